What follows belongs to an exercise in optimizing a design on an open flow for small area; a production flow would make more cautious choices. At most, simulation tests tie the RTL to the original design; equivalence was not proved. Runs are listed by start time; runs that overlapped did not see each other's results, and the first one shown may already differ from the original design. Not every run is shown, and edits may drop behaviour that the tests do not exercise. For runs 3 and 4, only the layout was checked, not whether the RTL still works. No activity file was given, so power comes from the tool's default toggle rates.

File: flow/run.sh
#!/bin/bash
# synth_recipe.tcl (not shown) runs the flow's synth.tcl, then flattens the netlist and writes it again
# the make line also repeats each setting of config.mk as NAME=value (left out here)
make -C /OpenROAD-flow-scripts/flow DESIGN_CONFIG=/design/flow/config.mk WORK_HOME=/design/flow/orfs CLKGATE_MAP_FILE= SYNTH_SCRIPT=/design/flow/synth_recipe.tcl finish
File: flow/config.mk
export PLATFORM = sky130hd
export DESIGN_NAME = mscc_top
export DESIGN_NICKNAME = mscc_top
export VERILOG_FILES = /design/flow/design.v
export SDC_FILE = /design/flow/constraint.sdc
export NUM_CORES = 4
export LEC_CHECK = 0
export CAP_MARGIN = 20
export CELL_PAD_IN_SITES_DETAIL_PLACEMENT = 2
export CELL_PAD_IN_SITES_GLOBAL_PLACEMENT = 3
export CORE_MARGIN = 2
export CORE_UTILIZATION = 30
export SETUP_SLACK_MARGIN = 0.5
export SLEW_MARGIN = 20
File: flow/constraint.sdc
create_clock -name core_clock -period 15.0 [get_ports {clk}]
set_input_delay 3.0000 -clock core_clock [delete_from_list [all_inputs] [get_ports {clk}]]
set_output_delay 3.0000 -clock core_clock [all_outputs]
set_load 0.01 [all_outputs]
File: flow/design.v
module instruction_decoder
  (
   FD_reset, inst, aluout_1_0,
   immediate,
   alu_is_signed, aluop1_sel, aluop2_sel, alu_op,
   pc_update, pc_mepc,
   regwrite, jump, link, jr, br,
   dm_be, dm_we, mem_is_signed,
   csr_read, csr_write, csr_set, csr_clear, csr_imm,
   a_rs1, a_rs2, a_rd, funct3, funct7,
   exception_illegal_instruction,
   exception_load_misaligned,
   exception_store_misaligned,
   exception_ecall,
   exception_ebreak
   );
   input wire FD_reset;
   input wire [31:0] inst;
   input wire [1:0] aluout_1_0;
   output [31:0]     immediate;
   output 	     alu_is_signed;
   output [31:0]     aluop1_sel, aluop2_sel, alu_op;
   output 	     pc_update, pc_mepc;
   output 	     regwrite;
   output 	     jump, link, jr;
   output 	     br;
   output [3:0]      dm_be;
   output 	     dm_we;
   output 	     mem_is_signed;
   output 	     csr_read, csr_write, csr_set, csr_clear, csr_imm;
   output [4:0]      a_rs1, a_rs2, a_rd;
   output [2:0]      funct3;
   output [6:0]      funct7;
   output 	     exception_illegal_instruction;
   output 	     exception_load_misaligned;
   output 	     exception_store_misaligned;
   /*verilator lint_off UNUSED*/
   wire [6:0] 	     opcode;
   /*verilator lint_on UNUSED*/
   assign opcode = inst[6:0];
   reg [5:0] 	     instr_IURJBS;
   always @ (*) begin : INSTRUCTION_FORMAT
      /*verilator lint_off CASEOVERLAP*/
      case (opcode[6:2])
	5'b00100: instr_IURJBS = 6'b100000;
	5'b11001: instr_IURJBS = 6'b100000;
	5'b00000: instr_IURJBS = 6'b100000;
	5'b00011: instr_IURJBS = 6'b100000;
	5'b00100: instr_IURJBS = 6'b100000;
	5'b11100: instr_IURJBS = 6'b100000;
	5'b01101: instr_IURJBS = 6'b010000;
	5'b00101: instr_IURJBS = 6'b010000;
	5'b01100: instr_IURJBS = 6'b001000;
	5'b11011: instr_IURJBS = 6'b000100;
	5'b11000: instr_IURJBS = 6'b000010;
	5'b01000: instr_IURJBS = 6'b000001;
	default: instr_IURJBS = 6'b000000;
      endcase  
      /*verilator lint_on CASEOVERLAP*/
   end  
   reg [31:0] immediate;
   always @ (*) begin : IMMEDIATE_DECODE
      case (instr_IURJBS)
	6'b100000: begin : I_TYPE
	   immediate
	     = (opcode[6:2] == 5'b00100
		&& 
		(funct3 == 3'b101 || funct3 == 3'b001))
	       ? {27'b0, inst[24:20]}
	       : {{21{inst[31]}}, inst[30:20]};
	end
	6'b010000: immediate = {inst[31:12], 12'b0};
	6'b001000: immediate = 32'b0;
	6'b000100: immediate = {{12{inst[31]}}, inst[19:12], inst[20], inst[30:21], 1'b0};
	6'b000010: immediate = {{20{inst[31]}}, inst[7], inst[30:25], inst[11:8], 1'b0};
	6'b000001: immediate = {{21{inst[31]}}, inst[30:25], inst[11:8], inst[7]};
	default: begin
	   immediate = 32'b0;
	end
      endcase  
   end  
   wire [2:0] funct3;
   wire [6:0] funct7;
   assign funct3 = inst[14:12];
   assign funct7 = inst[31:25];
   reg 	      alu_is_signed, pc_update, pc_mepc, regwrite, jump, link, jr;
   reg 	      br;
   reg [3:0]  dm_be;
   reg 	      dm_we;
   reg 	      mem_is_signed;
   reg 	      csr_read, csr_write, csr_set, csr_clear, csr_imm;
   wire [4:0]  a_rs1, a_rs2, a_rd;
   reg 	      exception_illegal_instruction;
   reg 	      exception_load_misaligned;
   reg 	      exception_store_misaligned;
   output reg        exception_ecall, exception_ebreak;
   reg [31:0] aluop1_sel, aluop2_sel, alu_op;
   assign a_rs1 = (opcode[6:2] == 5'b01101) ? 5'd0 : inst[19:15];
   assign a_rs2 = inst[24:20];
   assign a_rd  = inst[11:7];
   always @ (*) begin : CONTROL_SIG_GENERATOR
      alu_is_signed = 1'b1;
      aluop1_sel = 0;
      aluop2_sel = 32'bX;
      alu_op = 32'bX;
      regwrite = 1'b0;
      pc_update = 1'b0;
      pc_mepc = 1'b0;
      dm_be = 4'b0;
      dm_we = 1'b0;
      mem_is_signed = 1'b0;
      jump = 1'b0;
      jr = 1'b0;
      link = 1'b0;
      br = 1'b0;
      csr_read = 1'b0;
      csr_write = 1'b0;
      csr_set = 1'b0;
      csr_clear = 1'b0;
      csr_imm = 1'b0;
      exception_illegal_instruction = 1'b0;
      exception_load_misaligned = 1'b0;
      exception_store_misaligned = 1'b0;
      exception_ecall = 1'b0;
      exception_ebreak = 1'b0;
      if (!FD_reset) begin
        case (opcode[6:2])
          5'b00100: begin
            regwrite = 1'b1;
            aluop2_sel = 1;
            case (funct3)
              3'b000: begin : ADDI
                alu_op = 0;
              end
              3'b001: begin : SLLI
                alu_op = 5;
              end
              3'b010: begin : SLTI
                alu_op = 1;
              end
              3'b011: begin : SLTIU
                alu_op = 1;
                alu_is_signed = 1'b0;
              end
              3'b100: begin : XORI
                alu_op = 4;
              end
              3'b101: begin : SRLI_SRAI
                alu_op = inst[30] ? 7 : 6;
              end
              3'b110: begin : ORI
                alu_op = 3;
              end
              3'b111: begin : ANDI
                alu_op = 2;
              end
            endcase  
          end  
          5'b01101: begin
            aluop2_sel = 1;
            alu_op = 0;
            regwrite = 1'b1;
          end
          5'b00101: begin
            regwrite = 1'b1;
            aluop1_sel = 1;
            aluop2_sel = 1;
            alu_op = 0;
          end
          5'b01100: begin
            regwrite = 1'b1;
            aluop2_sel = 0;
            case (funct3)
              3'b000: begin : ADD_SUB
                if (funct7[5]) begin : SUB
                  alu_op = 8; 
                end
                else begin : ADD
                  alu_op = 0;
                end
              end
              3'b001: begin : SLL
                alu_op = 5;
              end
              3'b010: begin : SLT
                alu_op = 1;
              end
              3'b011: begin : SLTU
                alu_op = 1;
                alu_is_signed = 1'b0;
              end
              3'b100: begin : XOR
                alu_op = 4;
              end
              3'b101: begin : SRL_SRA
                alu_op = funct7[5] ? 7 : 6;
              end
              3'b110: begin : OR
                alu_op = 3;
              end
              3'b111: begin : AND
                alu_op = 2;
              end
            endcase  
          end
          5'b11011: begin
            jump = 1'b1;
            link = 1'b1;
            regwrite = 1'b1;
            alu_op = 0;
            aluop2_sel = 0;
          end
          5'b11001: begin
            jr = 1'b1;
            link = 1'b1;
            regwrite = 1'b1;
            alu_op = 0;
            aluop2_sel = 0;
          end
          5'b11000: begin
            br = 1'b1;
            case (funct3)
              3'b000,3'b001,3'b100,3'b101,3'b110,3'b111: begin
              end
              default: begin
                exception_illegal_instruction = 1'b1;
              end
            endcase  
          end
          5'b00000: begin
            regwrite = 1'b1;
            case (funct3)
              3'b000, 3'b100: begin : LB
                mem_is_signed = (funct3 == 3'b000) ? 1'b1 : 1'b0;
                case (aluout_1_0[1:0])
                  2'b00: begin
                    dm_be = 4'b0001;
                  end
                  2'b01: begin
                    dm_be = 4'b0010;
                  end
                  2'b10: begin
                    dm_be = 4'b0100;
                  end
                  2'b11: begin
                    dm_be = 4'b1000;
                  end
                  default:
                    dm_be = 4'bX;
                endcase  
              end
              3'b001, 3'b101: begin : LH
                mem_is_signed = (funct3 == 3'b001) ? 1'b1 : 1'b0;
                exception_load_misaligned = aluout_1_0[0] ? 1'b1 : 1'b0;
                dm_be = aluout_1_0[0] ? 4'b0000
                : aluout_1_0[1] ? 4'b1100 : 4'b0011;
              end
              3'b010: begin : LW
                dm_be = 4'b1111;
                exception_load_misaligned 
                = (aluout_1_0[0] | aluout_1_0[1]) ? 1'b1 : 1'b0;
              end
              default: begin 
              exception_illegal_instruction = 1'b1;
            end
          endcase  
        end
        5'b01000: begin
          dm_we = 1'b1;
          case (funct3)
            3'b000: begin : SB
              case (aluout_1_0[1:0])
                2'b00: begin
                  dm_be = 4'b0001;
                end
                2'b01: begin
                  dm_be = 4'b0010;
                end
                2'b10: begin
                  dm_be = 4'b0100;
                end
                2'b11: begin
                  dm_be = 4'b1000;
                end
              endcase  
            end
            3'b001: begin : SH
              exception_store_misaligned = aluout_1_0[0] ? 1'b1 : 1'b0;
              dm_be = aluout_1_0[0] ? 4'b0
              : aluout_1_0[1] ? 4'b1100 : 4'b0011;
            end
            3'b010: begin : SW
              dm_be = 4'b1111;
              exception_store_misaligned
              = (aluout_1_0[0] | aluout_1_0[1]) ? 1'b1 : 1'b0;
            end
            default: begin 
            exception_illegal_instruction = 1'b1;
          end
        endcase  
      end
      5'b00011: begin
      end
      5'b11100: begin
        case (funct3)
          3'b000: begin : ECALL_EBREAK_RET
            case (funct7)
              7'b0: begin : ECALL_EBREAK_URET
                exception_ecall = ~immediate[0];
                exception_ebreak = immediate[0];
              end
              7'b0001000: begin : SRET_WFI
                exception_illegal_instruction = 1'b1;
              end
              7'b0011000: begin : MRET
                pc_update = 1'b1;
                pc_mepc = 1'b1;
              end
              default: begin 
              exception_illegal_instruction = 1'b1;
            end
          endcase  
        end
        3'b001: begin : CSRRW
          regwrite = 1'b1;
          csr_read = 1'b1;
          csr_write = 1'b1;
        end
        3'b010: begin : CSRRS
          regwrite = 1'b1;
          csr_read = 1'b1;
          csr_set = 1'b1;
        end
        3'b011: begin : CSRRC
          regwrite = 1'b1;
          csr_read = 1'b1;
          csr_clear = 1'b1;
        end
        3'b101: begin : CSRRWI
          regwrite = 1'b1;
          csr_read = 1'b1;
          csr_write = 1'b1;
          csr_imm = 1'b1;
        end
        3'b110: begin : CSRRSI
          regwrite = 1'b1;
          csr_read = 1'b1;
          csr_set = 1'b1;
          csr_imm = 1'b1;
        end
        3'b111: begin : CSRRCI
          regwrite = 1'b1;
          csr_read = 1'b1;
          csr_clear = 1'b1;
          csr_imm = 1'b1;
        end
        default: begin
          exception_illegal_instruction = 1'b1;
        end
      endcase  
    end
    default: begin
      exception_illegal_instruction = 1'b1;
    end
  endcase  
end 
      /*verilator lint_on CASEOVERLAP*/
      if (  exception_illegal_instruction
	  | exception_load_misaligned
	  | exception_store_misaligned) begin
	 regwrite = 1'b0;
      end
   end
endmodule  
module csr_ehu
  (
   clk, resetb, XB_bubble,
   read, write, set, clear, imm, a_rd,
   initiate_exception,
   XB_FD_exception_illegal_instruction,
   XB_FD_exception_ecall,
   XB_FD_exception_ebreak,
   XB_FD_exception_instruction_misaligned,
   XB_FD_exception_load_misaligned,
   XB_FD_exception_store_misaligned,
   irq_mtimecmp,
   src_dst, d_rs1, uimm, FD_aluout, 
   nextPC, XB_pc, 
   data_out, csr_mepc, csr_mtvec
   );
   input wire clk, resetb, XB_bubble;
   input wire read, write, set, clear, imm;
   input wire [4:0] a_rd;
   input wire [11:0] src_dst;
   input wire [31:2] XB_pc;
   input wire [31:0] d_rs1, FD_aluout, nextPC;
   input wire [4:0]  uimm;
   input wire	     XB_FD_exception_illegal_instruction;
   input wire	     XB_FD_exception_ecall;
   input wire	     XB_FD_exception_ebreak;
   input wire	     XB_FD_exception_instruction_misaligned;
   input wire	     XB_FD_exception_load_misaligned;
   input wire	     XB_FD_exception_store_misaligned;
   input wire        irq_mtimecmp;
   output reg [31:0] data_out;
   output reg 	     initiate_exception;
   output wire [31:0] csr_mepc;
   output wire [31:0] csr_mtvec;
   reg 		      XB_exception_illegal_instruction;
   reg [31:2] 	      mepc;
   reg [31:0] 	      mscratch, mcause, mtval;
   reg [31:2] 	      mtvec;
   reg 		      mpie, mie;
   reg 		      mtie;
   reg [63:0] 	      mcycle, minstret;
   reg 		     irq_mtimecmp_p;
   wire 	      FD_exception, XB_exception;
   assign csr_mepc = {mepc[31:2], 2'b0};
   assign csr_mtvec = {mtvec[31:2], 2'b0};
   reg 		      initiate_irq_mtimecmp,
		      initiate_illinst, initiate_misaligned, 
		      initiate_ecall, initiate_ebreak;
   always @ (*) begin : EXCEPTION_HANDLING_UNIT
      initiate_irq_mtimecmp
	= mtie & irq_mtimecmp & ~irq_mtimecmp_p;
      initiate_ecall
        = ~XB_bubble & XB_FD_exception_ecall;
      initiate_ebreak
        = ~XB_bubble & XB_FD_exception_ebreak;
      initiate_illinst
        = ~XB_bubble & (XB_exception_illegal_instruction |
			XB_FD_exception_illegal_instruction);
      initiate_misaligned
        = ~XB_bubble & (XB_FD_exception_instruction_misaligned |
			XB_FD_exception_load_misaligned |
			XB_FD_exception_store_misaligned);
      initiate_exception = initiate_irq_mtimecmp 
			   | initiate_ecall | initiate_ebreak
			   | initiate_illinst | initiate_misaligned;
   end
   assign FD_exception = XB_FD_exception_illegal_instruction |
			 XB_FD_exception_ecall |
			 XB_FD_exception_ebreak |
			 XB_FD_exception_instruction_misaligned |
			 XB_FD_exception_load_misaligned |
			 XB_FD_exception_store_misaligned;
   assign XB_exception = XB_exception_illegal_instruction | initiate_irq_mtimecmp;
   wire [31:0] 	     operand;
   assign operand = imm ? {27'b0, uimm} : d_rs1;
   wire 	     really_read, really_write, really_set, really_clear;
   assign really_read = read && (a_rd != 5'b0);
   assign really_write = write;
   assign really_set = set && (uimm != 5'b0);
   assign really_clear = clear && (uimm != 5'b0);
   reg [31:0] 	     badaddr_p, nextPC_p;
   /*verilator lint_off BLKSEQ*/
   always @ (posedge clk) begin : CSR_PIPELINE
      if (!resetb) begin
         mcycle <= 64'b0;
         minstret <= 64'b0;
         mepc <= 30'bX;
         data_out <= 32'bX;
         mtvec[31:2] <= 30'h1;  
         mpie <= 1'b0;
         mie <= 1'b0;
	 mtie <= 1'b0;
         badaddr_p <= 32'bX;
         nextPC_p <= 32'bX;
	 irq_mtimecmp_p <= 1'b0;
      end
      else begin
         XB_exception_illegal_instruction <= 1'b0;
         mcycle <= mcycle + 64'b1;
         if (initiate_exception) mpie <= mie;
	 irq_mtimecmp_p <= irq_mtimecmp;
         if (!XB_bubble) begin
            minstret <= minstret + 64'b1;
         end
         badaddr_p <= FD_aluout;
         nextPC_p <= nextPC;
         case (src_dst)
           12'hF11: begin
              if (really_read) data_out <= 32'b0;
           end
           12'hF12: begin
              if (really_read) data_out <= 32'b0;
           end
           12'hF13: begin
              if (really_read) data_out <= 32'b0;
           end
           12'hF14: begin
              if (really_read) data_out <= 32'b0;
           end
	   12'h300: begin
              if (really_read) 
		data_out <= {19'b0,2'b11,3'b0,mpie,3'b0,mie,3'b0};
              if (really_write) begin
		 mpie <= operand[7];
		 mie <= operand[3];
              end
              if (really_set) begin
		 mpie <= operand[7] ? 1 : mpie;
		 mie <= operand[3] ? 1 : mie;
              end
              if (really_clear) begin
		 mpie <= operand[7] ? 0 : mpie;
		 mie <= operand[3] ? 0 : mie;
              end
	   end
	   12'h301: begin
              if (really_read) data_out <= 32'b0100_0000_0000_0000_0000_0001_0000_0000;
	   end
	   12'h304: begin
	      if (really_read) data_out <= {24'b0, mtie, 7'b0};
	      if (really_write) mtie <= operand[7];
	      if (really_set) mtie <= mtie | operand[7];
	      if (really_clear) mtie <= mtie & ~operand[7];
	   end
	   12'h305: begin
	      if (really_read) data_out <= {mtvec[31:2], 2'b0};
	      if (really_write) mtvec[31:2] <= operand[31:2];
	      if (really_set) mtvec[31:2] <= mtvec[31:2] | operand[31:2];
	      if (really_clear) mtvec[31:2] <= mtvec[31:2] & ~operand[31:2];
	   end
	   12'h340: begin
	      if (really_read) data_out <= mscratch;
	      if (really_write) mscratch <= operand;
	      if (really_set) mscratch <= mscratch | operand;
	      if (really_clear) mscratch <= mscratch & ~operand;
	   end
	   12'h341: begin
	      if (really_read) data_out <= {mepc, 2'b0};
	      if (really_write) mepc[31:2] <= operand[31:2];
	      if (really_set) mepc[31:2] <= mepc[31:2] | operand[31:2];
	      if (really_clear) mepc[31:2] <= mepc & ~operand[31:2];
	   end
           12'h342: begin
              if (really_read) data_out <= mcause;
              if (really_write) mcause <= operand;
              if (really_set) mcause <= mcause | operand;
              if (really_clear) mcause <= mcause & ~operand;
           end
           12'h343: begin
              if (really_read) data_out <= mtval;
              if (really_write) mtval <= operand;
              if (really_set) mtval <= mtval | operand;
              if (really_clear) mtval <= mtval & ~operand;
           end
	   12'h344: begin
	      if (really_read) data_out <= {24'b0, irq_mtimecmp, 7'b0};
	   end
	   12'hB00: begin
              if (really_read) data_out <= mcycle[0+:32];
              if (really_write) mcycle[0+:32] <= operand;
              if (really_set) mcycle[0+:32] <= mcycle[0+:32] | operand;
              if (really_clear) mcycle[0+:32] <= mcycle[0+:32] & ~operand;
	   end
	   12'hB02: begin
	      if (really_read) data_out <= minstret[0+:32];
	      if (really_write) minstret[0+:32] <= operand;
	      if (really_set) minstret[0+:32] <= minstret[0+:32] | operand;
	      if (really_clear) minstret[0+:32] <= minstret[0+:32] & ~operand;
	   end
	   12'hB80: begin
	      if (really_read) data_out <= mcycle[32+:32];
	      if (really_write) mcycle[32+:32] <= operand;
	      if (really_set) mcycle[32+:32] <= mcycle[32+:32] | operand;
	      if (really_clear) mcycle[32+:32] <= mcycle[32+:32] & ~operand;
	   end
	   12'hB82: begin
	      if (really_read) data_out <= minstret[32+:32];
	      if (really_write) minstret[32+:32] <= operand;
	      if (really_set) minstret[32+:32] <= minstret[32+:32] | operand;
	      if (really_clear) minstret[32+:32] <= minstret[32+:32] & ~operand;
	   end
           default: begin
              if (src_dst[11:4] == 8'hB0 || 
		  src_dst[11:4] == 8'hB1 ||
		  src_dst[11:4] == 8'hB8 ||
		  src_dst[11:4] == 8'hB9 ||
		  src_dst[11:4] == 8'h32 ||
		  src_dst[11:4] == 8'h33
		  ) begin : PERFORMANCE_MONITORS
		 data_out <= 32'b0;
              end
              else begin
		 if (~XB_bubble & (read|write|set|clear))
                   XB_exception_illegal_instruction <= 1'b1;
              end  
           end  
         endcase  
         if (~XB_bubble & XB_exception) begin
	    mepc <= XB_pc[31:2];
            if (initiate_irq_mtimecmp) begin
	       mcause <= {1'b1, 31'd7};
	       mtval <= 32'b0;
            end
            else if (XB_exception_illegal_instruction) begin
               mcause <= 32'd2;  
               mtval <= 32'b0;
            end
         end
         else if (~XB_bubble & FD_exception) begin
            mepc <= XB_pc[31:2];
            if (XB_FD_exception_instruction_misaligned) begin
               mcause <= 32'd0;
               mtval <= nextPC_p;
            end
            else if (XB_FD_exception_illegal_instruction) begin
               mcause <= 32'd2;
               mtval <= 32'b0;
            end
            else if (XB_FD_exception_ebreak) begin
               mcause <= 32'd3;
            end
            else if (XB_FD_exception_load_misaligned) begin
               mcause <= 32'd4;
               mtval <= badaddr_p;
            end
            else if (XB_FD_exception_store_misaligned) begin
               mcause <= 32'd6;
               mtval <= badaddr_p;
            end
            else if (XB_FD_exception_ecall) begin
               mcause <= 32'd11;
            end
         end  
      end  
   end  
   /*verilator lint_on BLKSEQ*/
endmodule  
module regfile(
	       input wire 	  clk, input wire resetb,
	       input wire [4:0]   a_rs1,
	       output reg [31:0] d_rs1,
	       input wire [4:0]   a_rs2,
	       output reg [31:0] d_rs2,
	       input wire [4:0]   a_rd,
	       input wire [31:0] d_rd,
	       input wire we_rd
	       );
   reg [31:0] 		  data [0:31] ;
   integer 		  i;
   always @ (posedge clk) begin : MAIN_CLK_PROCESS
      if (!resetb) begin
      end
      else begin
	 if (we_rd) begin
	    data[a_rd] <= d_rd;
	 end
      end
   end  
   always @ (*) begin : COMBINATIONAL_PROCESS
      if (a_rs1 == 5'b0)
	d_rs1 = 32'b0;
      else if (we_rd && a_rd != 5'b0 && a_rs1 == a_rd)
	d_rs1 = d_rd;
      else
	d_rs1 = data[a_rs1];
      if (a_rs2 == 5'b0)
	d_rs2 = 32'b0;
      else if (we_rd && a_rd != 5'b0 && a_rs2 == a_rd)
	d_rs2 = d_rd;
      else
	d_rs2 = data[a_rs2];
   end
endmodule  
module mmu(
           clk, resetb, dm_we,
           im_addr, im_do, dm_addr, dm_di, dm_do,
           dm_be, is_signed,
	   ram_iaddr, ram_irdata, 
	   ram_addr, ram_wstrb, ram_rdata, ram_wdata,
           io_addr, io_en, io_we, io_data_read, io_data_write
           );
   parameter 
     WORD_DEPTH = 65536,
     WORD_DEPTH_LOG = 16;
   localparam
     DEV_RAM = 1,
     DEV_IO = 2,
     DEV_UNKN = 3;
   input wire clk, resetb, dm_we;
   /*verilator lint_off UNUSED*/
   input wire [31:0] im_addr, dm_addr, dm_di;
   /*verilator lint_on UNUSED*/
   input wire [3:0]  dm_be;
   input wire 	     is_signed;
   input wire [31:0] io_data_read;
   output reg [31:0]  io_data_write, dm_do;
   reg [31:0] 	      dm_do_tmp;
   output wire [31:0]  im_do;
   output reg [7:0]   io_addr;
   output reg 	      io_en, io_we;
   reg [31:0] 	      dm_di_shift;
   output reg [WORD_DEPTH_LOG-1:2] ram_addr;
   output wire [WORD_DEPTH_LOG-1:2] ram_iaddr;
   output reg [3:0]		    ram_wstrb;
   input wire [31:0] 		    ram_irdata, ram_rdata;
   output reg [31:0] 		    ram_wdata;
   /*verilator lint_off UNUSED*/
   integer 		    chosen_device_tmp;
   /*verilator lint_on UNUSED*/
   reg [2:0] 		    chosen_device_p;
   reg [3:0] 		    dm_be_p;
   reg 			    is_signed_p;
   reg [31:0] 		    io_data_write_tmp;
   reg [7:0] 		    io_addr_tmp;
   reg 			    io_en_tmp, io_we_tmp;
   assign ram_iaddr = im_addr[2+:WORD_DEPTH_LOG-2];
   assign im_do = ram_irdata;
   always @ (posedge clk) begin : MMU_PIPELINE
      if (!resetb) begin
	 chosen_device_p <= 3'bX;
	 is_signed_p <= 1'bX;
	 dm_be_p <= 4'b0;
	 io_data_write <= 32'bX;
	 io_en <= 1'b0;
	 io_we <= 1'b0;
	 io_addr <= 8'bX;
      end
      else begin
	 dm_be_p <= dm_be;
	 chosen_device_p <= chosen_device_tmp[2:0];
	 is_signed_p <= is_signed;
	 io_data_write <= io_data_write_tmp;
	 io_en <= io_en_tmp;
	 io_we <= io_we_tmp;
	 io_addr <= io_addr_tmp;
      end
   end
   /*verilator lint_off UNUSED*/
   reg [31:0] 		    ram_addr_temp, io_addr_temp;
   /*verilator lint_on UNUSED*/
   always @ (*) begin : DM_ADDR_MAP
      ram_addr_temp = dm_addr;
      io_addr_temp = dm_addr - 32'h80000000;
      io_addr_tmp = io_addr_temp[7:0];
      io_en_tmp = 1'b0;
      io_we_tmp = 1'b0;
      io_data_write_tmp = 32'bX;
      ram_wstrb = 4'b0;
      ram_addr = ram_addr_temp[2+:WORD_DEPTH_LOG-2];
      ram_wdata = 32'bX;
      chosen_device_tmp = DEV_UNKN;
      if (dm_addr[31] == 1'b0) begin
	 chosen_device_tmp = DEV_RAM;
	 ram_addr = ram_addr_temp[2+:WORD_DEPTH_LOG-2];
	 ram_wdata = dm_di_shift;
	 ram_wstrb = dm_we ? dm_be : 4'b0;
      end
      else if (dm_addr[31:8] == 24'h800000) begin
	 io_en_tmp = 1'b1;
	 io_we_tmp = dm_we;
	 io_data_write_tmp = dm_di_shift;
	 chosen_device_tmp = DEV_IO;
      end
   end  
   always @ (*) begin : DM_IN_SHIFT
      dm_di_shift = 32'bX;
      if (dm_be == 4'b1111) begin
   	 dm_di_shift = dm_di;
      end
      else if (dm_be == 4'b1100) begin
   	 dm_di_shift[16+:16] = dm_di[0+:16];
      end
      else if (dm_be == 4'b0011) begin
   	 dm_di_shift[0+:16] = dm_di[0+:16];
      end
      else if (dm_be == 4'b0001) begin
   	 dm_di_shift[0+:8] = dm_di[0+:8];
      end
      else if (dm_be == 4'b0010) begin
   	 dm_di_shift[8+:8] = dm_di[0+:8];
      end
      else if (dm_be == 4'b0100) begin
   	 dm_di_shift[16+:8] = dm_di[0+:8];
      end
      else if (dm_be == 4'b1000) begin
   	 dm_di_shift[24+:8] = dm_di[0+:8];
      end
   end  
   always @ (*) begin : DM_OUT_SHIFT
      case (chosen_device_p)
        DEV_RAM:
   	  dm_do_tmp = ram_rdata;
   	DEV_IO:
   	  dm_do_tmp = io_data_read;
   	default:
   	  dm_do_tmp = 32'bX;
      endcase  
      dm_do = 32'bX;
      if (dm_be_p == 4'b1111) begin
   	 dm_do = dm_do_tmp;
      end
      else if (dm_be_p == 4'b1100) begin
   	 if (is_signed_p)
   	   dm_do = {{16{dm_do_tmp[31]}}, dm_do_tmp[16+:16]};
   	 else
   	   dm_do = {16'b0, dm_do_tmp[16+:16]};
      end
      else if (dm_be_p == 4'b0011) begin
   	 if (is_signed_p)
   	   dm_do = {{16{dm_do_tmp[15]}}, dm_do_tmp[0+:16]};
   	 else
   	   dm_do = {16'b0, dm_do_tmp[0+:16]};
      end
      else if (dm_be_p == 4'b0001) begin
   	 if (is_signed_p)
   	   dm_do = {{24{dm_do_tmp[7]}}, dm_do_tmp[0+:8]};
   	 else
   	   dm_do = {24'b0, dm_do_tmp[0+:8]};
      end
      else if (dm_be_p == 4'b0010) begin
   	 if (is_signed_p)
   	   dm_do = {{24{dm_do_tmp[15]}}, dm_do_tmp[8+:8]};
   	 else
   	   dm_do = {24'b0, dm_do_tmp[8+:8]};
      end
      else if (dm_be_p == 4'b0100) begin
   	 if (is_signed_p)
   	   dm_do = {{24{dm_do_tmp[23]}}, dm_do_tmp[16+:8]};
   	 else
   	   dm_do = {24'b0, dm_do_tmp[16+:8]};
      end
      else if (dm_be_p == 4'b1000) begin
   	 if (is_signed_p)
   	   dm_do = {{24{dm_do_tmp[31]}}, dm_do_tmp[24+:8]};
   	 else
   	   dm_do = {24'b0, dm_do_tmp[24+:8]};
      end
   end
endmodule  
module core 
  (
   clk, resetb,
   dm_we, im_addr, im_do, dm_addr, dm_di, dm_do, dm_be, dm_is_signed,
   irq_mtimecmp
   );
   input wire clk, resetb;
   input wire [31:0] im_do, dm_do ;
   output 	     dm_we, dm_is_signed;
   output [31:0]     im_addr, dm_addr, dm_di;
   output [3:0]      dm_be;
   wire 	     dm_we, dm_is_signed;
   wire [31:0] 	     dm_addr, dm_di;
   reg [31:0] 	     im_addr;
   wire [3:0] 	     dm_be ;
   input wire irq_mtimecmp;
   wire [31:0] 	     FD_imm;
   wire 	     FD_alu_is_signed;
   wire [31:0] 	     FD_aluop1_sel, FD_aluop2_sel, FD_alu_op;
   wire 	     FD_pc_update, FD_pc_mepc;
   wire 	     FD_regwrite ;
   wire 	     FD_jump, FD_link, FD_jr, FD_br ;
   wire [3:0] 	     FD_dm_be;
   wire 	     FD_dm_we;
   wire 	     FD_dm_is_signed;
   wire 	     FD_csr_read, FD_csr_write, FD_csr_set, FD_csr_clear, FD_csr_imm;
   wire [4:0] 	     FD_a_rs1, FD_a_rs2, FD_a_rd;
   wire [2:0] 	     FD_funct3;
   /*verilator lint_off UNUSED*/
   wire [6:0] 	     FD_funct7;
   /*verilator lint_on UNUSED*/   
   wire 	     FD_exception_illegal_instruction;
   wire 	     FD_exception_ecall;
   wire 	     FD_exception_ebreak;
   reg 		     FD_exception_instruction_misaligned;
   wire 	     FD_exception_load_misaligned;
   wire 	     FD_exception_store_misaligned;
   wire 	     FD_initiate_exception;
   reg [31:0] FD_PC ;
   reg [31:0] 	     nextPC ;
   wire [31:0] FD_aluout;
   reg [4:0]   XB_a_rd;
   reg [31:0]  XB_d_rd;
   wire [31:0]  FD_d_rs1, FD_d_rs2;
   reg [31:0]  XB_d_rs1, XB_d_rs2, XB_imm;
   /*verilator lint_off UNUSED*/   
   reg [4:0]   XB_a_rs1;
   /*verilator lint_on UNUSED*/   
   reg 	       XB_regwrite ;
   reg 	       XB_memtoreg;
   reg 	       XB_alu_is_signed;
   reg [31:0]  XB_aluop1_sel, XB_aluop2_sel, XB_alu_op;
   reg 	       XB_FD_exception_illegal_instruction;
   reg 	       XB_FD_exception_ecall;
   reg 	       XB_FD_exception_ebreak;
   reg 	       XB_FD_exception_instruction_misaligned;
   reg 	       XB_FD_exception_load_misaligned;
   reg 	       XB_FD_exception_store_misaligned;
   reg [31:0]  XB_PC ;
   wire        FD_bubble;
   reg FD_reset;
   reg 	       XB_bubble;
   reg [31:0]  XB_aluop1, XB_aluop2, XB_aluout;
   wire [31:0] XB_csr_out;
   wire        XB_csr_read, XB_csr_write, XB_csr_set, XB_csr_clear, XB_csr_imm;
   wire [31:0] CSR_mepc , CSR_mtvec;
   reg 	       XB_csr_writeback;
   assign dm_be = FD_bubble ? 4'b0 : FD_dm_be;
   assign dm_we = (FD_exception_store_misaligned | FD_bubble) ?
     1'b0 : FD_dm_we;
   assign dm_is_signed = FD_dm_is_signed;
   instruction_decoder inst_dec
   (
     .FD_reset(FD_reset),
     .inst(im_do), .aluout_1_0(FD_aluout[1:0]),
     .immediate(FD_imm),
     .alu_is_signed(FD_alu_is_signed),
     .aluop1_sel(FD_aluop1_sel), .aluop2_sel(FD_aluop2_sel), 
     .alu_op(FD_alu_op),
     .pc_update(FD_pc_update), .pc_mepc(FD_pc_mepc),
     .regwrite(FD_regwrite), .jump(FD_jump), .link(FD_link),
     .jr(FD_jr), .br(FD_br),
     .dm_be(FD_dm_be), .dm_we(FD_dm_we), 
     .mem_is_signed(FD_dm_is_signed),
     .csr_read(FD_csr_read), .csr_write(FD_csr_write),
     .csr_set(FD_csr_set), .csr_clear(FD_csr_clear), .csr_imm(FD_csr_imm),
     .a_rs1(FD_a_rs1), .a_rs2(FD_a_rs2), .a_rd(FD_a_rd), 
     .funct3(FD_funct3), .funct7(FD_funct7),
     .exception_illegal_instruction(FD_exception_illegal_instruction),
     .exception_ecall(FD_exception_ecall),
     .exception_ebreak(FD_exception_ebreak),
     .exception_load_misaligned(FD_exception_load_misaligned),
     .exception_store_misaligned(FD_exception_store_misaligned)
   );
   reg 	       do_branch;
   always @ (*) begin : PC_UPDATE
      do_branch = FD_br == 1'b0 ? 1'b0
		  :
		  (
		   (FD_funct3==3'b000&&FD_d_rs1 == FD_d_rs2)
		   ||
		   (FD_funct3==3'b001&&FD_d_rs1 != FD_d_rs2)
		   ||
		   (FD_funct3==3'b100&&$signed(FD_d_rs1)<$signed(FD_d_rs2))
		   ||
		   (FD_funct3==3'b101&&$signed(FD_d_rs1)>=$signed(FD_d_rs2))
		   ||
		   (FD_funct3==3'b110&&$unsigned(FD_d_rs1)<$unsigned(FD_d_rs2))
		   ||
		   (FD_funct3==3'b111&&$unsigned(FD_d_rs1)>=$unsigned(FD_d_rs2))
		   )
		    ? 1'b1 : 1'b0;
      nextPC = (FD_initiate_exception) ? CSR_mtvec
	       : (FD_pc_update & FD_pc_mepc) ? CSR_mepc
	       : (do_branch) ? FD_imm + FD_PC
	       : (FD_jump) ? FD_PC + FD_imm
	       : (FD_jr) ? {FD_aluout[31:1], 1'b0}
	       : FD_PC + 32'd4;
      FD_exception_instruction_misaligned = nextPC[1:0] != 2'b00;
      im_addr = nextPC;
   end
   always @ (posedge clk) begin : PROGRAM_COUNTER
      if (!resetb) begin
	 FD_PC <= 32'hFFFFFFFC;
      end
      else begin
	 FD_PC <= nextPC;
      end  
   end
   assign FD_aluout = FD_d_rs1 + FD_imm;
   regfile RF(
	      .clk(clk), .resetb(resetb),
	      .a_rs1(FD_a_rs1), .d_rs1(FD_d_rs1),
	      .a_rs2(FD_a_rs2), .d_rs2(FD_d_rs2),
	      .a_rd(XB_a_rd), .d_rd(XB_d_rd), .we_rd(XB_regwrite)
	      );
   always @ (*) begin : XB_ALU
      case (XB_aluop1_sel)
	0: XB_aluop1 = XB_d_rs1;
	1: XB_aluop1 = XB_PC;
	default: XB_aluop1 = 32'bX;
      endcase  
      case (XB_aluop2_sel)
	0: XB_aluop2 = XB_d_rs2;
	1: XB_aluop2 = XB_imm;
	default: XB_aluop2 = 32'bX;
      endcase  
      case (XB_alu_op)
	0: begin
	   XB_aluout = XB_aluop1 + XB_aluop2;
	end
	1: begin
	   XB_aluout = (XB_alu_is_signed)
	     ? ($signed(XB_aluop1) < $signed(XB_aluop2) ? 32'h1 : 32'h0)
	       : ($unsigned(XB_aluop1) < $unsigned(XB_aluop2) ? 32'h1 : 32'h0);
	end
	2: begin
	   XB_aluout = XB_aluop1 & XB_aluop2;
	end
	3: begin
	   XB_aluout = XB_aluop1 | XB_aluop2;
	end
	4: begin
	   XB_aluout = XB_aluop1 ^ XB_aluop2;
	end
	5: begin
	   XB_aluout = XB_aluop1 << XB_aluop2[4:0];
	end
	6: begin
	   XB_aluout = XB_aluop1 >> XB_aluop2[4:0];
	end
	7: begin
	   XB_aluout = $signed(XB_aluop1) >>> XB_aluop2[4:0];
	end
	8: begin
	   XB_aluout = XB_aluop1 - XB_aluop2;
	end
	default:
	  XB_aluout = 32'bX;
      endcase  
   end  
   assign XB_csr_read = FD_bubble ? 1'b0 : FD_csr_read;
   assign XB_csr_write = FD_bubble ? 1'b0 : FD_csr_write;
   assign XB_csr_set = FD_bubble ? 1'b0 : FD_csr_set;
   assign XB_csr_clear = FD_bubble ? 1'b0 : FD_csr_clear;
   assign XB_csr_imm = FD_csr_imm;
   csr_ehu CSR_EHU0
     (
      .clk(clk), .resetb(resetb), .XB_bubble(XB_bubble),
      .read(XB_csr_read), .write(XB_csr_write),
      .set(XB_csr_set), .clear(XB_csr_clear),
      .imm(XB_csr_imm), .a_rd(FD_a_rd),
      .initiate_exception(FD_initiate_exception),
      .XB_FD_exception_illegal_instruction(XB_FD_exception_illegal_instruction),
      .XB_FD_exception_instruction_misaligned(XB_FD_exception_instruction_misaligned),
      .XB_FD_exception_ecall(XB_FD_exception_ecall),
      .XB_FD_exception_ebreak(XB_FD_exception_ebreak),
      .XB_FD_exception_load_misaligned(XB_FD_exception_load_misaligned),
      .XB_FD_exception_store_misaligned(XB_FD_exception_store_misaligned),
      .irq_mtimecmp(irq_mtimecmp),
      .src_dst(FD_imm[11:0]),
      .d_rs1(FD_d_rs1), .uimm(FD_a_rs1), .FD_aluout(FD_aluout),
      .nextPC(nextPC), .XB_pc(XB_PC[31:2]), .data_out(XB_csr_out), 
      .csr_mepc(CSR_mepc), .csr_mtvec(CSR_mtvec)
      );
   always @ (*) begin : XB_Writeback_Path
      XB_d_rd = XB_memtoreg ? dm_do
		: XB_csr_writeback ? XB_csr_out
		: XB_aluout;
   end
   assign dm_addr = FD_aluout;
   assign dm_di = FD_d_rs2;
   assign FD_bubble = FD_initiate_exception;
   always @ (posedge clk) begin : CORE_PIPELINE
      if (!resetb) begin
	 XB_regwrite <= 1'b0;
	 XB_csr_writeback <= 1'b0;
	 XB_FD_exception_illegal_instruction <= 1'b0;
	 XB_FD_exception_ecall <= 1'b0;
	 XB_FD_exception_ebreak <= 1'b0;
	 XB_FD_exception_instruction_misaligned <= 1'b0;
	 XB_FD_exception_load_misaligned <= 1'b0;
	 XB_FD_exception_store_misaligned <= 1'b0;
	 XB_bubble <= 1'b1;
	 XB_PC <= 32'bX;
	 XB_d_rs1 <= 32'bX;
	 XB_d_rs2 <= 32'bX;
	 XB_a_rs1 <= 5'bX;
	 XB_a_rd <= 5'bX;
	 XB_memtoreg <= 1'bX;
	 XB_alu_is_signed <= 1'bX;
	 XB_aluop1_sel <= 32'bX;
	 XB_aluop2_sel <= 32'bX;
         FD_reset <= 1'b1;
      end
      else begin
        FD_reset <= 1'b0;
	 if (!FD_link) begin
	    XB_d_rs1 <= FD_d_rs1;
	    XB_d_rs2 <= FD_d_rs2;
	 end
	 else begin
	    XB_d_rs1 <= FD_PC;
	    XB_d_rs2 <= 32'h4;
	 end
	 XB_imm <= FD_imm;
	 XB_a_rs1 <= FD_a_rs1;
	 XB_a_rd <= FD_a_rd;
	 XB_memtoreg <= FD_dm_be[3] | FD_dm_be[2] | FD_dm_be[1] | FD_dm_be[0];
	 XB_aluop1_sel <= FD_aluop1_sel;
	 XB_aluop2_sel <= FD_aluop2_sel;
	 XB_alu_op <= FD_alu_op;
	 XB_alu_is_signed <= FD_alu_is_signed;
	 XB_PC <= FD_PC;
	 XB_bubble <= FD_bubble;
	 if (!FD_bubble) begin
	    XB_csr_writeback <= XB_csr_read;
	    XB_regwrite <= FD_regwrite;
	    XB_FD_exception_illegal_instruction
	      <= FD_exception_illegal_instruction;
	    XB_FD_exception_ecall <= FD_exception_ecall;
	    XB_FD_exception_ebreak <= FD_exception_ebreak;
	    XB_FD_exception_instruction_misaligned
	      <= FD_exception_instruction_misaligned;
	    XB_FD_exception_load_misaligned
	      <= FD_exception_load_misaligned;
	    XB_FD_exception_store_misaligned
	      <= FD_exception_store_misaligned;
	 end
	 else begin
	    XB_regwrite <= 1'b0;
	    XB_FD_exception_illegal_instruction <= 1'b0;
	    XB_FD_exception_instruction_misaligned <= 1'b0;
	    XB_FD_exception_load_misaligned <= 1'b0;
	    XB_FD_exception_store_misaligned <= 1'b0;
	 end  
      end
   end
endmodule  
module core_top
(
  input wire 	      clk, 
  input wire 	      resetb,
  /*verilator lint_off UNDRIVEN*/
  output wire [31:2] ram_iaddr,
  input wire [31:0] ram_irdata,
  output wire [31:2] ram_addr,
  output wire [3:0] ram_wstrb,
  input wire [31:0] ram_rdata,
  output wire [31:0] ram_wdata,
  /*verilator lint_on UNDRIVEN*/
  output wire [7:0]  io_addr,
  output wire 	      io_en, 
  output wire 	      io_we, 
  input wire [31:0]  io_data_read, 
  output wire [31:0] io_data_write,
  input wire irq_mtimecmp
);
wire 	      dm_we;
wire [31:0] 	      im_addr;
wire [31:0] 	      im_do;
wire [31:0] 	      dm_addr;
wire [31:0] 	      dm_di;
wire [31:0] 	      dm_do;
wire [3:0] 	      dm_be;
wire 	      dm_is_signed;
core CPU0
(
  .clk(clk), .resetb(resetb),
  .dm_we(dm_we), .im_addr(im_addr), .im_do(im_do),
  .dm_addr(dm_addr), .dm_di(dm_di), .dm_do(dm_do),
  .dm_be(dm_be), .dm_is_signed(dm_is_signed),
  .irq_mtimecmp(irq_mtimecmp)
);
mmu MMU0
(
  .clk(clk), .resetb(resetb),
  .dm_we(dm_we),
  .im_addr(im_addr), .im_do(im_do),
  .dm_addr(dm_addr), .dm_di(dm_di), .dm_do(dm_do),
  .dm_be(dm_be), .is_signed(dm_is_signed),
  .ram_iaddr(ram_iaddr[15:2]), .ram_irdata(ram_irdata), 
  .ram_addr(ram_addr[15:2]), .ram_wstrb(ram_wstrb), 
  .ram_rdata(ram_rdata), .ram_wdata(ram_wdata),
  .io_addr(io_addr), .io_en(io_en), .io_we(io_we),
  .io_data_read(io_data_read), .io_data_write(io_data_write)
);
endmodule
module timer(
  input wire clk,
  input wire resetb,
  input wire [3:2] io_addr_3_2,
    input wire io_we,
    input wire [31:0] io_din,
    output wire [31:0] io_dout,
    output reg irq_mtimecmp
    );
    reg [63:0] mtime ;
    reg [63:0] mtimecmp;
    always @ (posedge clk) begin : TIMER_PIPELINE
      if (!resetb) begin
        mtime <= 64'b0;
        mtimecmp <= 64'b0;
        irq_mtimecmp <= 1'b0;
      end
      else begin
        mtime <= mtime + 1;
        if (io_we) begin
          case (io_addr_3_2[3:2])
            2'b00: mtime[0+:32] <= io_din;
            2'b01: mtime[32+:32] <= io_din;
            2'b10: begin 
            mtimecmp[0+:32] <= io_din;
            irq_mtimecmp <= 1'b0;
          end
          2'b11: begin 
          mtimecmp[32+:32] <= io_din;
          irq_mtimecmp <= 1'b0;
        end
      endcase
    end
    if (mtime == mtimecmp) begin
      irq_mtimecmp <= 1'b1;
    end
  end
end
assign io_dout = 
  io_addr_3_2[3]
  ? ( io_addr_3_2[2] ? mtimecmp[32+:32] : mtimecmp[0+:32] )
  : ( io_addr_3_2[2] ? mtime[32+:32] : mtime[0+:32] );
  endmodule
module io_port
(
	input wire 	      clk,
	input wire 	      resetb,
	/*verilator lint_off UNUSED*/
	input wire [7:0]   io_addr,
	input wire 	      io_en,
	/*verilator lint_on UNUSED*/
	input wire 	      io_we,
	input wire [31:0]  io_data_write,
	output reg [31:0] io_data_read,
		output wire 	      irq_mtimecmp,
		output reg [7:0] output0,
		input wire [7:0] input0,
		output reg [7:0] dir0
	);
	wire 	      mtime_we;
	wire [31:0] 	      mtime_dout;
	assign mtime_we = io_addr[7:4] == 4'b0001 ? io_we : 1'b0;
	integer i;
	always @ (*) begin
		io_data_read = 32'bX;
		case (io_addr)
			8'h00: begin
				for (i=0; i<8; i=i+1) begin
					io_data_read[i] = dir0[i] ? output0[i] : input0_p[i];
				end
			end
			8'h01: begin
				io_data_read[15:8] = dir0;
			end
			8'h10: io_data_read = mtime_dout;
			default: begin
			end
		endcase
	end
	reg [7:0]   input0_p;
	always @ (posedge clk) begin : GPIO0
		if (!resetb) begin
			input0_p <= 8'b0;
			output0 <= 8'b0;
			dir0 <= 8'b0;
		end
		else begin
			input0_p <= input0;
			if (io_we) begin
				case (io_addr[7:0])
					8'b0: output0 <= io_data_write[7:0];
					8'b1: dir0 <= io_data_write[15:8];
					default: begin
					end
				endcase
			end
		end
	end
	timer TIMER0
	(
		.clk(clk), .resetb(resetb),
		.io_addr_3_2(io_addr[3:2]), .io_we(mtime_we), .io_din(io_data_write),
		.io_dout(mtime_dout), .irq_mtimecmp(irq_mtimecmp)
	);
	endmodule
module mscc_top
(
  input  wire        clk,
  input  wire        resetb,
  output wire [15:2] ram_iaddr,
  input  wire [31:0] ram_irdata,
  output wire [15:2] ram_addr,
  output wire [3:0]  ram_wstrb,
  input  wire [31:0] ram_rdata,
  output wire [31:0] ram_wdata,
  input  wire [7:0]  gpio_in,
  output wire [7:0]  gpio_out,
  output wire [7:0]  gpio_dir
);
wire [7:0]  io_addr;
wire        io_en, io_we;
wire [31:0] io_data_read;
wire [31:0] io_data_write;
wire        irq_mtimecmp;
/*verilator lint_off UNUSED*/
wire [31:2] ram_iaddr_full;
wire [31:2] ram_addr_full;
/*verilator lint_on UNUSED*/
assign ram_iaddr = ram_iaddr_full[15:2];
assign ram_addr  = ram_addr_full[15:2];
core_top CT0
(
  .clk(clk), .resetb(resetb),
  .ram_iaddr(ram_iaddr_full), .ram_irdata(ram_irdata),
  .ram_addr(ram_addr_full), .ram_wstrb(ram_wstrb),
  .ram_rdata(ram_rdata), .ram_wdata(ram_wdata),
  .io_addr(io_addr), .io_en(io_en), .io_we(io_we),
  .io_data_read(io_data_read), .io_data_write(io_data_write),
  .irq_mtimecmp(irq_mtimecmp)
);
io_port IO0
(
  .clk(clk), .resetb(resetb),
  .io_addr(io_addr), .io_en(io_en), .io_we(io_we),
  .io_data_read(io_data_read), .io_data_write(io_data_write),
  .irq_mtimecmp(irq_mtimecmp),
  .output0(gpio_out), .input0(gpio_in), .dir0(gpio_dir)
);
endmodule
==> results.tsv, run 1 <==
metric	value	unit
Max-slew headroom	0.136	
setup slack, reg-to-reg	3.93	ns
largest net degree at the start of global routing	75	
R2R depth	30	
vias in the first global route	98900	
DRT iter0 DRCs	12700	
#FFs+latches synth	1784	
Syn Nets	10500	
Post-synth top flop	edfxtp_1	
first-pass GRT wire length	909000	µm
critical path depth in cells	34	
DP Worst Slack	0.160	ns
P_sw	5390	µW
via count	99100	
CTS tree	yes	
Skew-Pair Late Insertion Delay	1.01	ns
internal power	9860	µW
H-tree Lvls	4	
Setup Skew	0.130	ns
vias per cell	6.47	
pwr dens	124	nW/µm²
Reg power frac	0.389	
Leakage	0.0434	µW
setup violators final	0	
gr ovfl total	0	
critical path required time	12.00	ns
CP endpoint kind	primary output	
clock sinks	1784	
die span in y	597	µm
critical path buffer and inverter count	13	
Netlist Area Pre-Place	105000	µm²
Max rail drop VDD	0.111	mV
Worst R2R Start	CT0.CPU0.XB_aluop1_sel[0]$_SDFF_PP0_	
post-route ant nets	0	
hold slack final	0.419	ns
Max Slew Vio Count	0	
Final Cycle Share	0.964	
dpl cells	14900	
dpl hpwl	501000	µm
IO Count	154	
fillers	37200	
Post-synth EDFFs	1219	
Yosys top cell by area	edfxtp_1	
DR DRC count	0	
most common cell after layout, fill and taps aside	nand2_1	
top cell family by delay on the critical path	buffers and inverters	
Die Wd	597	µm
slowest CP cell	clkdlybuf4s50_1	
Final Cell Area	123000	µm²
routed length per instance	44.4	µm
maxcap violations	0	
Area Overhead vs Synth	17.0	%
Post-Syn Instances	10300	
largest cells by area after synthesis	edfxtp_1 (35%), dfxtp_1 (11%), mux4_2 (8.4%)	
Post-layout nets	10800	
sw frac	0.353	
initial antenna violation count	78	
Setup crit end	ram_iaddr[12]	
clock-pin slew on the worst setup and hold paths	0.06	ns
Buffers on Ports	151	
Detailed Routing Iterations Pass 1	6	
Starting Density	0.301	
Period minus WS final	14.46	ns
Post-Place Cell Area	116000	µm²
Critical Path AT	11.46	ns
worst setup path start	ram_irdata[3]	
die area	356000	µm²
Core Box Area	349000	µm²
share of the synthesized area in the top cell type	0.348	
Critical Path Source Type	primary input	
outcome	complete, no violations	
Crit path top cell by count	buf_4	
YS warnings	7	
post-synthesis sequential area ratio	0.455	
Hold Crit Class	reg -> reg	
Comb power frac	0.255	
final WL	680000	µm
Bufs on Longest Clock Path	4	
Hold Vio Cnt, Final	0	
Crit path largest cell delay	0.56	ns
share of layout cells above drive strength 1	0.166	
Worst-Margin Slew	1.30	ns
site row count	217	
Root Buffer	clkbuf_16	
Async SR Flop Fraction	0	
Avg Synthesized Cell Area	10.3	µm²
Max Clk Rate	69.2	MHz
RR Endpoint	CT0.CPU0.FD_PC[16]$_SDFF_PN1_	
clock share of power	0.357	
global router's overall resource usage	0.372	
Max FO, Critical Path	21	
worst setup margin	0.543	ns
Synth cell types	120	
Finished Layout Cells	15300	
setup TNS	0	ns
routability congestion estimate	0.959	
clock buffer count from CTS	221	
kind of critical path	in -> out	
unrepaired setup endpoints after global routing	no	
most frequent cells in the layout	nand2_1 (1,225), edfxtp_1 (1,219), nor2_1 (676)	
==> flip-flops by register name (all words and copies together), names as in the netlist, 64 cells and up <==
| name | count |
|---|---|
| IO0.TIMER0.mtimecmp | 64 |
| CT0.CPU0.CSR_EHU0.minstret | 64 |
| CT0.CPU0.RF.data | 1024 |
| CT0.CPU0.CSR_EHU0.mcycle | 64 |
| IO0.TIMER0.mtime | 64 |
==> logic make-up (layout without fill, tap and decap cells) <==
group	count (synthesis)	count (layout)	synth area share
adder cells (fa/ha/maj)	202	202	0.0243
AO/OA/AOI/OAI	2804	2804	0.179
XOR/XNOR	308	308	0.0258
buffers and inverters	1028	1472	0.0408
flip-flops	1784	1784	0.455
AND/OR/NAND/NOR	3230	3230	0.142
multiplexers	901	901	0.133
other	0	21	0
==> worst min path at each step <==
stage	from	endpoint	slack, ns	cells past startpoint
6_report	CT0.CPU0.FD_PC[31]$_SDFF_PN1_	CT0.CPU0.XB_PC[31]$_DFF_P_	0.42	0
5_1_grt	CT0.CPU0.FD_PC[31]$_SDFF_PN1_	CT0.CPU0.XB_PC[31]$_DFF_P_	0.43	0
4_1_cts	CT0.CPU0.FD_PC[31]$_SDFF_PN1_	CT0.CPU0.XB_PC[31]$_DFF_P_	0.42	0
3_5_place_dp	CT0.CPU0.FD_PC[31]$_SDFF_PN1_	CT0.CPU0.XB_PC[31]$_DFF_P_	0.41	0
3_3_place_gp	CT0.CPU0.FD_PC[31]$_SDFF_PN1_	CT0.CPU0.XB_PC[31]$_DFF_P_	0.41	0
2_1_floorplan	CT0.CPU0.FD_PC[0]$_SDFF_PN0_	CT0.CPU0.XB_PC[0]$_DFF_P_	0.37	0
==> cells in the mapped netlist (133+ instances only) <==
master / number
dfxtp_1: 565
nor3_1: 162
edfxtp_1: 1219
nand3_1: 317
nand2_1: 1235
o21ai_0: 500
ha_1: 198
mux4_2: 392
and3_1: 180
a21oi_1: 679
mux2i_1: 444
a211oi_1: 213
a31oi_1: 133
nor2_1: 739
clkbuf_1: 533
xnor2_1: 171
inv_1: 208
xor2_1: 136
==> routing by layer <==
layer  share of wire  up-vias  global-route usage  routed length (µm)
met5         0.00061        -                   0                 413
li1                -    39900                   -                   -
met4           0.044       34               0.141               29900
met1            0.44    53400               0.529              301000
met2            0.43     4805               0.554              291000
met3           0.086      920              0.0724               58400
==> per-stage QoR <==
stage                      util  power [µW]
after floorplan               -        7730
after global placement    0.331        9690
after detailed placement  0.331        9760
after CTS                 0.352       15200
after global routing      0.353       15600
final                     0.353       15300
==> power by group through the flow <==
stage	registers [µW]	clock network [µW]	logic (µW)
after global routing	5930	5690	4000
after CTS	5920	5520	3760
after global placement	6020	0	3670
after detailed placement	6020	0	3740
final	5930	5440	3880
after floorplan	5870	0	1860
==> repair_timing <==
action	4_1_cts	5_1_grt
hold buffers	0	0
pin swaps	4	2
gates resized for setup	6	31
buffers inserted	14	4
hold endpoints to repair	0	0
endpoints found under the setup margin	17	18
==> final cells by class <==
class | instances | area (µm²) | share of cell area
multi-input combinational | 7445 | 54200 | 0.440
sequential | 1784 | 47900 | 0.389
timing repair buffer | 846 | 7430 | 0.0603
clock buffer | 305 | 6140 | 0.0498
tap | 4599 | 5750 | 0.0467
clock inverter | 103 | 888 | 0.00721
inverter | 218 | 832 | 0.00675
antenna | 21 | 52.6 | 0.000426
==> run 2, diff against run 1 <==
==> flow/design.v (replaced) <==
module mscc_top
(
  input  wire        clk,
  input  wire        resetb,
  output wire [15:2] ram_iaddr,
  input  wire [31:0] ram_irdata,
  output wire [15:2] ram_addr,
  output wire [3:0]  ram_wstrb,
  input  wire [31:0] ram_rdata,
  output wire [31:0] ram_wdata,
  input  wire [7:0]  gpio_in,
  output wire [7:0]  gpio_out,
  output wire [7:0]  gpio_dir
);
  integer i;
  reg [31:1] pc;             
  reg        fd_reset;       
  reg        xb_bubble;
  reg        xb_regwrite;
  reg [4:0]  xb_rd;
  reg        xb_load;
  reg [2:0]  xb_f3;          
  reg        xb_exc;         
  reg [3:0]  xb_code;        
  reg [31:0] xb_res;         
  reg [31:2] xb_pc;
  reg        w_out, w_dir, w_mtl, w_mth, w_cmpl, w_cmph;
  reg [31:0] csr_dout;       
  reg [63:0] mcycle, minstret;
  reg [31:2] mepc, mtvec;
  reg [31:0] mscratch, mcause, mtval;
  reg        mpie, mie, mtie, irq_p;
  reg [63:0] mtime, mtimecmp;
  reg        irq;
  reg [7:0]  gin_p, gout, gdir;
  reg [32*32-1:32] rf;       
  assign gpio_out = gout;
  assign gpio_dir = gdir;
  wire [31:0] inst = ram_irdata;
  wire [4:0]  opc  = inst[6:2];
  wire [2:0]  f3   = inst[14:12];
  wire [6:0]  f7   = inst[31:25];
  wire        run  = ~fd_reset;
  wire o_load   = opc == 5'b00000;
  wire o_fence  = opc == 5'b00011;
  wire o_imm    = opc == 5'b00100;
  wire o_auipc  = opc == 5'b00101;
  wire o_store  = opc == 5'b01000;
  wire o_op     = opc == 5'b01100;
  wire o_lui    = opc == 5'b01101;
  wire o_branch = opc == 5'b11000;
  wire o_jalr   = opc == 5'b11001;
  wire o_jal    = opc == 5'b11011;
  wire o_sys    = opc == 5'b11100;
  wire known = o_load | o_fence | o_imm | o_auipc | o_store | o_op | o_lui
             | o_branch | o_jalr | o_jal | o_sys;
  reg [31:0] imm;
  always @(*) begin
    if (o_imm | o_jalr | o_load | o_fence | o_sys)
      imm = (o_imm & f3[1:0] == 2'b01) ? {27'b0, inst[24:20]}
                                        : {{21{inst[31]}}, inst[30:20]};
    else if (o_lui | o_auipc)
      imm = {inst[31:12], 12'b0};
    else if (o_jal)
      imm = {{12{inst[31]}}, inst[19:12], inst[20], inst[30:21], 1'b0};
    else if (o_branch)
      imm = {{20{inst[31]}}, inst[7], inst[30:25], inst[11:8], 1'b0};
    else if (o_store)
      imm = {{21{inst[31]}}, inst[30:25], inst[11:8], inst[7]};
    else
      imm = 32'b0;
  end
  wire [4:0] a1 = o_lui ? 5'd0 : inst[19:15];
  wire [4:0] a2 = inst[24:20];
  reg  [31:0] ld_data;
  wire [31:0] xb_wd = xb_load ? ld_data : xb_res;
  wire fwd1 = xb_regwrite & (xb_rd != 5'd0) & (a1 == xb_rd);
  wire fwd2 = xb_regwrite & (xb_rd != 5'd0) & (a2 == xb_rd);
  reg [31:0] rs1, rs2;
  always @(*) begin
    rs1 = fwd1 ? xb_wd : 32'b0;
    rs2 = fwd2 ? xb_wd : 32'b0;
    for (i = 1; i < 32; i = i + 1) begin
      rs1 = rs1 | (rf[32*i +: 32] & {32{~fwd1 & (a1 == i[4:0])}});
      rs2 = rs2 | (rf[32*i +: 32] & {32{~fwd2 & (a2 == i[4:0])}});
    end
  end
  wire        sub  = o_branch | ((o_op | o_imm) & f3[2:1] == 2'b01)
                   | (o_op & f3 == 3'b000 & f7[5]);
  wire [31:0] op2  = (o_op | o_branch) ? rs2 : imm;
  wire [32:0] sum  = {1'b0, rs1} + {1'b0, op2 ^ {32{sub}}} + {32'b0, sub};
  wire        ltu  = ~sum[32];
  wire        lts  = ltu ^ rs1[31] ^ op2[31];
  wire        eq   = sum[31:0] == 32'b0;
  wire        ltx  = f3[1] ? ltu : lts;
  wire        take = run & o_branch
                   & (f3[2] ? (ltx ^ f3[0]) : (f3[1] ? 1'b0 : (eq ^ f3[0])));
  wire        mret = run & o_sys & f3 == 3'b000 & f7 == 7'b0011000;
  wire [31:1] pc_imm = pc + imm[31:1];
  wire [31:1] pc_4   = {pc[31:2] + 30'd1, pc[1]};
  wire irq_init = mtie & irq & ~irq_p;
  wire init_exc = irq_init | (~xb_bubble & xb_exc);
  reg [31:1] npc;
  always @(*) begin
    if (init_exc)                     npc = {mtvec, 1'b0};
    else if (mret)                    npc = {mepc, 1'b0};
    else if (take | (run & o_jal))    npc = pc_imm;
    else if (run & o_jalr)            npc = sum[31:1];
    else                              npc = pc_4;
  end
  assign ram_iaddr = npc[15:2];
  wire ill = run & (~known
           | (o_branch & f3[2:1] == 2'b01)
           | (o_load & (f3 == 3'b011 | f3[2:1] == 2'b11))
           | (o_store & (f3[2] | f3[1:0] == 2'b11))
           | (o_sys & ((f3 == 3'b000 & f7 != 7'b0 & f7 != 7'b0011000)
                       | f3 == 3'b100)));
  wire ld_mis = run & o_load
              & ((f3[1:0] == 2'b01 & sum[0]) | (f3 == 3'b010 & (sum[0] | sum[1])));
  wire st_mis = run & o_store
              & ((f3 == 3'b001 & sum[0]) | (f3 == 3'b010 & (sum[0] | sum[1])));
  wire sys0   = run & o_sys & f3 == 3'b000 & f7 == 7'b0;
  wire ecall  = sys0 & ~inst[20];
  wire ebreak = sys0 & inst[20];
  wire imis   = npc[1];
  wire [11:0] ca = inst[31:20];
  wire csr_op = run & o_sys & f3[1:0] != 2'b00;
  wire c_mstatus  = ca == 12'h300;
  wire c_misa     = ca == 12'h301;
  wire c_mie      = ca == 12'h304;
  wire c_mtvec    = ca == 12'h305;
  wire c_mscratch = ca == 12'h340;
  wire c_mepc     = ca == 12'h341;
  wire c_mcause   = ca == 12'h342;
  wire c_mtval    = ca == 12'h343;
  wire c_mip      = ca == 12'h344;
  wire c_mcycle   = ca == 12'hB00;
  wire c_minstret = ca == 12'hB02;
  wire c_mcycleh  = ca == 12'hB80;
  wire c_minstreth= ca == 12'hB82;
  wire c_id       = ca == 12'hF11 | ca == 12'hF12 | ca == 12'hF13 | ca == 12'hF14;
  wire c_impl = c_mstatus | c_misa | c_mie | c_mtvec | c_mscratch | c_mepc
              | c_mcause | c_mtval | c_mip | c_mcycle | c_minstret | c_mcycleh
              | c_minstreth | c_id;
  wire perf = (imm[11:8] == 4'hB & imm[6:5] == 2'b00
               & ~(imm[4] == 1'b0 & (imm[3:0] == 4'h0 | imm[3:0] == 4'h2)))
            | (imm[11:8] == 4'h3 & imm[7:5] == 3'b001);
  reg [31:0] csr_rdata;
  always @(*) begin
    csr_rdata = 32'b0;
    if (c_mstatus)   csr_rdata = csr_rdata | {19'b0, 2'b11, 3'b0, mpie, 3'b0, mie, 3'b0};
    if (c_misa)      csr_rdata = csr_rdata | 32'h40000100;
    if (c_mie)       csr_rdata = csr_rdata | {24'b0, mtie, 7'b0};
    if (c_mtvec)     csr_rdata = csr_rdata | {mtvec, 2'b0};
    if (c_mscratch)  csr_rdata = csr_rdata | mscratch;
    if (c_mepc)      csr_rdata = csr_rdata | {mepc, 2'b0};
    if (c_mcause)    csr_rdata = csr_rdata | mcause;
    if (c_mtval)     csr_rdata = csr_rdata | mtval;
    if (c_mip)       csr_rdata = csr_rdata | {24'b0, irq, 7'b0};
    if (c_mcycle)    csr_rdata = csr_rdata | mcycle[31:0];
    if (c_minstret)  csr_rdata = csr_rdata | minstret[31:0];
    if (c_mcycleh)   csr_rdata = csr_rdata | mcycle[63:32];
    if (c_minstreth) csr_rdata = csr_rdata | minstret[63:32];
  end
  wire [31:0] csr_opnd = f3[2] ? {27'b0, inst[19:15]} : rs1;
  wire [31:0] csr_wval = (f3[1:0] == 2'b01) ? csr_opnd
                       : (f3[1:0] == 2'b10) ? (csr_rdata | csr_opnd)
                       : (csr_rdata & ~csr_opnd);
  wire csr_go = csr_op & ~init_exc;
  wire csr_we = csr_go & (f3[1:0] == 2'b01 | inst[19:15] != 5'd0);
  wire csr_rd = csr_go & inst[11:7] != 5'd0 & c_impl;
  wire [31:0] csr_dnext = perf ? 32'b0 : csr_rd ? csr_rdata : csr_dout;
  wire ill_csr = csr_op & ~c_impl & ~perf & ~xb_bubble;
  wire [31:0] sh_l  = rs1 << op2[4:0];
  wire [31:0] sh_r  = $signed({inst[30] & rs1[31], rs1}) >>> op2[4:0];
  reg  [31:0] alu;
  always @(*) begin
    case (f3)
      3'b000: alu = sum[31:0];
      3'b001: alu = sh_l;
      3'b010: alu = {31'b0, lts};
      3'b011: alu = {31'b0, ltu};
      3'b100: alu = rs1 ^ op2;
      3'b101: alu = sh_r;
      3'b110: alu = rs1 | op2;
      default: alu = rs1 & op2;
    endcase
  end
  reg [31:0] res;
  always @(*) begin
    if (o_imm | o_op)          res = alu;
    else if (o_auipc)          res = {pc_imm, 1'b0};
    else if (o_jal | o_jalr)   res = {pc_4, 1'b0};
    else if (o_sys)            res = csr_dnext;
    else if (o_store & ~st_mis) res = rs2;
    else                       res = sum[31:0];
  end
  wire rw = run & (o_imm | o_lui | o_auipc | o_op | o_jal | o_jalr | o_load | csr_op)
          & ~ill & ~ld_mis;
  wire [3:0] be_b = 4'b0001 << sum[1:0];
  wire [3:0] be_h = sum[0] ? 4'b0000 : (sum[1] ? 4'b1100 : 4'b0011);
  wire [3:0] st_be = (f3 == 3'b000) ? be_b : (f3 == 3'b001) ? be_h
                   : (f3 == 3'b010) ? 4'b1111 : 4'b0000;
  wire st_go = run & o_store & ~st_mis & ~init_exc;
  assign ram_wstrb = (st_go & ~sum[31]) ? st_be : 4'b0;
  assign ram_addr  = sum[15:2];
  assign ram_wdata = {f3[1] ? rs2[31:24] : f3[0] ? rs2[15:8] : rs2[7:0],
                      f3[1] ? rs2[23:16] : rs2[7:0],
                      (f3[1:0] == 2'b00) ? rs2[7:0] : rs2[15:8],
                      rs2[7:0]};
  wire io_we = st_go & sum[31:8] == 24'h800000;
  always @(posedge clk) begin
    if (!resetb) begin
      pc <= 31'h7FFFFFFE;
      fd_reset <= 1'b1;
      xb_bubble <= 1'b1;
      xb_regwrite <= 1'b0;
      w_out <= 1'b0; w_dir <= 1'b0;
      w_mtl <= 1'b0; w_mth <= 1'b0; w_cmpl <= 1'b0; w_cmph <= 1'b0;
    end else begin
      pc <= npc;
      fd_reset <= 1'b0;
      xb_bubble <= init_exc;
      xb_regwrite <= rw & ~init_exc;
      w_out  <= io_we & sum[7:0] == 8'h00;
      w_dir  <= io_we & sum[7:0] == 8'h01;
      w_mtl  <= io_we & sum[7:2] == 6'b000100;
      w_mth  <= io_we & sum[7:2] == 6'b000101;
      w_cmpl <= io_we & sum[7:2] == 6'b000110;
      w_cmph <= io_we & sum[7:2] == 6'b000111;
    end
    xb_rd   <= inst[11:7];
    xb_load <= o_load;
    xb_f3   <= f3;
    xb_res  <= res;
    xb_pc   <= pc[31:2];
    xb_exc  <= imis | ill | ebreak | ld_mis | st_mis | ecall | ill_csr;
    xb_code <= imis ? 4'd0 : (ill | ill_csr) ? 4'd2 : ebreak ? 4'd3
             : ld_mis ? 4'd4 : st_mis ? 4'd6 : 4'd11;
  end
  wire [7:0]  gval = (gdir & gout) | (~gdir & gin_p);
  wire [31:0] io_rd = {mtime[31:16],
                       xb_res[4] ? mtime[15:8] : gdir,
                       xb_res[4] ? mtime[7:0]  : gval};
  wire [31:0] src = xb_res[31] ? io_rd : ram_rdata;
  wire [15:0] hw  = xb_res[1] ? src[31:16] : src[15:0];
  wire [7:0]  bt  = xb_res[0] ? hw[15:8] : hw[7:0];
  always @(*) begin
    if (xb_f3[1])      ld_data = src;
    else if (xb_f3[0]) ld_data = {{16{~xb_f3[2] & hw[15]}}, hw};
    else               ld_data = {{24{~xb_f3[2] & bt[7]}}, bt};
  end
  always @(posedge clk) begin
    for (i = 1; i < 32; i = i + 1)
      if (resetb & xb_regwrite & (xb_rd == i[4:0])) rf[32*i +: 32] <= xb_wd;
  end
  wire trap = ~xb_bubble & (irq_init | xb_exc);
  wire [63:0] mcycle_inc = mcycle + 64'd1;
  wire [63:0] minstret_inc = minstret + {63'b0, ~xb_bubble};
  always @(posedge clk) begin
    if (!resetb) begin
      mcycle <= 64'b0;
      minstret <= 64'b0;
      mtvec <= 30'h1;
      mpie <= 1'b0;
      mie <= 1'b0;
      mtie <= 1'b0;
      irq_p <= 1'b0;
    end else begin
      irq_p <= irq;
      mcycle <= {(csr_we & c_mcycleh) ? csr_wval : mcycle_inc[63:32],
                 (csr_we & c_mcycle)  ? csr_wval : mcycle_inc[31:0]};
      minstret <= {(csr_we & c_minstreth) ? csr_wval : minstret_inc[63:32],
                   (csr_we & c_minstret)  ? csr_wval : minstret_inc[31:0]};
      if (init_exc) mpie <= mie;
      if (csr_we & c_mstatus) begin
        mpie <= csr_wval[7];
        mie <= csr_wval[3];
      end
      if (csr_we & c_mie) mtie <= csr_wval[7];
      if (csr_we & c_mtvec) mtvec <= csr_wval[31:2];
    end
    csr_dout <= csr_dnext;
    if (csr_we & c_mscratch) mscratch <= csr_wval;
    if (trap) mepc <= xb_pc;
    else if (csr_we & c_mepc) mepc <= csr_wval[31:2];
    if (trap) begin
      if (irq_init) mcause <= 32'h80000007;
      else mcause <= {28'b0, xb_code};
    end else if (csr_we & c_mcause) mcause <= csr_wval;
    if (trap) begin
      if (irq_init | xb_code == 4'd2) mtval <= 32'b0;
      else if (xb_code == 4'd0) mtval <= {pc, 1'b0};
      else if (xb_code[2]) mtval <= xb_res;
    end else if (csr_we & c_mtval) mtval <= csr_wval;
  end
  wire [63:0] mtime_inc = mtime + 64'd1;
  always @(posedge clk) begin
    if (!resetb) begin
      gin_p <= 8'b0;
      gout <= 8'b0;
      gdir <= 8'b0;
      mtime <= 64'b0;
      mtimecmp <= 64'b0;
      irq <= 1'b0;
    end else begin
      gin_p <= gpio_in;
      if (w_out) gout <= xb_res[7:0];
      if (w_dir) gdir <= xb_res[7:0];
      mtime <= {w_mth ? xb_res : mtime_inc[63:32],
                w_mtl ? xb_res : mtime_inc[31:0]};
      if (w_cmpl) mtimecmp[31:0] <= xb_res;
      if (w_cmph) mtimecmp[63:32] <= xb_res;
      if (mtime == mtimecmp) irq <= 1'b1;
      else if (w_cmpl | w_cmph) irq <= 1'b0;
    end
  end
endmodule
==> run 2 against run 1 <==
Critical path type unchanged; synthesized cell count fell by 23%; still clean on timing, DRC and antenna; via count is 16% lower; power shrank 7.3%; cell area shrank 13%.
==> results.tsv, run 2 <==
metric	value	unit
Final Cell Area	107000	µm²
R2R depth	35	
clock sinks	1581	
Crit path largest cell delay	0.49	ns
Post-synth top flop	edfxtp_1	
Synth cell types	96	
routed length per instance	44.6	µm
setup slack, reg-to-reg	5.40	ns
Detailed Routing Iterations Pass 1	10	
Buffers on Ports	151	
vias in the first global route	81200	
Setup Skew	0.0864	ns
CTS tree	yes	
vias per cell	6.51	
Core Box Area	274000	µm²
Max Slew Vio Count	0	
post-route ant nets	0	
Critical Path AT	11.45	ns
clock share of power	0.358	
routability congestion estimate	0.954	
kind of critical path	in -> out	
multiplexer share of the synthesized area	0.0418	
Async SR Flop Fraction	0	
Synth Area in Simple Gates	0.127	
Crit path top cell by count	buf_6	
unrepaired setup endpoints after global routing	yes	
DR DRC count	0	
dpl hpwl	411000	µm
#FFs+latches synth	1581	
main combinational cell family by area after synthesis	compound AO/OA/AOI/OAI gates	
Starting Density	0.302	
Largest register FFs	992	
Yosys top cell by area	edfxtp_1	
Compound-Gate Fraction of Synth Area	0.216	
Hold Vio Cnt, Final	0	
H-tree Lvls	4	
initial antenna violation count	59	
Worst R2R Start	gdir[7]$_SDFFE_PN0P_	
largest net degree at the start of global routing	82	
post-synthesis sequential area ratio	0.519	
Comb power frac	0.276	
Max FO, Critical Path	6	
via count	82800	
Post-synth EDFFs	1118	
Syn Nets	8083	
IO Count	154	
Max rail drop VDD	0.100	mV
Avg Synthesized Cell Area	10.5	µm²
sw frac	0.351	
Hold Path End	xb_pc[28]$_DFF_P_	
clock-pin slew on the worst setup and hold paths	0.06	ns
CP endpoint kind	primary output	
share of layout cells above drive strength 1	0.230	
Post-Syn Instances	7876	
global router's overall resource usage	0.393	
Reg power frac	0.366	
fillers	28500	
Leakage	0.0388	µW
setup violators final	0	
site row count	192	
slowest CP cell	or4_4	
Bufs on Longest Clock Path	4	
Final Cycle Share	0.963	
pwr dens	132	nW/µm²
Netlist Area Pre-Place	82500	µm²
Post-layout nets	9154	
top cells by count, synth	edfxtp_1 (1,118), nor2_1 (859), clkbuf_1 (497), nand2_1 (470), dfxtp_1 (463)	
XOR/XNOR Fraction of Synth Area	0.0395	
Max Clk Rate	69.2	MHz
worst setup margin	0.555	ns
first-pass GRT wire length	750000	µm
largest cells by area after synthesis	edfxtp_1 (41%), dfxtp_1 (11%), a22oi_1 (4.1%)	
Post-Place Cell Area	98100	µm²
DP Worst Slack	-1.50	ns
Max-slew headroom	0.0940	
final WL	567000	µm
most common cell after layout, fill and taps aside	buf_4	
YS warnings	1	
share of the synthesized area in the top cell type	0.407	
Die Wd	528	µm
P_sw	4960	µW
clock buffer count from CTS	195	
hold depth	0	
Critical Path Source Type	primary input	
Root Buffer	clkbuf_16	
outcome	complete, no violations	
Area Overhead vs Synth	29.9	%
internal power	9180	µW
setup TNS	0	ns
Most flops, register	rf	
maxcap violations	0	
die area	279000	µm²
RR Endpoint	pc[30]$_SDFF_PN1_	
critical path required time	12.00	ns
Synth Area in Adders	0.0203	
Worst-Margin Slew	1.34	ns
Hold Crit Class	reg -> reg	
Period minus WS final	14.45	ns
Skew-Pair Late Insertion Delay	0.93	ns
hold slack final	0.475	ns
DRT iter0 DRCs	12800	
gr ovfl total	0	
hold path startpoint	pc[28]$_SDFF_PN1_	
most frequent cell after synthesis	edfxtp_1	
most frequent cells in the layout	buf_4 (1,119), edfxtp_1 (1,118), nor2_1 (797)	
die span in y	528	µm
[run 2: cell types whose count changed after synthesis, sizes merged, moves of 169 or more]
| cell | change |
|---|---|
| a22o | +196 |
| buf | -170 |
| o21ai | -246 |
| a22oi | +340 |
| a21oi | -338 |
| nand2 | -766 |
| a221oi | +169 |
| mux4 | -390 |
[run 2: final cells by class]
type | instances | area [µm²] | area share
clock buffer | 239 | 5210 | 0.0486
clock inverter | 114 | 1390 | 0.0130
antenna | 20 | 50.0 | 0.000467
multi-input combinational | 5518 | 38900 | 0.363
inverter | 173 | 664 | 0.00620
timing repair buffer | 1478 | 13700 | 0.127
tap | 3589 | 4490 | 0.0419
sequential | 1581 | 42800 | 0.400
[run 2: worst max-delay path by stage]
stage,start,end,cells past startpoint
after floorplan,ram_irdata[21],ram_iaddr[3],36
after CTS,ram_irdata[22],ram_iaddr[15],41
after global placement,ram_irdata[22],ram_iaddr[13],42
after detailed placement,ram_irdata[22],ram_iaddr[13],42
final,ram_irdata[21],ram_iaddr[3],40
after global routing,ram_irdata[23],ram_iaddr[3],44
[run 2: logic make-up (layout without fill, tap and decap cells)]
family	count (synthesis)	count (layout)
buf+inv	777	2004
other cells	0	20
fa+ha+maj	133	133
simple gates	2239	2239
compound gates	2435	2435
flops	1581	1581
mux	339	339
xor+xnor	372	372
[run 2: layer usage]
layer / wire length (µm) / GRT usage
met4: 34300 / 0.204
met5: 203 / 0
met2: 230000 / 0.553
met3: 59700 / 0.0931
met1: 243000 / 0.555
[run 2: worst max-delay path, delay by kind of cell]
family,cells,cell delay [ns]
AO/OA/AOI/OAI,11,2.36
AND/OR/NAND/NOR,10,2.29
buffers and inverters,12,2.02
multiplexers,3,0.85
XOR/XNOR,3,0.50
adder cells (fa/ha/maj),1,0.37
[run 2: repair_timing]
action	4_1_cts	5_1_grt
setup buffers	82	25
pin swaps	70	52
hold buffers	0	0
cloned	2	0
gates resized for setup	266	79
setup endpoints to repair	16	14
[run 2: power by group through the flow]
stage,Sequential [µW],Combinational (µW),Clock [µW]
CTS,5180,3720,5110
global placement,5260,3580,0
detailed placement,5270,3640,0
floorplan,5250,1420,0
finish,5180,3900,5060
global route,5180,3980,5260
[run 2: metrics by stage]
step	utilization	power (µW)	std cells
finish	0.392	14100	12700
CTS	0.389	14000	12700
floorplan	-	6670	7876
global placement	0.359	8840	12200
global route	0.392	14400	12700
detailed placement	0.359	8900	12200
==> run 3, diff against run 2 <==
--- a/flow/design.v
+++ b/flow/design.v
@@ -76,15 +76,25 @@
   wire [31:0] xb_wd = xb_load ? ld_data : xb_res;
   wire fwd1 = xb_regwrite & (xb_rd != 5'd0) & (a1 == xb_rd);
   wire fwd2 = xb_regwrite & (xb_rd != 5'd0) & (a2 == xb_rd);
-  reg [31:0] rs1, rs2;
+  reg [30:0] sel1, sel2;
   always @(*) begin
-    rs1 = fwd1 ? xb_wd : 32'b0;
-    rs2 = fwd2 ? xb_wd : 32'b0;
     for (i = 1; i < 32; i = i + 1) begin
-      rs1 = rs1 | (rf[32*i +: 32] & {32{~fwd1 & (a1 == i[4:0])}});
-      rs2 = rs2 | (rf[32*i +: 32] & {32{~fwd2 & (a2 == i[4:0])}});
+      sel1[i-1] = ~fwd1 & (a1 == i[4:0]);
+      sel2[i-1] = ~fwd2 & (a2 == i[4:0]);
     end
   end
+  wire [31:0] rd1, rd2;
+  genvar gb, gk;
+  generate for (gb = 0; gb < 32; gb = gb + 1) begin : RDBIT
+    wire [30:0] col;
+    for (gk = 1; gk < 32; gk = gk + 1) begin : COL
+      assign col[gk-1] = rf[32*gk + gb];
+    end
+    mscc_ao31 m1 (.s(sel1), .d(col), .y(rd1[gb]));
+    mscc_ao31 m2 (.s(sel2), .d(col), .y(rd2[gb]));
+  end endgenerate
+  wire [31:0] rs1 = fwd1 ? xb_wd : rd1;
+  wire [31:0] rs2 = fwd2 ? xb_wd : rd2;
   wire        sub  = o_branch | ((o_op | o_imm) & f3[2:1] == 2'b01)
                    | (o_op & f3 == 3'b000 & f7[5]);
   wire [31:0] op2  = (o_op | o_branch) ? rs2 : imm;
@@ -316,3 +326,6 @@
     end
   end
 endmodule
+module mscc_ao31 (input wire [30:0] s, input wire [30:0] d, output wire y);
+  assign y = |(s & d);
+endmodule
--- a/flow/config.mk
+++ b/flow/config.mk
@@ -12,3 +12,5 @@
 export CORE_UTILIZATION = 30
 export SETUP_SLACK_MARGIN = 0.5
 export SLEW_MARGIN = 20
+export SYNTH_HIERARCHICAL = 1
+export SYNTH_MINIMUM_KEEP_SIZE = 0
==> run 3 against run 2 <==
Largest power group unchanged; maximum frequency down 4.7%; clock power down 4.7%; global-route usage down 5.9 points; synthesized cell count down 1.2%; first-iteration DRC count down 50%; the layout now fails its checks (setup timing).
==> results.tsv, run 3 <==
metric	value	unit
Post-synth top flop	edfxtp_1	
H-tree Lvls	4	
Max rail drop VDD	0.103	mV
clock-pin slew on the worst setup and hold paths	0.06	ns
Max-slew headroom	0.148	
Max Slew Vio Count	0	
most frequent cell after synthesis	edfxtp_1	
Comb power frac	0.287	
Avg Synthesized Cell Area	10.6	µm²
Area Overhead vs Synth	28.3	%
global router's overall resource usage	0.334	
fillers	28700	
Post-layout nets	9075	
Synth cell types	98	
gr ovfl total	0	
Die Wd	528	µm
routed length per instance	37.5	µm
unrepaired setup endpoints after global routing	yes	
P_sw	5020	µW
die span in y	528	µm
multiplexer share of the synthesized area	0.0489	
clock share of power	0.341	
top cells by count, synth	edfxtp_1 (1,118), a22oi_1 (835), nor2_1 (811), nand2_1 (551), dfxtp_1 (463)	
Post-Syn Instances	7780	
Starting Density	0.301	
post-route ant nets	0	
WL met2	221000	µm
Bufs on Longest Clock Path	4	
Async SR Flop Fraction	0	
Critical Path AT	12.16	ns
Netlist Area Pre-Place	82400	µm²
Hold Crit Class	reg -> reg	
Worst-Margin Slew	1.27	ns
Synth Area in Adders	0.0204	
Max Clk Rate	66.0	MHz
Synth Area in Simple Gates	0.130	
clock sinks	1581	
Yosys top cell by area	edfxtp_1	
SO Viols	setup timing	
Seq. cell area	42900	µm²
slowest CP cell	or4_4	
Critical Path Source Type	primary input	
DR DRC count	0	
Post-synth EDFFs	1118	
Compound-Gate Fraction of Synth Area	0.211	
Leakage	0.0377	µW
YS warnings	7	
outcome	failed layout checks	
Skew-Pair Late Insertion Delay	0.95	ns
most frequent cells in the layout	edfxtp_1 (1,118), buf_4 (1,002), a22oi_1 (812)	
Final Cycle Share	1.01	
Core Box Area	273000	µm²
Buffers on Ports	151	
met3 WL	20600	µm
Multi-input gate area	39800	µm²
CP endpoint kind	primary output	
post-layout power	14200	µW
Reg power frac	0.373	
post-synthesis sequential area ratio	0.520	
Root Buffer	clkbuf_16	
vias in the first global route	78900	
setup TNS	-0.863	ns
initial antenna violation count	43	
share of the synthesized area in the top cell type	0.408	
site row count	192	
Util after Layout	0.387	
DRT iter0 DRCs	6427	
share of layout cells above drive strength 1	0.216	
#FFs+latches synth	1581	
main combinational cell family by area after synthesis	compound AO/OA/AOI/OAI gates	
metal1 wirelength	194000	µm
sw frac	0.355	
dpl hpwl	360000	µm
critical path required time	12.00	ns
Max FO, Critical Path	13	
hold slack final	0.445	ns
Crit path largest cell delay	0.62	ns
Most flops, register	rf	
maxcap violations	0	
Syn Nets	7987	
CTS tree	yes	
Finished Layout Cells	12800	
largest net degree at the start of global routing	79	
dpl cells	12200	
Largest register FFs	992	
worst setup margin	-0.161	ns
largest cells by area after synthesis	edfxtp_1 (41%), dfxtp_1 (11%), a22oi_1 (7.6%)	
vias per cell	5.91	
kind of critical path	in -> out	
die area	279000	µm²
IO Count	154	
pwr dens	134	nW/µm²
Setup Skew	0.128	ns
internal power	9130	µW
XOR/XNOR Fraction of Synth Area	0.0427	
Period minus WS final	15.16	ns
final WL	478000	µm
Detailed Routing Iterations Pass 1	9	
via count	75400	
# hold bufs at CTS	0	
routability congestion estimate	0.973	
first-pass GRT wire length	653000	µm
Hold Vio Cnt, Final	0	
most common cell after layout, fill and taps aside	edfxtp_1	
setup violators final	11	
top layer used by detailed routing	met5	
clock buffer count from CTS	197	
run 3: final timing paths:
check,start,end,slack [ns],depth (start not counted)
max,ram_irdata[21],ram_iaddr[9],-0.16,45
min,pc[11]$_SDFF_PN1_,xb_pc[11]$_DFF_P_,0.45,0
max reg2reg,xb_rd[0]$_DFF_P_,pc[25]$_SDFF_PN1_,4.30,43
min reg2reg,pc[11]$_SDFF_PN1_,xb_pc[11]$_DFF_P_,0.45,0
run 3: kinds of logic after synthesis:
family | count (synthesis)
buffers and inverters | 569
XOR/XNOR | 400
AND/OR/NAND/NOR | 2294
flip-flops | 1581
AO/OA/AOI/OAI | 2410
adder cells (fa/ha/maj) | 133
multiplexers | 393
run 3: area by class of cell:
type | count | share of cell area
flip-flops and latches | 1581 | 0.405
multi-input cells | 5631 | 0.377
repair buffers | 1280 | 0.105
clock buffers | 254 | 0.0505
well taps | 3589 | 0.0425
clock inverters | 105 | 0.00967
inverters | 177 | 0.00642
diodes | 143 | 0.00339
run 3: routing by layer:
layer / up-vias / GRT usage
li1: 32600 / -
met4: 2 / 0.253
met2: 2219 / 0.540
met1: 39800 / 0.410
met5: - / 0
met3: 741 / 0.0358
run 3: power by group through the flow:
stage	Sequential [µW]	Combinational, µW	Clock (µW)
6_report	5280	4060	4820
2_1_floorplan	5270	1510	0
5_1_grt	5280	4180	5070
3_5_place_dp	5360	3860	0
4_1_cts	5270	3970	4920
3_3_place_gp	5360	3790	0
run 3: per-module statistics from Yosys (local to each module, per instance):
module | copies in the design | area, µm²
mscc_top | 1 | 72500
mscc_ao31 | 64 | 154
run 3: per-stage QoR:
stage / worst slack (ns) / area [µm²]
global placement: -1.17 / 96800
floorplan: 0.553 / 82700
finish: -0.161 / 106000
detailed placement: -1.28 / 96800
global route: -0.344 / 106000
CTS: 0.0251 / 105000
run 3: worst max-delay path, delay by kind of cell:
kind                     cells  cell delay, ns
AND/OR/NAND/NOR             15            3.91
buffers and inverters       17            2.35
AO/OA/AOI/OAI                7            1.51
multiplexers                 2            0.53
XOR/XNOR                     3            0.49
adder cells (fa/ha/maj)      1            0.29
run 3: repair_timing:
item                                    4_1_cts  5_1_grt
gates resized for setup                     336       76
buffers inserted                             54       22
endpoints found under the setup margin       18       14
pin swaps                                    90       38
cloned                                        4        0
==> run 4, diff against run 3 <==
--- a/flow/design.v
+++ b/flow/design.v
@@ -79,8 +79,8 @@
   reg [30:0] sel1, sel2;
   always @(*) begin
     for (i = 1; i < 32; i = i + 1) begin
-      sel1[i-1] = ~fwd1 & (a1 == i[4:0]);
-      sel2[i-1] = ~fwd2 & (a2 == i[4:0]);
+      sel1[i-1] = a1 == i[4:0];
+      sel2[i-1] = a2 == i[4:0];
     end
   end
   wire [31:0] rd1, rd2;
@@ -95,14 +95,16 @@
   end endgenerate
   wire [31:0] rs1 = fwd1 ? xb_wd : rd1;
   wire [31:0] rs2 = fwd2 ? xb_wd : rd2;
-  wire        sub  = o_branch | ((o_op | o_imm) & f3[2:1] == 2'b01)
+  wire        sub  = ((o_op | o_imm) & f3[2:1] == 2'b01)
                    | (o_op & f3 == 3'b000 & f7[5]);
-  wire [31:0] op2  = (o_op | o_branch) ? rs2 : imm;
+  wire [31:0] op2  = o_op ? rs2 : imm;
   wire [32:0] sum  = {1'b0, rs1} + {1'b0, op2 ^ {32{sub}}} + {32'b0, sub};
   wire        ltu  = ~sum[32];
   wire        lts  = ltu ^ rs1[31] ^ op2[31];
-  wire        eq   = sum[31:0] == 32'b0;
-  wire        ltx  = f3[1] ? ltu : lts;
+  wire        eq   = rs1 == rs2;
+  wire        b_ltu = rs1 < rs2;
+  wire        b_lts = b_ltu ^ rs1[31] ^ rs2[31];
+  wire        ltx  = f3[1] ? b_ltu : b_lts;
   wire        take = run & o_branch
                    & (f3[2] ? (ltx ^ f3[0]) : (f3[1] ? 1'b0 : (eq ^ f3[0])));
   wire        mret = run & o_sys & f3 == 3'b000 & f7 == 7'b0011000;
@@ -110,14 +112,15 @@
   wire [31:1] pc_4   = {pc[31:2] + 30'd1, pc[1]};
   wire irq_init = mtie & irq & ~irq_p;
   wire init_exc = irq_init | (~xb_bubble & xb_exc);
-  reg [31:1] npc;
+  reg [31:1] npc_early;
   always @(*) begin
-    if (init_exc)                     npc = {mtvec, 1'b0};
-    else if (mret)                    npc = {mepc, 1'b0};
-    else if (take | (run & o_jal))    npc = pc_imm;
-    else if (run & o_jalr)            npc = sum[31:1];
-    else                              npc = pc_4;
+    if (init_exc)                     npc_early = {mtvec, 1'b0};
+    else if (mret)                    npc_early = {mepc, 1'b0};
+    else if (run & o_jal)             npc_early = pc_imm;
+    else                              npc_early = pc_4;
   end
+  wire        sel_jalr = run & o_jalr & ~init_exc;
+  wire [31:1] npc = (take & ~init_exc) ? pc_imm : sel_jalr ? sum[31:1] : npc_early;
   assign ram_iaddr = npc[15:2];
   wire ill = run & (~known
            | (o_branch & f3[2:1] == 2'b01)
==> flow/config.mk (replaced) <==
export PLATFORM = sky130hd
export DESIGN_NAME = mscc_top
export DESIGN_NICKNAME = mscc_top
export VERILOG_FILES = /design/flow/design.v
export SDC_FILE = /design/flow/constraint.sdc
export NUM_CORES = 4
export LEC_CHECK = 0
export CAP_MARGIN = 15
export CELL_PAD_IN_SITES_DETAIL_PLACEMENT = 2
export CELL_PAD_IN_SITES_GLOBAL_PLACEMENT = 3
export CORE_MARGIN = 2
export CORE_UTILIZATION = 30
export CTS_CLUSTER_DIAMETER = 60
export CTS_CLUSTER_SIZE = 18
export GPL_TIMING_DRIVEN = 1
export SETUP_SLACK_MARGIN = 0.4
export SLEW_MARGIN = 15
export SYNTH_HIERARCHICAL = 1
export SYNTH_MINIMUM_KEEP_SIZE = 0
==> run 4 against run 3 <==
Now clean on timing, DRC and antenna; power decreased by 5.3%; core utilization decreased by 2.7 points; global-route usage increased by 1.5 points; sequential cell count unchanged; highest routed layer unchanged; routed wire length increased by 7.7%; synthesized cell count increased by 3.2%; clock skew decreased by 0.054 ns.
==> results.tsv, run 4 <==
metric	value	unit
outcome	complete, no violations	
Setup Skew	0.0740	ns
H-tree Lvls	4	
Bufs on Longest Clock Path	4	
clock-pin slew on the worst setup and hold paths	0.06	ns
Yosys top cell by area	edfxtp_1	
Hold Vio Cnt, Final	0	
Util after Layout	0.360	
# hold bufs at CTS	0	
kind of critical path	in -> out	
Leakage	0.0340	µW
setup TNS	0	ns
post-route ant nets	0	
main combinational cell family by area after synthesis	compound AO/OA/AOI/OAI gates	
largest net degree at the start of global routing	81	
Finished Layout Cells	12500	
Worst-Margin Slew	1.32	ns
Compound-Gate Fraction of Synth Area	0.226	
Seq. cell area	42800	µm²
Detailed Routing Iterations Pass 1	8	
gr ovfl total	0	
share of the synthesized area in the top cell type	0.397	
final WL	515000	µm
Max rail drop VDD	0.103	mV
CTS tree	yes	
DR DRC count	0	
vias per cell	6.19	
XOR/XNOR Fraction of Synth Area	0.0410	
Post-synth top flop	edfxtp_1	
Post-layout nets	8709	
largest cells by area after synthesis	edfxtp_1 (40%), dfxtp_1 (11%), a22oi_1 (7.1%)	
Core Box Area	280000	µm²
top cells by count, synth	edfxtp_1 (1,118), a22oi_1 (803), nor2_1 (790), nand2_1 (515), dfxtp_1 (463)	
Buffers on Ports	151	
first-pass GRT wire length	693000	µm
multiplexer share of the synthesized area	0.0416	
DRT iter0 DRCs	7825	
global router's overall resource usage	0.349	
most common cell after layout, fill and taps aside	edfxtp_1	
Max Clk Rate	67.3	MHz
Max-slew headroom	0.113	
share of layout cells above drive strength 1	0.142	
Synth Area in Simple Gates	0.132	
dpl cells	12000	
site row count	194	
fillers	29700	
Critical Path Source Type	primary input	
vias in the first global route	79000	
Syn Nets	8265	
Post-synth EDFFs	1118	
YS warnings	7	
Area Overhead vs Synth	19.1	%
setup violators final	0	
Final Cell Area	101000	µm²
Largest register FFs	992	
Hold Crit Class	reg -> reg	
Final Cycle Share	0.991	
maxcap violations	0	
CP endpoint kind	primary output	
IO Count	154	
Max FO, Critical Path	19	
via count	77400	
Period minus WS final	14.87	ns
Most flops, register	rf	
post-synthesis sequential area ratio	0.507	
most frequent cell after synthesis	edfxtp_1	
Async SR Flop Fraction	0	
Skew-Pair Late Insertion Delay	0.91	ns
Synth Area in Adders	0.0246	
Root Buffer	clkbuf_16	
die span in y	535	µm
routed length per instance	41.2	µm
dpl hpwl	382000	µm
critical path required time	12.00	ns
Critical Path AT	11.87	ns
Starting Density	0.302	
unrepaired setup endpoints after global routing	no	
#FFs+latches synth	1581	
clock buffer count from CTS	175	
Post-Place Cell Area	94200	µm²
Die Wd	535	µm
Netlist Area Pre-Place	84600	µm²
Max Slew Vio Count	0	
Avg Synthesized Cell Area	10.5	µm²
initial antenna violation count	58	
Multi-input gate area	40600	µm²
pwr dens	133	nW/µm²
hold slack final	0.453	ns
die area	286000	µm²
Synth cell types	105	
routability congestion estimate	0.995	
setup slack, reg-to-reg	5.05	ns
most frequent cells in the layout	edfxtp_1 (1,118), a22oi_1 (803), nor2_1 (692)	
clock sinks	1581	
Post-Syn Instances	8026	
==> run 4: changes by cell type after synthesis, moves of 25 or more <==
cell and change:
o21bai_1 +40, nand2_1 -36, ha_1 +32, o22ai_1 -25
mux2i_1 -40, buf_2 +47, nor2b_1 -26, a22oi_1 -32
a21oi_1 +47, a31oi_1 +28
==> run 4: per-stage QoR <==
| step | power (µW) | worst slack, ns |
|---|---|---|
| after floorplan | 6720 | 2.00 |
| after global placement | 8730 | 0.538 |
| after detailed placement | 8810 | 0.364 |
| after CTS | 13400 | 0.459 |
| after global routing | 13700 | 0.282 |
| final | 13400 | 0.133 |
==> run 4: worst max-delay path: stages <==
cell             delay [ns]
clkdlybuf4s50_1        0.71
buf_4                  0.38
nand3b_1               0.52
nor2_4                 0.27
buf_12                 0.25
a22oi_1                0.17
nand3_1                0.64
or4_1                  0.74
mux2i_1                0.31
inv_1                  0.37
a21oi_1                0.42
xnor2_1                0.17
ha_1                   0.31
nand4_1                0.19
nor4_1                 0.10
a21oi_1                0.90
a21boi_1               0.31
buf_4                  0.22
buf_4                  0.15
a31o_2                 0.24
nor2_1                 0.14
or3b_2                 0.51
nor3_1                 0.21
clkdlybuf4s50_1        0.57
==> run 4: final cells by class <==
| cell class | instances | share of cell area |
|---|---|---|
| diodes | 159 | 0.00395 |
| clock buffers | 189 | 0.0450 |
| clock inverters | 130 | 0.0140 |
| inverters | 170 | 0.00644 |
| multi-input cells | 5854 | 0.403 |
| flip-flops and latches | 1581 | 0.425 |
| well taps | 3724 | 0.0463 |
| repair buffers | 688 | 0.0560 |
==> run 4: modules after synthesis (local to each module, per instance) <==
module	flip-flops and latches	area, µm²	cells inside
mscc_ao31	0	154	20
mscc_top	1581	74700	6746
==> run 4: layer usage <==
metal / track usage / wire, µm / vias up / part of all wire
li1: - / - / 32600 / -
met1: 0.439 / 210000 / 41100 / 0.41
met2: 0.552 / 233000 / 2805 / 0.45
met3: 0.0421 / 26700 / 916 / 0.052
met4: 0.259 / 44700 / 18 / 0.087
met5: 0 / 115 / - / 0.00022
==> run 4: final timing paths <==
check | startpoint | endpoint | depth (start not counted)
setup reg to reg | xb_res[31]$_DFF_P_ | w_mth$_SDFF_PN0_ | 25
setup / recovery | ram_irdata[24] | ram_wstrb[2] | 24
hold / removal | pc[28]$_SDFF_PN1_ | xb_pc[28]$_DFF_P_ | 0
hold reg to reg | pc[28]$_SDFF_PN1_ | xb_pc[28]$_DFF_P_ | 0
==> run 4: repair_timing <==
action,in CTS,in global routing
pin swaps,0,1
gates cloned,0,0
resized for setup,0,7
setup endpoints to repair,3,5
buffers inserted,1,3
endpoints found under the hold margin,0,0
==> run 4: kinds of logic after synthesis <==
| group | after synthesis |
|---|---|
| adders and majority gates | 165 |
| muxes | 338 |
| xor gates and xnor gates | 396 |
| DFF | 1581 |
| buffers and inverters | 591 |
| AOI/OAI and AO/OA | 2610 |
| and+or+nand+nor | 2345 |
==> run 4: report_power, final <==
part           leakage, µW  internal [µW]  switching, µW
clock network      0.00285           2410           2180
registers           0.0139           5050            130
logic               0.0173            944           2690
==> run 5, diff against run 4 <==
--- a/flow/design.v
+++ b/flow/design.v
@@ -184,8 +184,13 @@
   wire csr_rd = csr_go & inst[11:7] != 5'd0 & c_impl;
   wire [31:0] csr_dnext = perf ? 32'b0 : csr_rd ? csr_rdata : csr_dout;
   wire ill_csr = csr_op & ~c_impl & ~perf & ~xb_bubble;
-  wire [31:0] sh_l  = rs1 << op2[4:0];
-  wire [31:0] sh_r  = $signed({inst[30] & rs1[31], rs1}) >>> op2[4:0];
+  wire        sh_left = ~f3[2];
+  reg  [31:0] rs1_rev, sh_l;
+  always @(*) for (i = 0; i < 32; i = i + 1) rs1_rev[i] = rs1[31-i];
+  wire [31:0] sh_in = sh_left ? rs1_rev : rs1;
+  wire [32:0] sh_o  = $signed({~sh_left & inst[30] & rs1[31], sh_in}) >>> op2[4:0];
+  always @(*) for (i = 0; i < 32; i = i + 1) sh_l[i] = sh_o[31-i];
+  wire [31:0] sh_r  = sh_o[31:0];
   reg  [31:0] alu;
   always @(*) begin
     case (f3)
@@ -330,5 +335,15 @@
   end
 endmodule
 module mscc_ao31 (input wire [30:0] s, input wire [30:0] d, output wire y);
-  assign y = |(s & d);
+  wire [10:0] g;
+  genvar k;
+  generate for (k = 0; k < 10; k = k + 1) begin : G
+    mscc_aoi222 u (.a1(s[3*k]), .a2(d[3*k]), .b1(s[3*k+1]), .b2(d[3*k+1]),
+                   .c1(s[3*k+2]), .c2(d[3*k+2]), .y(g[k]));
+  end endgenerate
+  assign g[10] = ~(s[30] & d[30]);
+  assign y = ~&g;
+endmodule
+module mscc_aoi222 (input wire a1, a2, b1, b2, c1, c2, output wire y);
+  assign y = ~((a1 & a2) | (b1 & b2) | (c1 & c2));
 endmodule
==> run 5 against run 4 <==
Cell count is 7.3% lower; sequential share of layout area is 1.7 points higher; clock power is 2% higher; still clean on timing, DRC and antenna; critical path type unchanged.
==> results.tsv, run 5 <==
metric	value	unit
Synth cell types	101	
maxcap violations	0	
fillers	28600	
share of the synthesized area in the top cell type	0.412	
Skew-Pair Late Insertion Delay	0.91	ns
routed length per instance	41.6	µm
Netlist Area Pre-Place	81500	µm²
clock-pin slew on the worst setup and hold paths	0.06	ns
Detailed Routing Iterations Pass 1	12	
Worst-Margin Slew	1.42	ns
DRT iter0 DRCs	9996	
die area	276000	µm²
Reg power frac	0.394	
Die Wd	525	µm
Starting Density	0.301	
most frequent cells in the layout	edfxtp_1 (1,118), nor2_1 (741), a222oi_1 (661)	
Bufs on Longest Clock Path	4	
post-synthesis sequential area ratio	0.525	
Yosys top cell by area	edfxtp_1	
Max Clk Rate	68.8	MHz
Max-slew headroom	0.0526	
critical path required time	12.00	ns
setup violators final	0	
final WL	481000	µm
#FFs+latches synth	1581	
initial antenna violation count	39	
post-layout power	13500	µW
Area Overhead vs Synth	18.8	%
post-route ant nets	0	
Largest register FFs	992	
clock share of power	0.348	
IO Count	154	
Most flops, register	rf	
Leakage	0.0331	µW
Setup Skew	0.0779	ns
Post-layout nets	8081	
Hold Vio Cnt, Final	0	
hold depth	0	
Syn Nets	7690	
Max FO, Critical Path	21	
Post-Syn Instances	7452	
routability congestion estimate	0.990	
Critical Path AT	11.54	ns
setup TNS	0	ns
Buffers on Ports	151	
outcome	complete, no violations	
hold slack final	0.454	ns
global router's overall resource usage	0.338	
clock buffer count from CTS	177	
Final Cycle Share	0.969	
kind of critical path	in -> out	
worst setup margin	0.462	ns
share of layout cells above drive strength 1	0.133	
unrepaired setup endpoints after global routing	no	
Max Slew Vio Count	0	
internal power	8520	µW
most common cell after layout, fill and taps aside	edfxtp_1	
P_sw	4970	µW
most frequent cell after synthesis	edfxtp_1	
site row count	191	
Async SR Flop Fraction	0	
largest net degree at the start of global routing	145	
Comb power frac	0.258	
DR DRC count	0	
Period minus WS final	14.54	ns
vias in the first global route	75200	
top cells by count, synth	edfxtp_1 (1,118), nor2_1 (847), a222oi_1 (661), nand2_1 (605), dfxtp_1 (463)	
gr ovfl total	0	
Critical Path Source Type	primary input	
clock sinks	1581	
sw frac	0.369	
CTS tree	yes	
Core Box Area	271000	µm²
Post-synth EDFFs	1118	
Util after Layout	0.358	
Root Buffer	clkbuf_16	
dpl hpwl	349000	µm
Post-synth top flop	edfxtp_1	
H-tree Lvls	4	
Hold Crit Class	reg -> reg	
largest cells by area after synthesis	edfxtp_1 (41%), dfxtp_1 (11%), a222oi_1 (8.1%)	
YS warnings	7	
pwr dens	139	nW/µm²
Max rail drop VDD	0.0923	mV
R2R depth	22	
first-pass GRT wire length	650000	µm
vias per cell	6.33	
DP Worst Slack	0.380	ns
die span in y	525	µm
Avg Synthesized Cell Area	10.9	µm²
CP endpoint kind	primary output	
via count	73200	
-- run 5: power groups by stage --
stage          logic [µW]  registers [µW]  clock network, µW
4_1_cts              3400            5310               4780
5_1_grt              3550            5310               4910
2_1_floorplan        1490            5240                  0
6_report             3480            5310               4700
3_5_place_dp         3380            5410                  0
3_3_place_gp         3320            5400                  0
-- run 5: kinds of logic after synthesis --
group           count (synthesis)  share of synthesized area
compound gates               2195                      0.209
xor+xnor                      392                     0.0421
fa+ha+maj                     164                     0.0253
buf+inv                       541                     0.0265
flops                        1581                      0.525
mux                           318                     0.0451
simple gates                 2261                      0.126
-- run 5: per-module statistics from Yosys (local to each module, per instance) --
module	area, µm²	cells inside	copies in the design
mscc_ao31	27.5	4	64
mscc_aoi222	10.0	1	640
mscc_top	73400	6556	1
-- run 5: final timing paths --
kind                           start                 to  slack [ns]
setup / recovery       ram_irdata[3]       ram_wstrb[1]        0.46
hold / removal     pc[25]$_SDFF_PN1_  xb_pc[25]$_DFF_P_        0.45
setup reg to reg  xb_res[31]$_DFF_P_   w_mth$_SDFF_PN0_        5.65
hold reg to reg    pc[25]$_SDFF_PN1_  xb_pc[25]$_DFF_P_        0.45
-- run 5: final cells by class --
cell class	count	area, µm²	area share
Inverter	144	554	0.00572
Sequential cell	1581	42800	0.442
Timing Repair Buffer	609	5130	0.0529
Tap cell	3570	4470	0.0461
Antenna cell	17	42.5	0.000439
Clock buffer	198	4630	0.0478
Multi-Input combinational cell	5330	37800	0.390
Clock inverter	128	1460	0.0150
-- run 5: metal layers --
metal | part of all wire | up-vias | track usage | routed length (µm)
met2 | 0.47 | 2859 | 0.555 | 225000
met1 | 0.41 | 38800 | 0.424 | 195000
li1 | - | 30800 | - | -
met4 | 0.066 | 12 | 0.191 | 31800
met5 | 0.00016 | - | 0 | 78
met3 | 0.060 | 791 | 0.0472 | 29000
-- run 5: worst max-delay path, stage by stage --
cell and delay [ns]:
clkdlybuf4s50_1 0.74, and4bb_1 0.44, nand2_1 0.20, nand3_1 0.43
buf_4 0.31, nor2_4 0.16, buf_4 0.33, a222oi_1 0.46
nand4_1 0.46, a2111o_1 0.65, mux2i_1 0.41, inv_1 0.37
ha_1 0.42, buf_4 0.16, inv_1 0.11, o21bai_1 0.09
a21o_1 0.19, a21oi_1 0.16, o21bai_1 0.09, a31oi_1 0.22
o31ai_2 0.12, a31oi_1 0.24, buf_4 0.21, xor2_1 0.19
nor4b_1 0.30, buf_4 0.22, and2_1 0.23, clkdlybuf4s50_1 0.58
-- run 5: repair_timing --
item                                    in CTS  in global routing
setup buffers                                0                  2
endpoints found under the setup margin       1                 12
endpoints found under the hold margin        0                  0
gates resized for setup                      1                  4
pin swaps                                    0                  0
hold buffers                                 0                  0
-- run 5: through the flow --
step           cell area, µm²  std cells
6_report                96900      11600
5_1_grt                 96900      11600
4_1_cts                 96800      11600
3_5_place_dp            90700      11200
3_3_place_gp            90700      11200
2_1_floorplan           81500       7452
==> run 6, diff against run 5 <==
==> flow/config.mk (replaced) <==
export PLATFORM = sky130hd
export DESIGN_NAME = mscc_top
export DESIGN_NICKNAME = mscc_top
export VERILOG_FILES = /design/flow/design.v
export SDC_FILE = /design/flow/constraint.sdc
export NUM_CORES = 4
export LEC_CHECK = 0
export CAP_MARGIN = 20
export CELL_PAD_IN_SITES_DETAIL_PLACEMENT = 2
export CELL_PAD_IN_SITES_GLOBAL_PLACEMENT = 3
export CORE_MARGIN = 2
export CORE_UTILIZATION = 30
export CTS_CLUSTER_DIAMETER = 80
export CTS_CLUSTER_SIZE = 24
export GPL_TIMING_DRIVEN = 1
export SETUP_SLACK_MARGIN = 0.3
export SLEW_MARGIN = 20
export SYNTH_HIERARCHICAL = 1
export SYNTH_MINIMUM_KEEP_SIZE = 0
==> run 6 against run 5 <==
Hold slack gained 0.017 ns; sequential power barely moved; critical path depth down 3; sequential share of layout area rose by 0.86 points; critical path type unchanged; critical endpoint is now ram_iaddr[13]; largest cell class unchanged.
==> results.tsv, run 6 <==
metric	value	unit
outcome	complete, no violations	
Max FO, Critical Path	23	
H-tree Lvls	3	
vias per cell	6.35	
Core Box Area	271000	µm²
setup bufs post-CTS	0	
Yosys top cell by area	edfxtp_1	
Most flops, register	rf	
vias in the first global route	74500	
Final Cycle Share	0.971	
Starting Density	0.301	
setup violators final	0	
CP endpoint kind	primary output	
most frequent cell after synthesis	edfxtp_1	
Synth Area in Simple Gates	0.126	
die area	276000	µm²
Compound-Gate Fraction of Synth Area	0.209	
# hold bufs at CTS	0	
Period minus WS final	14.57	ns
setup slack, reg-to-reg	5.73	ns
Leakage	0.0323	µW
critical path required time	12.00	ns
Post-synth EDFFs	1118	
Skew-Pair Late Insertion Delay	0.88	ns
YS warnings	7	
most frequent cells in the layout	edfxtp_1 (1,118), nor2_1 (742), a222oi_1 (661)	
Crit path largest cell delay	0.75	ns
setup TNS	0	ns
Max-slew headroom	0.124	
clock sinks	1581	
Post-layout nets	8026	
kind of critical path	in -> out	
share of the synthesized area in the top cell type	0.412	
multiplexer share of the synthesized area	0.0451	
XOR/XNOR Fraction of Synth Area	0.0421	
clock-pin slew on the worst setup and hold paths	0.08	ns
R2R depth	22	
final WL	479000	µm
die span in y	525	µm
initial antenna violation count	32	
hold path startpoint	pc[31]$_SDFF_PN1_	
post-synthesis sequential area ratio	0.525	
Netlist Area Pre-Place	81500	µm²
slowest CP cell	clkdlybuf4s50_1	
largest net degree at the start of global routing	145	
DRT iter0 DRCs	9755	
gr ovfl total	0	
Max Clk Rate	68.6	MHz
pwr dens	131	nW/µm²
most common cell after layout, fill and taps aside	edfxtp_1	
Root Buffer	clkbuf_16	
Synth cell types	101	
Hold Path End	xb_pc[31]$_DFF_P_	
clock buffer count from CTS	119	
post-route ant nets	0	
site row count	191	
global router's overall resource usage	0.336	
Largest register FFs	992	
share of layout cells above drive strength 1	0.124	
Area Overhead vs Synth	16.6	%
DR DRC count	0	
largest cells by area after synthesis	edfxtp_1 (41%), dfxtp_1 (11%), a222oi_1 (8.1%)	
Critical Path Source Type	primary input	
hold depth	0	
Avg Synthesized Cell Area	10.9	µm²
#FFs+latches synth	1581	
routability congestion estimate	0.990	
dpl hpwl	349000	µm
routed length per instance	41.7	µm
RR Endpoint	w_mth$_SDFF_PN0_	
Buffers on Ports	151	
IO Count	154	
Setup Skew	0.0786	ns
Hold Vio Cnt, Final	0	
Post-Syn Instances	7452	
unrepaired setup endpoints after global routing	no	
first-pass GRT wire length	647000	µm
Hold Crit Class	reg -> reg	
Detailed Routing Iterations Pass 1	10	
Syn Nets	7690	
Post-synth top flop	edfxtp_1	
post-layout power	12400	µW
Critical Path AT	11.57	ns
via count	72800	
maxcap violations	0	
Synth Area in Adders	0.0253	
Max Slew Vio Count	0	
main combinational cell family by area after synthesis	compound AO/OA/AOI/OAI gates	
Die Wd	525	µm
Async SR Flop Fraction	0	
Worst R2R Start	xb_res[31]$_DFF_P_	
top cells by count, synth	edfxtp_1 (1,118), nor2_1 (847), a222oi_1 (661), nand2_1 (605), dfxtp_1 (463)	
CTS tree	yes	
Worst-Margin Slew	1.30	ns
Bufs on Longest Clock Path	3	
Max rail drop VDD	0.127	mV
Crit path top cell by count	nand4_1	
-- run 6: modules after synthesis, one instance, submodules excluded --
module | cell area (µm²) | cells
mscc_top | 73400 | 6556
mscc_ao31 | 27.5 | 4
mscc_aoi222 | 10.0 | 1
-- run 6: final cells by class --
type / count / area, µm²
antenna: 20 / 50.0
clock buffer: 127 / 3040
clock inverter: 91 / 1190
fill: 28800 / 175000
inverter: 144 / 551
multi-input combinational: 5330 / 37800
sequential: 1581 / 42800
tap: 3570 / 4470
timing repair buffer: 612 / 5140
-- run 6: report_power, final --
group | switching [µW] | leakage [µW] | internal, µW
logic | 2560 | 0.0163 | 923
clock network | 1960 | 0.00205 | 1710
registers | 242 | 0.0139 | 5070
total | 4760 | 0.0323 | 7690
-- run 6: worst max path at each step --
| stage | start | end | slack, ns | cells after the start |
|---|---|---|---|---|
| 2_1_floorplan | ram_irdata[21] | ram_wstrb[1] | 2.75 | 27 |
| 3_3_place_gp | ram_irdata[3] | ram_iaddr[3] | 0.37 | 27 |
| 3_5_place_dp | ram_irdata[3] | ram_iaddr[3] | 0.35 | 27 |
| 4_1_cts | ram_irdata[3] | ram_iaddr[3] | 0.48 | 27 |
| 5_1_grt | ram_irdata[3] | ram_iaddr[13] | 0.35 | 24 |
| 6_report | ram_irdata[3] | ram_iaddr[13] | 0.43 | 25 |
-- run 6: stage by stage --
step	worst slack [ns]	area, µm²	hold WS (ns)	util	instances
5_1_grt	0.353	95000	0.466	0.351	11500
3_5_place_dp	0.351	90700	0.452	0.335	11200
6_report	0.431	95100	0.471	0.351	11500
2_1_floorplan	2.75	81500	0.368	-	7452
3_3_place_gp	0.372	90700	0.449	0.335	11200
4_1_cts	0.479	95000	0.464	0.351	11500
-- run 6: cells by family after synthesis --
group,count (synthesis)
simple gates,2261
compound gates,2195
flops,1581
buf+inv,541
xor+xnor,392
mux,318
fa+ha+maj,164
-- run 6: what timing repair did --
action / CTS / global route
hold endpoints to repair: 0 / 0
setup endpoints to repair: 1 / 5
gates resized for setup: 1 / 1
-- run 6: metal layers --
layer / wire length (µm) / track usage / up-vias
li1: - / - / 30600
met1: 195000 / 0.422 / 38800
met2: 224000 / 0.554 / 2762
met3: 28500 / 0.0492 / 706
met4: 30900 / 0.185 / 10
met5: 63 / 0 / -
-- run 6: worst max-delay path: cells and delay by family --
kind            cells  cell delay, ns
mux                 1            0.20
simple gates       10            2.85
buf+inv             7            2.79
fa+ha+maj           1            0.44
compound gates      6            2.21

-- what the ideal ports hide --
No port has a modelled driver above. Below, the same layouts with a new extraction and two added sets of constraints. Step 1 sets driving cells, clkbuf_16 on the clock port and buf_2 on the other inputs (assumed; they add their load-dependent delay and slew). Step 2 moves the port delays by t, midway between the first and last clock arrival at a register: inputs arrive t later, outputs are due t later. That takes back most of the time a late clock gives input paths. a / b / c = ideal ports / drivers / drivers and shift; a / b = the first two.
| run | t, ns | setup slack, ns | worst data-port slew with drivers (ns) | cell pins on the clock port's net |
|---|---|---|---|---|
| run 1 | 1.048 | 0.543 / 0.452 / 0.452 | 0.14 | 1 |
| run 2 | 0.994 | 0.555 / 0.517 / 0.517 | 0.09 | 1 |
| run 3 | 0.989 | -0.161 / -0.186 / -0.186 | 0.17 | 1 |
| run 4 | 0.990 | 0.133 / 0.099 / 0.099 | 0.18 | 1 |
| run 5 | 0.972 | 0.462 / 0.436 / 0.436 | 0.24 | 1 |
| run 6 | 0.937 | 0.431 / 0.405 / 0.405 | 0.24 | 1 |
The setup slack of run 1, which loses most, moves by -0.091 ns with the drivers and by -0.091 ns with both steps.
